What follows belongs to an exercise in optimizing a design on an open flow for small area; a production flow would make more cautious choices.
Where RTL was checked, it was by simulation tests only, not by an equivalence proof against the original.
Runs are listed by start time; runs that overlapped did not see each other's results, and the first one shown may already differ from the original design.
Not every run is shown, and edits may drop behaviour that the tests do not exercise.
The RTL of runs 1 to 3 was laid out without a check of its function.
In runs 8 to 12 the design's own scripts or RTL, not TritonCTS, make the clock network.
The flow treats the clock pin as an ideal source. Dropping or thinning the clock tree relies on that and would not hold on a real chip.
Power figures rest on the tool's default switching activity, not on a simulated workload.

### flow/config.mk
export PLATFORM = sky130hd
export DESIGN_NAME = sram
export DESIGN_NICKNAME = sram
export VERILOG_FILES = /design/flow/design.v
export SDC_FILE = /design/flow/constraint.sdc
export NUM_CORES = 8
export LEC_CHECK = 0
export CAP_MARGIN = 40
export CORE_MARGIN = 2
export CORE_UTILIZATION = 50
export SLEW_MARGIN = 20
### flow/constraint.sdc
create_clock -name core_clock -period 15.0 [get_ports {clk}]
set_input_delay 3.0000 -clock core_clock [delete_from_list [all_inputs] [get_ports {clk}]]
set_output_delay 3.0000 -clock core_clock [all_outputs]
set_load 0.01 [all_outputs]
### flow/design.v
module sram #(
    parameter ADDR_WIDTH = 8,
    parameter DATA_WIDTH = 8,
    parameter MEM_SIZE   = 1 << ADDR_WIDTH
)(
    input  wire                  clk,
    input  wire                  reset_n,
    input  wire                  chip_enable_n,
    input  wire                  write_enable_n,
    input  wire                  read_enable_n,
    input  wire [ADDR_WIDTH-1:0] address,
    input  wire [DATA_WIDTH-1:0] data_in,
    output reg  [DATA_WIDTH-1:0] data_out
);
    reg [DATA_WIDTH-1:0] mem [0:MEM_SIZE-1];
    integer i;
    reg [1:0] current_state;
    reg [1:0] next_state;
    localparam IDLE  = 2'b00;
    localparam WRITE = 2'b01;
    localparam READ  = 2'b10;
    always @(*) begin
        case (current_state)
            IDLE: begin
                if (!chip_enable_n && !write_enable_n && read_enable_n)
                    next_state = WRITE;
                else if (!chip_enable_n && !read_enable_n && write_enable_n)
                    next_state = READ;
                else
                    next_state = IDLE;
            end
            WRITE: begin
                if (chip_enable_n || write_enable_n)
                    next_state = IDLE;
                else
                    next_state = WRITE;
            end
            READ: begin
                if (chip_enable_n || read_enable_n)
                    next_state = IDLE;
                else
                    next_state = READ;
            end
            default: next_state = IDLE;
        endcase
    end
    always @(posedge clk or negedge reset_n) begin
        if (!reset_n)
            current_state <= IDLE;
        else
            current_state <= next_state;
    end
    always @(posedge clk or negedge reset_n) begin
        if (!reset_n) begin
            for (i = 0; i < MEM_SIZE; i = i + 1)
                mem[i] <= {DATA_WIDTH{1'b0}};
        end else if (current_state == WRITE && !chip_enable_n && !write_enable_n) begin
            mem[address] <= data_in;
        end
    end
    always @(*) begin
        if (current_state == READ && !chip_enable_n && !read_enable_n)
            data_out = mem[address];
        else
            data_out = {DATA_WIDTH{1'b0}};
    end
endmodule
### flow/run.sh
#!/bin/bash
# synth_recipe.tcl (not shown) runs the flow's synth.tcl, then flattens the netlist and writes it again
# the make line also repeats each setting of config.mk as NAME=value (left out here)
make -C /OpenROAD-flow-scripts/flow DESIGN_CONFIG=/design/flow/config.mk WORK_HOME=/design/flow/orfs CLKGATE_MAP_FILE= SYNTH_SCRIPT=/design/flow/synth_recipe.tcl finish
==> flow_metrics.py, run 1 <==
metrics = {
    "run_status": {
        "result_of_the_run": "complete, no violations",
    },
    "global_route": {
        "global_route.overflow_total": 0,
        "grt_first_pass_wirelength_mm": 633.7,
        "groute.usage.overall_pct": 50.18,
        "pin_count_of_the_biggest_net_entering_global_routing": 181,
        "grt_pass1_vias": 69800,
        "antenna_found_initial": 48,
    },
    "floorplanning": {
        "num_rows": 157,
        "die_area_sq_mm": 0.1881,
        "starting_density_pct": 50.36,
        "ios": 29,
        "chipHeight_um": 433.7,
        "floorplan.core_area_sq_mm": 0.1833,
        "die_w_um": 433.7,
    },
    "setup_path": {
        "rr_startpoint": "current_state[1]$_DFF_PN0_",
        "critical_path_start_end_classification": "primary input to output pin",
        "worst-r2r-setup-slack_ps": 10780,
        "startpoint_type_of_the_worst_setup_path": "primary input",
        "timing.critical_path.cells": "buf_4 -> buf_4 -> or4b_2 -> buf_4 -> nor2_1 -> buf_4 -> a2111oi_0 -> nand4_1 -> nor4_1 -> nand4_1 -> nor4_1 -> a211oi_1 -> clkdlybuf4s50_1",
        "critical_path_arrival_ps": 8810,
        "crit_fanout": 38,
        "crit_top_cell": "sky130_fd_sc_hd__buf_4",
        "rr_endpoint": "mem[91][1]$_DFFE_PN0P_",
        "critical_path.startpoint": "address[7]",
        "slowest_delay_ps": 810,
        "setup.worst_path.end_class": "output pin",
        "critical_path.slowest_cell": "sky130_fd_sc_hd__nor4_1",
        "timing.critical_path.buf_inv": 5,
        "cpLargestDelayFamily": "simple AND/OR/NAND/NOR gates",
        "rr_worst_depth": 6,
        "critPathRequiredTime_ps": 12000,
    },
    "route": {
        "dr.pass1.iters": 7,
        "final_antenna_net_count": 0,
        "avgRoutedWirePerCell_um": 48.74,
        "drc_errors": 0,
        "vias": 74260,
        "routed_wirelength_mm": 475.1,
        "drt_iter0_markers": 12720,
        "detail_routed_via_count_per_cell": 7.618,
    },
    "sta": {
        "setup_viol": 0,
        "maxSlewViolCount": 0,
        "fin_crit_sh_pct": 78.74,
        "timing.fmax_mhz": 84.67,
        "max_slew_margin_pct": 13.99,
        "rsz0062_at_grt": "false",
        "finalWorstPathRequiredPeriod_ps": 11810,
        "worst-slew-pin-transition_ps": 1290,
        "worst_clock_skew_ps": 31.17,
        "hold_viol_final": 0,
        "fin_tns_setup_ps": 0,
    },
    "placement": {
        "dp_hpwl_mm": 321.7,
        "placement.cell_area_sq_mm": 0.09807,
        "dpl.cell_count": 9284,
        "number_of_port_buffers": 28,
        "finalWeightedCongestion": 1.087,
    },
    "clock_network": {
        "cts_buffers": 216,
        "worst_setup_hold_path_clk_slew_ps": 50,
        "cts_repair_resize_count": 0,
        "clock-sinks": 2050,
        "tritoncts": "yes",
        "ctsHtreeMaxLevel": 4,
        "cts_buffer_depth": 3,
        "clock-root-buffer": "sky130_fd_sc_hd__clkbuf_16",
        "worstSkewPairLatency_ps": 900,
        "post_cts_hold_buffer_count": 0,
        "cts_post_setup_buffers_inserted": 0,
    },
    "pwr": {
        "total_power_w": 0.01165,
        "p_per_area_mw_per_mm2": 110.1,
        "max-vdd-ir-drop_mv": 0.1056,
        "total_leakage_power_nw": 50.59,
    },
    "synthesis": {
        "synth_edf_count": 0,
        "synth_warnings": 2,
        "synthesis.area_per_instance_sq_um": 13.22,
        "synth-main-ff-cell": "sky130_fd_sc_hd__dfrtp_1",
        "synth.top_cells.by_area": "sky130_fd_sc_hd__dfrtp_1, sky130_fd_sc_hd__mux2_2, sky130_fd_sc_hd__a22oi_1",
        "syn_area_sq_mm": 0.09231,
        "synth_largest_type_area_fraction_pct": 55.58,
        "synth.ff_latch_count": 2050,
        "syn-num-nets": 7005,
        "synthMostInstantiatedCell": "sky130_fd_sc_hd__mux2_2",
        "post_synth_inst_count": 6984,
        "yosys.area.top_type": "sky130_fd_sc_hd__dfrtp_1",
        "seq_area_frac_synth_pct": 55.58,
        "async_reset_ff_share_pct": 100.0,
        "synthDistinctLibCells": 79,
        "synth_commonest_cells": "sky130_fd_sc_hd__mux2_2, sky130_fd_sc_hd__dfrtp_1, sky130_fd_sc_hd__a22oi_1",
    },
    "cells_and_area": {
        "regArea_sq_mm": 0.05130,
        "final_nets": 7098,
        "filler_cell_count": 15030,
        "area_occupied_by_multi_input_gates_sq_mm": 0.03916,
        "layout-drive-gt1-share_pct": 41.63,
        "stdcell_area_sq_mm": 0.1058,
        "layout-area-overhead-vs-synth_pct": 14.58,
        "finalNonFillerCells": 9748,
    },
    "flow_run": {
        "cap_violations": 0,
    },
    "min_path": {
        "hold_path_class": "flip-flop to flip-flop",
        "min_delay_worst_endpoint": "mem[240][7]$_DFFE_PN0P_",
        "min_delay_path_depth": 1,
        "timing.hold.worst.start": "mem[240][7]$_DFFE_PN0P_",
    },
}
layout by cell type, fill, tap and decap left out, drive strengths merged, types with 157 or more instances in the layout:
| master | synthesis | final |
|---|---|---|
| nor2 | 185 | 185 |
| dfrtp | 2050 | 2050 |
| o22ai | 157 | 157 |
| nand2 | 222 | 222 |
| mux2 | 2057 | 2057 |
| a22oi | 404 | 404 |
| nand3 | 246 | 246 |
| a32oi | 179 | 179 |
| buf | 216 | 452 |
| clkbuf | 383 | 341 |
report_power, final:
part           switching (W)  internal (W)  total [W]
Sequential         0.0000165       0.00555    0.00557
Clock                0.00237       0.00315    0.00551
Combinational       0.000467     0.0000955   0.000563
Total                0.00285       0.00880     0.0116
cell type report:
type	instances	share of cell area, %
tap	2464	2.915
inverter	5	0.01775
clock buffer	331	6.069
multi-input combinational	4330	37.02
clock inverter	59	0.6589
antenna	35	0.08281
timing repair buffer	474	4.733
sequential	2050	48.50
flip-flops by register name, summed over array words and instances (netlist names):
register,count
mem,2048
current_state,2
kinds of logic (layout without fill, tap and decap cells):
| logic type | after synthesis | count (layout) | synth area share [%] |
|---|---|---|---|
| DFF | 2050 | 2050 | 55.58 |
| muxes | 2073 | 2073 | 25.27 |
| AOI/OAI and AO/OA | 1148 | 1148 | 9.731 |
| and+or+nand+nor | 1106 | 1106 | 6.670 |
| other | 0 | 35 | 0 |
| buffers and inverters | 604 | 869 | 2.727 |
| xor gates and xnor gates | 3 | 3 | 0.02847 |
metrics by stage:
step           hold WS, ps  setup WS (ps)  utilization, %
6_report             498.8           3190           57.71
5_1_grt              507.5           3331           57.66
4_1_cts              498.6           3303           57.39
3_5_place_dp         485.1           3287           53.51
3_3_place_gp         478.9           2821           52.40
2_1_floorplan        444.2           6620               -
worst max path at each step:
stage / end / slack [ps] / cells past startpoint
2_1_floorplan: data_out[5] / 6620 / 12
3_3_place_gp: data_out[5] / 2820 / 11
3_5_place_dp: data_out[0] / 3290 / 13
4_1_cts: data_out[0] / 3300 / 13
5_1_grt: data_out[5] / 3330 / 13
6_report: data_out[5] / 3190 / 13
metal layers:
| layer | vias to the layer above | GRT usage (%) | wire length [um] |
|---|---|---|---|
| met5 | - | 0 | 176 |
| met4 | 28 | 36.66 | 43730 |
| met3 | 1776 | 22.96 | 71200 |
| met2 | 6409 | 67.18 | 187500 |
| met1 | 39060 | 63.29 | 172500 |
| li1 | 26980 | - | - |
==> run 2, diff against run 1 <==
==> flow/design.v (replaced) <==
module sram_bit (
    input  wire q,
    input  wire load,
    input  wire col,
    input  wire hold,
    output wire d
);
    assign d = ~((q | load) & (col | hold));
endmodule
module sram_rd16 (
    input  wire [15:0] q,
    input  wire [15:0] nsel,
    input  wire        nhi,
    output wire        t
);
    assign t = ~(&(q | nsel) | nhi);
endmodule
module sram #(
    parameter ADDR_WIDTH = 8,
    parameter DATA_WIDTH = 8,
    parameter MEM_SIZE   = 1 << ADDR_WIDTH
)(
    input  wire                  clk,
    input  wire                  reset_n,
    input  wire                  chip_enable_n,
    input  wire                  write_enable_n,
    input  wire                  read_enable_n,
    input  wire [ADDR_WIDTH-1:0] address,
    input  wire [DATA_WIDTH-1:0] data_in,
    output wire [DATA_WIDTH-1:0] data_out
);
    localparam IDLE  = 2'b00;
    localparam WRITE = 2'b01;
    localparam READ  = 2'b10;
    reg [1:0] current_state;
    reg [1:0] next_state;
    always @(*) begin
        case (current_state)
            IDLE: begin
                if (!chip_enable_n && !write_enable_n && read_enable_n)
                    next_state = WRITE;
                else if (!chip_enable_n && !read_enable_n && write_enable_n)
                    next_state = READ;
                else
                    next_state = IDLE;
            end
            WRITE:   next_state = (chip_enable_n || write_enable_n) ? IDLE : WRITE;
            READ:    next_state = (chip_enable_n || read_enable_n)  ? IDLE : READ;
            default: next_state = IDLE;
        endcase
    end
    always @(posedge clk or negedge reset_n) begin
        if (!reset_n)
            current_state <= IDLE;
        else
            current_state <= next_state;
    end
    reg live;
    always @(posedge clk or negedge reset_n) begin
        if (!reset_n)
            live <= 1'b0;
        else
            live <= 1'b1;
    end
    reg phase;
    always @(posedge clk or negedge reset_n) begin
        if (!reset_n)
            phase <= 1'b0;
        else
            phase <= !phase;
    end
    wire wr = (current_state == WRITE) && !chip_enable_n && !write_enable_n;
    wire rd = (current_state == READ)  && !chip_enable_n && !read_enable_n;
    wire [DATA_WIDTH-1:0] col = data_in ^ {DATA_WIDTH{!phase}};
    wire [15:0] wlo, whi, klo, khi;
    genvar i;
    generate
        for (i = 0; i < 16; i = i + 1) begin : pre
            assign wlo[i] = wr && (address[3:0] == i);
            assign whi[i] = (address[7:4] == i);
            assign klo[i] = live && !wlo[i];
            assign khi[i] = live && !whi[i];
        end
    endgenerate
    reg  [DATA_WIDTH-1:0] mem [0:MEM_SIZE-1];
    wire [MEM_SIZE-1:0]   rdq [0:DATA_WIDTH-1];
    genvar w, b;
    generate
        for (w = 0; w < MEM_SIZE; w = w + 1) begin : word
            wire hold = !(wlo[w % 16] && whi[w / 16]);
            wire load = !(klo[w % 16] || khi[w / 16]);
            wire [DATA_WIDTH-1:0] d;
            for (b = 0; b < DATA_WIDTH; b = b + 1) begin : bits
                sram_bit u (.q(mem[w][b]), .load(load), .col(col[b]), .hold(hold), .d(d[b]));
                assign rdq[b][w] = mem[w][b];
            end
            always @(posedge clk)
                mem[w] <= d;
        end
    endgenerate
    wire [15:0] rlo_n, rhi_n;
    generate
        for (i = 0; i < 16; i = i + 1) begin : rpre
            assign rlo_n[i] = !(address[3:0] == i);
            assign rhi_n[i] = !(address[7:4] == i);
        end
    endgenerate
    wire [DATA_WIDTH-1:0] rbit;
    genvar h;
    generate
        for (b = 0; b < DATA_WIDTH; b = b + 1) begin : rbits
            wire [15:0] t;
            for (h = 0; h < 16; h = h + 1) begin : grp
                sram_rd16 u (.q(rdq[b][16*h +: 16]), .nsel(rlo_n), .nhi(rhi_n[h]), .t(t[h]));
            end
            assign rbit[b] = ~|t;
        end
    endgenerate
    assign data_out = rd ? ~(rbit ^ {DATA_WIDTH{phase}}) : {DATA_WIDTH{1'b0}};
endmodule
--- a/flow/config.mk
+++ b/flow/config.mk
@@ -10,2 +10,3 @@
 export CORE_UTILIZATION = 50
 export SLEW_MARGIN = 20
+export SYNTH_HIERARCHICAL = 1
==> flow_metrics.py, run 2 <==
metrics = {
    "pwr": {
        "clock_power_share_pct": 42.7,
        "power_switching_share_pct": 24.53,
        "internal-power_w": 0.009303,
        "p_per_area_mw_per_mm2": 152.7,
        "max-vdd-ir-drop_mv": 0.1348,
        "total_leakage_power_nw": 29.31,
        "power.switching_w": 0.003023,
        "power_frac_comb_pct": 8.0,
        "p_seq_share_pct": 49.3,
        "total_power_w": 0.01233,
    },
    "cells_and_area": {
        "final_nets": 6998,
        "filler_cell_count": 11730,
        "registers.top_by_ff_count": "mem",
        "largest_reg_flops": 2048,
        "layout-area-overhead-vs-synth_pct": 16.66,
        "layout-drive-gt1-share_pct": 13.57,
        "finish.utilization_pct": 58.77,
        "largest_registers": "mem: 2048 flops, current_state: 2 flops",
        "mostFrequentLayoutCells": "sky130_fd_sc_hd__o22ai_1, sky130_fd_sc_hd__dfxtp_1, sky130_fd_sc_hd__nand2_1, sky130_fd_sc_hd__nor2_1, sky130_fd_sc_hd__o21ai_0",
        "layout_commonest_cell": "sky130_fd_sc_hd__o22ai_1",
    },
    "route": {
        "routed_wirelength_mm": 266.4,
        "drt_iter0_markers": 8217,
        "dr.pass1.iters": 6,
        "detail_routed_via_count_per_cell": 7.205,
        "avgRoutedWirePerCell_um": 29.78,
        "drc_errors": 0,
        "final_antenna_net_count": 0,
        "vias": 64450,
    },
    "synthesis": {
        "synthDistinctLibCells": 44,
        "synth-main-ff-cell": "sky130_fd_sc_hd__dfxtp_1",
        "post_synth_inst_count": 6541,
        "synthesis.area_per_instance_sq_um": 10.58,
        "synth_commonest_cells": "sky130_fd_sc_hd__o22ai_1, sky130_fd_sc_hd__dfxtp_1, sky130_fd_sc_hd__nand2_1",
        "syn-num-nets": 6562,
        "yosys.area.top_type": "sky130_fd_sc_hd__dfxtp_1",
        "synth_warnings": 9,
        "seq_area_frac_synth_pct": 59.41,
        "synth.top_cells.by_area": "sky130_fd_sc_hd__dfxtp_1, sky130_fd_sc_hd__o22ai_1, sky130_fd_sc_hd__o221ai_2",
        "synth_edf_count": 0,
        "synth.ff_latch_count": 2052,
        "synthMostInstantiatedCell": "sky130_fd_sc_hd__o22ai_1",
        "async_reset_ff_share_pct": 0.1949,
        "syn_area_sq_mm": 0.06918,
        "synth_largest_type_area_fraction_pct": 59.26,
    },
    "sta": {
        "fin_crit_sh_pct": 79.58,
        "max_slew_margin_pct": 4.924,
        "hold_viol_final": 0,
        "worst-slew-pin-transition_ps": 1426,
        "fin_tns_setup_ps": 0,
        "finalWorstPathRequiredPeriod_ps": 11940,
        "maxSlewViolCount": 0,
        "worst_clock_skew_ps": 16.77,
        "rsz0062_at_grt": "false",
        "final_critical_path_setup_slack_ps": 3063,
        "setup_viol": 0,
        "timing.fmax_mhz": 83.77,
    },
    "setup_path": {
        "setup.worst_path.end_class": "output pin",
        "crit_fanout": 51,
        "rr_startpoint": "phase$_DFF_PN0_",
        "critical_path_arrival_ps": 8940,
        "rr_endpoint": "mem[211][0]$_DFF_P_",
        "startpoint_type_of_the_worst_setup_path": "primary input",
        "worst-r2r-setup-slack_ps": 11390,
        "critPathRequiredTime_ps": 12000,
        "rr_worst_depth": 5,
        "critical_path_start_end_classification": "primary input to output pin",
    },
    "placement": {
        "place_ws_ps": 3254,
        "finalWeightedCongestion": 0.9302,
        "number_of_port_buffers": 28,
        "dp_hpwl_mm": 163.3,
    },
    "run_status": {
        "result_of_the_run": "complete, no violations",
    },
    "floorplanning": {
        "die_area_sq_mm": 0.1414,
        "starting_density_pct": 50.38,
        "floorplan.core_area_sq_mm": 0.1373,
        "ios": 29,
        "die_w_um": 376.0,
        "num_rows": 136,
        "chipHeight_um": 376.0,
    },
    "global_route": {
        "groute.usage.overall_pct": 36.19,
        "grt_first_pass_wirelength_mm": 394.3,
        "pin_count_of_the_biggest_net_entering_global_routing": 171,
        "antenna_found_initial": 5,
        "grt_pass1_vias": 61110,
        "global_route.overflow_total": 0,
    },
    "clock_network": {
        "cts_buffer_depth": 3,
        "clock-root-buffer": "sky130_fd_sc_hd__clkbuf_16",
        "cts_buffers": 203,
        "post_cts_hold_buffer_count": 0,
        "worst_setup_hold_path_clk_slew_ps": 50,
        "cts_repair_resize_count": 0,
        "cts_post_setup_buffers_inserted": 0,
        "clock-sinks": 2052,
        "ctsHtreeMaxLevel": 4,
        "worstSkewPairLatency_ps": 830,
        "tritoncts": "yes",
    },
    "min_path": {
        "timing.hold.worst.start": "mem[63][1]$_DFF_P_",
        "min_delay_path_depth": 1,
        "min_delay_worst_endpoint": "mem[63][1]$_DFF_P_",
        "hold_path_class": "flip-flop to flip-flop",
    },
    "flow_run": {
        "cap_violations": 0,
    },
}
==> run 2: cell count changes in the layout (fill, tap and decap cells not counted), sizes merged, moves of 124 or more <==
cell   before   now
o22ai     157  2816
mux2     2057     0
dfxtp       0  2048
dfrtp    2050     4
a22oi     404     0
o21ai      20   256
nand3     246    13
a32oi     179     0
buf       452   292
nor2      185   318
nand2     222   346
==> run 2: cell families (layout without fill, tap and decap cells) <==
kind of cell              after synthesis  after routing  share of synthesized area [%]
and+or+nand+nor                       903            903                          6.661
buffers and inverters                 113            721                         0.8338
AOI/OAI and AO/OA                    3456           3456                          32.87
xor gates and xnor gates                8              8                         0.1013
muxes                                   8              8                         0.1158
other                                   1              4                       0.005421
DFF                                  2052           2052                          59.41
==> run 2: how the worst max path moves through the flow <==
stage / start / slack, ps / endpoint
finish: address[1] / 3060 / data_out[4]
global route: address[1] / 3170 / data_out[6]
CTS: address[1] / 3230 / data_out[3]
detailed placement: address[1] / 3250 / data_out[3]
global placement: address[0] / 2520 / data_out[1]
floorplan: data_in[0] / 1980 / mem[0][0]$_DFF_P_
==> run 2: per-layer routing <==
metal  track usage, %  part of all wire, %  vias up
met1            49.77                   41    31760
li1                 -                    -    28110
met2            53.77                   43     3831
met3            8.091                   10      750
met5                0                0.011        -
met4            17.58                  5.0        4
==> run 2: power groups by stage <==
stage	registers, W	clock network (W)	logic, W
4_1_cts	0.00607	0.00529	0.000943
5_1_grt	0.00612	0.00552	0.00103
2_1_floorplan	0.00613	0	0.000637
3_5_place_dp	0.00619	0	0.000942
6_report	0.00608	0.00526	0.000987
3_3_place_gp	0.00618	0	0.000898
==> run 2: area by class of cell <==
cell class              instances  area (sq um)  area share [%]
well taps                    1794          2245           2.781
flip-flops and latches       2052         41100           50.93
clock buffers                 311          6254           7.748
multi-input cells            4376         27840           34.49
inverters                       1         3.754        0.004651
repair buffers                343          2560           3.172
diodes                          3         7.507        0.009302
clock inverters                66         696.9          0.8635
==> run 2: modules after synthesis (local to each module, per instance) <==
module | cells | cell area [sq um] | times used
sram | 2957 | 45480 | 1
sram_bit | 1 | 6.256 | 2048
sram_rd16 | 12 | 85.08 | 128
==> run 2: critical path, cell delays in order <==
cell and delay, ps:
sky130_fd_sc_hd__clkdlybuf4s50_1 850, sky130_fd_sc_hd__nor2_1 210, sky130_fd_sc_hd__buf_4 230, sky130_fd_sc_hd__nand2_4 620, sky130_fd_sc_hd__buf_4 700, sky130_fd_sc_hd__o22a_1 280
sky130_fd_sc_hd__o221ai_2 110, sky130_fd_sc_hd__nor3_2 250, sky130_fd_sc_hd__a31oi_1 290, sky130_fd_sc_hd__nor4_2 750, sky130_fd_sc_hd__nand4_1 670, sky130_fd_sc_hd__mux2i_1 330
sky130_fd_sc_hd__clkdlybuf4s50_1 570
==> run 2: stage by stage <==
step | instance area [sq um] | hold slack [ps] | cells
after CTS | 80290 | 445.8 | 8883
final | 80710 | 440.8 | 8946
after global placement | 72230 | 429.6 | 8336
after floorplan | 69180 | 422.5 | 6541
after global routing | 80700 | 452.8 | 8943
after detailed placement | 73340 | 437.7 | 8506
==> run 3, diff against run 2 <==
--- a/flow/config.mk
+++ b/flow/config.mk
@@ -8,5 +8,5 @@
 export CAP_MARGIN = 40
 export CORE_MARGIN = 2
-export CORE_UTILIZATION = 50
+export CORE_UTILIZATION = 70
 export SLEW_MARGIN = 20
 export SYNTH_HIERARCHICAL = 1
==> flow_metrics.py, run 3 <==
metrics = {
    "sta": {
        "fin_crit_sh_pct": 81.24,
        "max_slew_margin_pct": 17.28,
        "fin_tns_setup_ps": 0,
        "hold_viol_final": 0,
        "worst-slew-pin-transition_ps": 1241,
        "setup_viol": 0,
        "maxSlewViolCount": 0,
        "rsz0062_at_grt": "false",
        "timing.fmax_mhz": 82.07,
        "worst_clock_skew_ps": 17.96,
        "finalWorstPathRequiredPeriod_ps": 12190,
    },
    "pwr": {
        "power.switching_w": 0.002958,
        "internal-power_w": 0.009116,
        "p_per_area_mw_per_mm2": 151.6,
        "clock_power_share_pct": 41.3,
        "power_frac_comb_pct": 8.3,
        "p_seq_share_pct": 50.4,
        "max-vdd-ir-drop_mv": 0.1389,
        "total_leakage_power_nw": 29.09,
        "power_switching_share_pct": 24.50,
    },
    "route": {
        "detail_routed_via_count_per_cell": 8.145,
        "drt_iter0_markers": 12480,
        "routed_wirelength_mm": 267.2,
        "final_antenna_net_count": 0,
        "dr.pass1.iters": 11,
        "vias": 68570,
        "avgRoutedWirePerCell_um": 31.74,
        "drc_errors": 0,
    },
    "floorplanning": {
        "die_area_sq_mm": 0.1014,
        "chipHeight_um": 318.4,
        "ios": 29,
        "floorplan.core_area_sq_mm": 0.09813,
        "die_w_um": 318.4,
        "starting_density_pct": 70.50,
        "num_rows": 115,
    },
    "clock_network": {
        "tritoncts": "yes",
        "worst_setup_hold_path_clk_slew_ps": 60,
        "cts_post_setup_buffers_inserted": 0,
        "worstSkewPairLatency_ps": 830,
        "cts_buffer_depth": 3,
        "post_cts_hold_buffer_count": 0,
        "cts_buffers": 189,
        "clock-sinks": 2052,
        "cts_repair_resize_count": 0,
        "clock-root-buffer": "sky130_fd_sc_hd__clkbuf_16",
        "ctsHtreeMaxLevel": 4,
    },
    "placement": {
        "dp_hpwl_mm": 161.5,
        "finalWeightedCongestion": 1.037,
        "number_of_port_buffers": 28,
    },
    "cells_and_area": {
        "largest_reg_flops": 2048,
        "finish.utilization_pct": 81.18,
        "layout-area-overhead-vs-synth_pct": 15.16,
        "layout-drive-gt1-share_pct": 13.03,
        "mostFrequentLayoutCells": "sky130_fd_sc_hd__o22ai_1, sky130_fd_sc_hd__dfxtp_1, sky130_fd_sc_hd__nand2_1, sky130_fd_sc_hd__nor2_1, sky130_fd_sc_hd__o21ai_0",
        "filler_cell_count": 6084,
        "layout_commonest_cell": "sky130_fd_sc_hd__o22ai_1",
        "registers.top_by_ff_count": "mem",
        "final_nets": 6987,
        "largest_registers": "mem: 2048 flops, current_state: 2 flops",
    },
    "synthesis": {
        "synth_commonest_cells": "sky130_fd_sc_hd__o22ai_1, sky130_fd_sc_hd__dfxtp_1, sky130_fd_sc_hd__nand2_1",
        "synthDistinctLibCells": 44,
        "synth.ff_latch_count": 2052,
        "syn-num-nets": 6562,
        "synthesis.area_per_instance_sq_um": 10.58,
        "async_reset_ff_share_pct": 0.1949,
        "seq_area_frac_synth_pct": 59.41,
        "yosys.area.top_type": "sky130_fd_sc_hd__dfxtp_1",
        "synth.top_cells.by_area": "sky130_fd_sc_hd__dfxtp_1, sky130_fd_sc_hd__o22ai_1, sky130_fd_sc_hd__o221ai_2",
        "post_synth_inst_count": 6541,
        "synth-main-ff-cell": "sky130_fd_sc_hd__dfxtp_1",
        "syn_area_sq_mm": 0.06918,
        "synth_largest_type_area_fraction_pct": 59.26,
        "synth_edf_count": 0,
        "synth_warnings": 9,
        "synthMostInstantiatedCell": "sky130_fd_sc_hd__o22ai_1",
    },
    "setup_path": {
        "critical_path_start_end_classification": "primary input to output pin",
        "setup.worst_path.end_class": "output pin",
        "critPathRequiredTime_ps": 12000,
        "critical_path_arrival_ps": 9190,
        "startpoint_type_of_the_worst_setup_path": "primary input",
        "crit_fanout": 42,
    },
    "flow_run": {
        "cap_violations": 0,
    },
    "global_route": {
        "grt_first_pass_wirelength_mm": 393.7,
        "global_route.overflow_total": 0,
        "grt_pass1_vias": 63470,
        "pin_count_of_the_biggest_net_entering_global_routing": 181,
        "groute.usage.overall_pct": 50.21,
        "antenna_found_initial": 27,
    },
    "run_status": {
        "result_of_the_run": "complete, no violations",
    },
    "min_path": {
        "hold_path_class": "flip-flop to flip-flop",
    },
}
[run 3: cell counts after synthesis]
Identical to the previous run, type by type.
[run 3: per-module statistics from Yosys, one instance, submodules excluded]
module | flops+latches | cells inside | cell area [sq um]
sram | 2052 | 2957 | 45480
sram_bit | 0 | 1 | 6.256
sram_rd16 | 0 | 12 | 85.08
[run 3: cells by family after synthesis]
kind of cell              count (synthesis)  share of synthesized area (%)
AOI/OAI and AO/OA                      3456                          32.87
buffers and inverters                   113                         0.8338
and+or+nand+nor                         903                          6.661
DFF                                    2052                          59.41
muxes                                     8                         0.1158
other                                     1                       0.005421
xor gates and xnor gates                  8                         0.1013
[run 3: metrics by stage]
step | instances | cell area [sq um] | setup WS [ps] | power [W] | hold WS (ps)
CTS | 8312 | 78980 | 3380 | 0.01194 | 445.8
finish | 8418 | 79670 | 2815 | 0.01207 | 442.7
detailed placement | 7972 | 72590 | 3430 | 0.007109 | 437.7
global placement | 7831 | 71520 | 3098 | 0.007042 | 429.6
global route | 8405 | 79630 | 2947 | 0.01232 | 452.9
floorplan | 6541 | 69180 | 1977 | 0.006772 | 422.5
[run 3: final cells by class]
cell class | instances | area (sq um) | share of cell area (%)
Antenna cell | 16 | 40.04 | 0.05026
Clock buffer | 271 | 5525 | 6.936
Clock inverter | 69 | 859.6 | 1.079
Inverter | 1 | 3.754 | 0.004712
Multi-Input combinational cell | 4376 | 27800 | 34.90
Sequential cell | 2052 | 41100 | 51.59
Tap cell | 1287 | 1610 | 2.021
Timing Repair Buffer | 346 | 2720 | 3.414
[run 3: power groups by stage]
stage	clock [W]	sequential, W	combinational [W]
2_1_floorplan	0	0.00613	0.000637
3_3_place_gp	0	0.00617	0.000868
3_5_place_dp	0	0.00619	0.000920
4_1_cts	0.00494	0.00608	0.000928
5_1_grt	0.00517	0.00612	0.00103
6_report	0.00498	0.00609	0.00100
[run 3: worst paths after layout]
path	cells past startpoint	slack, ps	start	endpoint
setup / recovery	13	2810	address[0]	data_out[5]
hold / removal	1	440	mem[51][5]$_DFF_P_	mem[51][5]$_DFF_P_
setup reg to reg	6	11450	current_state[1]$_DFF_PN0_	mem[167][5]$_DFF_P_
hold reg to reg	1	440	mem[51][5]$_DFF_P_	mem[51][5]$_DFF_P_
max in group asynchronous	1	12210	reset_n	live$_DFF_PN0_
min in group asynchronous	1	2470	reset_n	current_state[0]$_DFF_PN0_
[run 3: routing by layer]
| layer | track usage [%] | vias up | part of all wire (%) |
|---|---|---|---|
| met2 | 71.31 | 6208 | 41 |
| met1 | 64.48 | 32700 | 35 |
| met4 | 33.09 | 30 | 8.0 |
| li1 | - | 28060 | - |
| met3 | 18.03 | 1575 | 15 |
| met5 | 0 | - | 0.14 |
[run 3: critical path, cell delays in order]
cell and delay, ps:
sky130_fd_sc_hd__clkdlybuf4s50_1 930, sky130_fd_sc_hd__nor2b_1 220, sky130_fd_sc_hd__buf_4 240, sky130_fd_sc_hd__nand2_4 540
sky130_fd_sc_hd__buf_4 680, sky130_fd_sc_hd__o22a_1 290, sky130_fd_sc_hd__o221ai_2 100, sky130_fd_sc_hd__nor3_2 280
sky130_fd_sc_hd__a31oi_1 230, sky130_fd_sc_hd__nor4_1 910, sky130_fd_sc_hd__nand4_1 240, sky130_fd_sc_hd__mux2i_1 750
sky130_fd_sc_hd__clkdlybuf4s50_1 700
==> run 4, diff against run 3 <==
--- a/flow/design.v
+++ b/flow/design.v
@@ -8,11 +8,62 @@
     assign d = ~((q | load) & (col | hold));
 endmodule
+module sram_nand2 (
+    input  wire a,
+    input  wire b,
+    output wire y
+);
+    assign y = ~(a & b);
+endmodule
+module sram_nor2 (
+    input  wire a,
+    input  wire b,
+    output wire y
+);
+    assign y = ~(a | b);
+endmodule
+module sram_oai22 (
+    input  wire a,
+    input  wire b,
+    input  wire c,
+    input  wire d,
+    output wire y
+);
+    assign y = ~((a | b) & (c | d));
+endmodule
+module sram_or4 (
+    input  wire a,
+    input  wire b,
+    input  wire c,
+    input  wire d,
+    output wire y
+);
+    assign y = a | b | c | d;
+endmodule
+module sram_oai21 (
+    input  wire a,
+    input  wire b,
+    input  wire c,
+    output wire y
+);
+    assign y = ~((a | b) & c);
+endmodule
 module sram_rd16 (
     input  wire [15:0] q,
     input  wire [15:0] nsel,
-    input  wire        nhi,
+    input  wire        hi,
     output wire        t
 );
-    assign t = ~(&(q | nsel) | nhi);
+    wire [7:0] y;
+    wire [1:0] z;
+    genvar k;
+    generate
+        for (k = 0; k < 8; k = k + 1) begin : pair
+            sram_oai22 u (.a(q[2*k]), .b(nsel[2*k]), .c(q[2*k+1]), .d(nsel[2*k+1]), .y(y[k]));
+        end
+        for (k = 0; k < 2; k = k + 1) begin : quad
+            sram_or4 u (.a(y[4*k]), .b(y[4*k+1]), .c(y[4*k+2]), .d(y[4*k+3]), .y(z[k]));
+        end
+    endgenerate
+    sram_oai21 u_t (.a(z[0]), .b(z[1]), .c(hi), .y(t));
 endmodule
 module sram #(
@@ -88,6 +139,7 @@
     generate
         for (w = 0; w < MEM_SIZE; w = w + 1) begin : word
-            wire hold = !(wlo[w % 16] && whi[w / 16]);
-            wire load = !(klo[w % 16] || khi[w / 16]);
+            wire hold, load;
+            sram_nand2 u_hold (.a(wlo[w % 16]), .b(whi[w / 16]), .y(hold));
+            sram_nor2  u_load (.a(klo[w % 16]), .b(khi[w / 16]), .y(load));
             wire [DATA_WIDTH-1:0] d;
             for (b = 0; b < DATA_WIDTH; b = b + 1) begin : bits
@@ -99,9 +151,9 @@
         end
     endgenerate
-    wire [15:0] rlo_n, rhi_n;
+    wire [15:0] rlo_n, rhi;
     generate
         for (i = 0; i < 16; i = i + 1) begin : rpre
             assign rlo_n[i] = !(address[3:0] == i);
-            assign rhi_n[i] = !(address[7:4] == i);
+            assign rhi[i]   = (address[7:4] == i);
         end
     endgenerate
@@ -112,7 +164,7 @@
             wire [15:0] t;
             for (h = 0; h < 16; h = h + 1) begin : grp
-                sram_rd16 u (.q(rdq[b][16*h +: 16]), .nsel(rlo_n), .nhi(rhi_n[h]), .t(t[h]));
+                sram_rd16 u (.q(rdq[b][16*h +: 16]), .nsel(rlo_n), .hi(rhi[h]), .t(t[h]));
             end
-            assign rbit[b] = ~|t;
+            assign rbit[b] = &t;
         end
     endgenerate
--- a/flow/config.mk
+++ b/flow/config.mk
@@ -9,4 +9,6 @@
 export CORE_MARGIN = 2
 export CORE_UTILIZATION = 70
+export CTS_CLUSTER_DIAMETER = 80
+export CTS_CLUSTER_SIZE = 30
 export SLEW_MARGIN = 20
 export SYNTH_HIERARCHICAL = 1
==> flow_metrics.py, run 4 <==
metrics = {
    "clock_network": {
        "cts_repair_resize_count": 0,
        "worstSkewPairLatency_ps": 720,
        "tritoncts": "yes",
        "cts_buffer_depth": 3,
        "post_cts_hold_buffer_count": 0,
        "cts_buffers": 78,
        "cts_post_setup_buffers_inserted": 0,
        "ctsHtreeMaxLevel": 3,
        "clock-root-buffer": "sky130_fd_sc_hd__clkbuf_16",
        "worst_setup_hold_path_clk_slew_ps": 100,
        "clock-sinks": 2052,
    },
    "setup_path": {
        "rr_endpoint": "mem[88][3]$_DFF_P_",
        "rr_worst_depth": 6,
        "critPathRequiredTime_ps": 12000,
        "crit_fanout": 50,
        "startpoint_type_of_the_worst_setup_path": "primary input",
        "critical_path_arrival_ps": 8650,
        "critical_path_start_end_classification": "primary input to output pin",
        "setup.worst_path.end_class": "output pin",
        "worst-r2r-setup-slack_ps": 11250,
        "rr_startpoint": "phase$_DFF_PN0_",
    },
    "pwr": {
        "max-vdd-ir-drop_mv": 0.1302,
        "total_power_w": 0.01040,
        "p_per_area_mw_per_mm2": 144.6,
        "total_leakage_power_nw": 26.66,
    },
    "placement": {
        "dp_hpwl_mm": 151.6,
        "number_of_port_buffers": 28,
        "finalWeightedCongestion": 0.9682,
        "dpl.cell_count": 7601,
    },
    "cells_and_area": {
        "final_nets": 6456,
        "finalNonFillerCells": 7704,
        "largest_reg_flops": 2048,
        "registers.top_by_ff_count": "mem",
        "layout-area-overhead-vs-synth_pct": 9.167,
        "largest_registers": "mem: 2048 flops, current_state: 2 flops",
        "mostFrequentLayoutCells": "sky130_fd_sc_hd__o22ai_1, sky130_fd_sc_hd__dfxtp_1, sky130_fd_sc_hd__nand2_1, sky130_fd_sc_hd__nor2_1, sky130_fd_sc_hd__or4_1",
        "layout_commonest_cell": "sky130_fd_sc_hd__o22ai_1",
        "layout-drive-gt1-share_pct": 4.534,
    },
    "global_route": {
        "pin_count_of_the_biggest_net_entering_global_routing": 184,
        "grt_pass1_vias": 56920,
        "grt_first_pass_wirelength_mm": 358.3,
        "groute.usage.overall_pct": 47.53,
        "global_route.overflow_total": 0,
        "antenna_found_initial": 15,
    },
    "synthesis": {
        "synth-main-ff-cell": "sky130_fd_sc_hd__dfxtp_1",
        "async_reset_ff_share_pct": 0.1949,
        "synth_warnings": 9,
        "syn_area_sq_mm": 0.06587,
        "synth.ff_latch_count": 2052,
        "yosys.area.top_type": "sky130_fd_sc_hd__dfxtp_1",
        "synthesis.area_per_instance_sq_um": 10.63,
        "synthDistinctLibCells": 30,
        "synth.top_cells.by_area": "sky130_fd_sc_hd__dfxtp_1, sky130_fd_sc_hd__o22ai_1, sky130_fd_sc_hd__or4_1",
        "synth_largest_type_area_fraction_pct": 62.24,
        "syn-num-nets": 6217,
        "post_synth_inst_count": 6196,
        "synth_edf_count": 0,
        "synthMostInstantiatedCell": "sky130_fd_sc_hd__o22ai_1",
        "seq_area_frac_synth_pct": 62.39,
        "synth_commonest_cells": "sky130_fd_sc_hd__o22ai_1, sky130_fd_sc_hd__dfxtp_1, sky130_fd_sc_hd__nor2_1",
    },
    "sta": {
        "worst-slew-pin-transition_ps": 1224,
        "max_slew_margin_pct": 18.37,
        "worst_clock_skew_ps": 18.54,
        "hold_viol_final": 0,
        "maxSlewViolCount": 0,
        "hold-worst-slack_ps": 449.2,
        "fin_crit_sh_pct": 77.66,
        "finalWorstPathRequiredPeriod_ps": 11650,
        "rsz0062_at_grt": "false",
        "setup_viol": 0,
        "timing.fmax_mhz": 85.85,
        "fin_tns_setup_ps": 0,
    },
    "route": {
        "avgRoutedWirePerCell_um": 31.49,
        "vias": 63230,
        "dr.pass1.iters": 10,
        "final_antenna_net_count": 0,
        "routed_wirelength_mm": 242.6,
        "detail_routed_via_count_per_cell": 8.207,
        "drt_iter0_markers": 11460,
        "drc_errors": 0,
    },
    "min_path": {
        "hold_path_class": "flip-flop to flip-flop",
        "min_delay_path_depth": 1,
        "timing.hold.worst.start": "mem[57][5]$_DFF_P_",
        "min_delay_worst_endpoint": "mem[57][5]$_DFF_P_",
    },
    "floorplanning": {
        "die_area_sq_mm": 0.09657,
        "starting_density_pct": 70.58,
        "chipHeight_um": 310.8,
        "ios": 29,
        "floorplan.core_area_sq_mm": 0.09333,
        "die_w_um": 310.8,
        "num_rows": 112,
    },
    "run_status": {
        "result_of_the_run": "complete, no violations",
    },
    "flow_run": {
        "cap_violations": 0,
    },
}
## run 4: cell count changes after synthesis, moves of 33 or more
cell / previous run / this run
sky130_fd_sc_hd__o221ai_2: 128 / 0
sky130_fd_sc_hd__o21ai_0: 241 / 0
sky130_fd_sc_hd__nand2_1: 343 / 273
sky130_fd_sc_hd__nor3_2: 128 / 0
sky130_fd_sc_hd__or4_1: 1 / 256
sky130_fd_sc_hd__nor2_1: 318 / 285
sky130_fd_sc_hd__o22ai_1: 2816 / 3072
sky130_fd_sc_hd__a31oi_1: 128 / 0
sky130_fd_sc_hd__o21ai_1: 15 / 128
sky130_fd_sc_hd__o22a_1: 128 / 0
sky130_fd_sc_hd__clkbuf_1: 67 / 1
## run 4: worst max-delay path, cell delays in order
cell and delay (ps):
sky130_fd_sc_hd__clkdlybuf4s50_1 740, sky130_fd_sc_hd__and2b_1 400, sky130_fd_sc_hd__nand2_4 450, sky130_fd_sc_hd__buf_4 620
sky130_fd_sc_hd__o22ai_1 230, sky130_fd_sc_hd__or4_1 640, sky130_fd_sc_hd__o21ai_1 300, sky130_fd_sc_hd__nand4_1 630
sky130_fd_sc_hd__nor4_1 540, sky130_fd_sc_hd__mux2i_1 400, sky130_fd_sc_hd__clkdlybuf4s50_1 610
## run 4: layout make-up
class                      count  area (sq um)
clock inverter                 2         21.27
antenna                       10         25.02
inverter                       1         3.754
multi-input combinational   4133         25090
clock buffer                  83          2054
sequential                  2052         41100
timing repair buffer         169          2053
tap                         1254          1569
fill                        6455         21420
## run 4: kinds of logic (layout without fill, tap and decap cells)
| family | Yosys count | count (layout) | share of synthesized area, % |
|---|---|---|---|
| AOI/OAI and AO/OA | 3216 | 3216 | 30.33 |
| DFF | 2052 | 2052 | 62.39 |
| and+or+nand+nor | 900 | 900 | 6.927 |
| buffers and inverters | 11 | 255 | 0.1178 |
| xor gates and xnor gates | 8 | 8 | 0.1064 |
| muxes | 8 | 8 | 0.1216 |
| other | 1 | 11 | 0.005693 |
## run 4: routing by layer
layer | wire (um) | up-vias | global-route usage, % | part of all wire (%)
met5 | 126 | - | 0 | 0.052
met4 | 16380 | 20 | 26.58 | 6.8
met3 | 38190 | 1049 | 17.11 | 16
met2 | 100100 | 5434 | 67.04 | 41
met1 | 87760 | 30310 | 63.37 | 36
li1 | - | 26420 | - | -
## run 4: per-stage QoR
step | util, % | setup WS (ps) | area [sq um]
floorplan | - | 1977 | 65870
global placement | 73.75 | 3435 | 68830
detailed placement | 74.60 | 3549 | 69630
CTS | 76.83 | 3502 | 71700
global route | 77.03 | 3374 | 71890
finish | 77.05 | 3352 | 71910
## run 4: worst max-delay path by stage
stage	cells after the start	endpoint	slack [ps]	start
after floorplan	2	mem[0][0]$_DFF_P_	1980	data_in[0]
after global placement	11	data_out[4]	3440	address[2]
after detailed placement	11	data_out[3]	3550	address[0]
after CTS	11	data_out[7]	3500	address[0]
after global routing	11	data_out[7]	3370	address[2]
final	11	data_out[6]	3350	address[1]
## run 4: power breakdown
| part | internal [W] | switching [W] | total (W) |
|---|---|---|---|
| Sequential | 0.00618 | 0.000405 | 0.00658 |
| Clock | 0.000991 | 0.00163 | 0.00262 |
| Combinational | 0.000505 | 0.000692 | 0.00120 |
| Total | 0.00767 | 0.00272 | 0.0104 |
## run 4: Yosys stat by module (local to each module, per instance), a selection
module / cell area [sq um] / cells inside / times used / flops+latches
sram_oai22: 6.256 / 1 / 1024 / 0
sram_or4: 7.507 / 1 / 256 / 0
sram: 42170 / 2228 / 1 / 2052
sram_oai21: 5.005 / 1 / 128 / 0
sram_nor2: 3.754 / 1 / 256 / 0
sram_nand2: 3.754 / 1 / 256 / 0
sram_bit: 6.256 / 1 / 2048 / 0
==> run 5, diff against run 4 <==
--- a/flow/config.mk
+++ b/flow/config.mk
@@ -6,9 +6,9 @@
 export NUM_CORES = 8
 export LEC_CHECK = 0
-export CAP_MARGIN = 40
+export CAP_MARGIN = 10
 export CORE_MARGIN = 2
 export CORE_UTILIZATION = 70
 export CTS_CLUSTER_DIAMETER = 80
 export CTS_CLUSTER_SIZE = 30
-export SLEW_MARGIN = 20
+export SLEW_MARGIN = 10
 export SYNTH_HIERARCHICAL = 1
==> flow_metrics.py, run 5 <==
metrics = {
    "run_status": {
        "result_of_the_run": "complete, no violations",
    },
    "synthesis": {
        "async_reset_ff_share_pct": 0.1949,
        "synthesis.area_per_instance_sq_um": 10.63,
        "synth-main-ff-cell": "sky130_fd_sc_hd__dfxtp_1",
        "synth_edf_count": 0,
        "largest_family_of_logic_cells_by_synthesized_area": "compound AO/OA/AOI/OAI gates",
        "syn-num-nets": 6217,
        "synth_compound_gate_area_share_pct": 30.33,
        "synthMostInstantiatedCell": "sky130_fd_sc_hd__o22ai_1",
        "yosys.area.top_type": "sky130_fd_sc_hd__dfxtp_1",
        "syn_area_sq_mm": 0.06587,
        "post_synth_simple_gate_area_pct": 6.927,
        "synth.top_cells.by_area": "sky130_fd_sc_hd__dfxtp_1, sky130_fd_sc_hd__o22ai_1, sky130_fd_sc_hd__or4_1",
        "synth_warnings": 9,
        "synthDistinctLibCells": 30,
        "synth_largest_type_area_fraction_pct": 62.24,
        "synth_adder_area_share_pct": 0,
        "post_synth_xor_area_fraction_pct": 0.1064,
        "synth_commonest_cells": "sky130_fd_sc_hd__o22ai_1, sky130_fd_sc_hd__dfxtp_1, sky130_fd_sc_hd__nor2_1",
        "muxShareOfSynthArea_pct": 0.1216,
        "seq_area_frac_synth_pct": 62.39,
        "post_synth_inst_count": 6196,
        "synth.ff_latch_count": 2052,
    },
    "setup_path": {
        "crit_fanout": 68,
        "critical_path_arrival_ps": 8880,
        "critPathRequiredTime_ps": 12000,
        "startpoint_type_of_the_worst_setup_path": "primary input",
        "critical_path.slowest_cell": "sky130_fd_sc_hd__buf_4",
        "critical_path_start_end_classification": "primary input to output pin",
        "setup.worst_path.end_class": "output pin",
        "timing.critical_path.cells": "clkdlybuf4s50_1 -> nor2b_1 -> nand3_4 -> buf_4 -> o22ai_1 -> or4_1 -> o21ai_1 -> nand4_1 -> nor4_1 -> mux2i_1 -> clkdlybuf4s50_1",
        "slowest_delay_ps": 870,
        "crit_top_cell": "sky130_fd_sc_hd__clkdlybuf4s50_1",
        "rr_worst_depth": 5,
    },
    "clock_network": {
        "worstSkewPairLatency_ps": 730,
        "post_cts_hold_buffer_count": 0,
        "clock-root-buffer": "sky130_fd_sc_hd__clkbuf_16",
        "cts_repair_resize_count": 0,
        "tritoncts": "yes",
        "worst_setup_hold_path_clk_slew_ps": 100,
        "cts_post_setup_buffers_inserted": 0,
        "cts_buffer_depth": 3,
        "ctsHtreeMaxLevel": 3,
        "cts_buffers": 78,
        "clock-sinks": 2052,
    },
    "cells_and_area": {
        "layout_commonest_cell": "sky130_fd_sc_hd__o22ai_1",
        "layout-area-overhead-vs-synth_pct": 7.805,
        "mostFrequentLayoutCells": "sky130_fd_sc_hd__o22ai_1, sky130_fd_sc_hd__dfxtp_1, sky130_fd_sc_hd__nand2_1, sky130_fd_sc_hd__nor2_1, sky130_fd_sc_hd__or4_1",
        "finish.utilization_pct": 76.09,
        "largest_registers": "mem: 2048 flops, current_state: 2 flops",
        "filler_cell_count": 6670,
        "layout-drive-gt1-share_pct": 3.907,
        "final_nets": 6412,
        "largest_reg_flops": 2048,
        "registers.top_by_ff_count": "mem",
    },
    "route": {
        "final_antenna_net_count": 0,
        "drt-met1-wl_mm": 88.67,
        "wl_met3_mm": 35.60,
        "detail_routed_via_count_per_cell": 8.186,
        "vias": 62810,
        "dr.pass1.iters": 14,
        "top_layer": "met5",
        "routed-wl-met2_mm": 98.45,
        "drc_errors": 0,
        "drt_iter0_markers": 10950,
        "avgRoutedWirePerCell_um": 31.26,
        "routed_wirelength_mm": 239.9,
    },
    "floorplanning": {
        "die_w_um": 310.8,
        "starting_density_pct": 70.58,
        "ios": 29,
        "chipHeight_um": 310.8,
        "num_rows": 112,
        "die_area_sq_mm": 0.09657,
        "floorplan.core_area_sq_mm": 0.09333,
    },
    "pwr": {
        "max-vdd-ir-drop_mv": 0.1358,
        "total_power_w": 0.01040,
        "p_per_area_mw_per_mm2": 146.5,
        "total_leakage_power_nw": 26.23,
    },
    "flow_run": {
        "cap_violations": 0,
    },
    "sta": {
        "finalWorstPathRequiredPeriod_ps": 11880,
        "rsz0062_at_grt": "false",
        "hold_viol_final": 0,
        "timing.fmax_mhz": 84.14,
        "worst_clock_skew_ps": 30.97,
        "max_slew_margin_pct": 7.578,
        "fin_tns_setup_ps": 0,
        "setup_viol": 0,
        "maxSlewViolCount": 0,
        "worst-slew-pin-transition_ps": 1383,
        "fin_crit_sh_pct": 79.23,
    },
    "global_route": {
        "global_route.overflow_total": 0,
        "pin_count_of_the_biggest_net_entering_global_routing": 184,
        "grt_first_pass_wirelength_mm": 354.1,
        "groute.usage.overall_pct": 46.96,
        "antenna_found_initial": 15,
        "grt_pass1_vias": 56160,
    },
    "placement": {
        "dp_hpwl_mm": 143.5,
        "number_of_port_buffers": 28,
        "finalWeightedCongestion": 0.9682,
    },
    "min_path": {
        "min_delay_path_depth": 1,
        "hold_path_class": "flip-flop to flip-flop",
    },
}
==> run 5: cell counts after synthesis <==
No cell type changed its count.
==> run 5: through the flow <==
step	area (sq um)	hold slack [ps]	setup WS (ps)	cells
floorplan	65870	422.5	1977	6196
global placement	68830	429.5	3435	7565
detailed placement	68830	437.7	3377	7565
CTS	70960	452.5	3368	7653
global route	70970	461.0	3058	7655
finish	71010	449.5	3115	7673
==> run 5: logic make-up (layout without fill, tap and decap cells) <==
kind of cell	Yosys count	in the layout
AND/OR/NAND/NOR	900	900
other	1	21
buffers and inverters	11	214
flip-flops	2052	2052
XOR/XNOR	8	8
AO/OA/AOI/OAI	3216	3216
multiplexers	8	8
==> run 5: layout make-up <==
cell class,count,area [sq um],share of cell area [%]
Multi-Input combinational cell,4133,25090,35.32
Timing Repair Buffer,125,1071,1.508
Tap cell,1254,1569,2.209
Sequential cell,2052,41100,57.87
Clock inverter,5,80.08,0.1128
Inverter,1,3.754,0.005286
Antenna cell,20,50.05,0.07048
Clock buffer,83,2056,2.895
==> run 5: worst max-delay path: cells and delay by family <==
family	cells	cell delay [ps]
AND/OR/NAND/NOR	5	2610
multiplexers	1	500
buffers and inverters	3	2290
AO/OA/AOI/OAI	2	410
==> run 5: power by group <==
part / internal, W / switching, W / leakage, nW
Combinational: 0.000486 / 0.000684 / 7.87
Clock: 0.00101 / 0.00164 / 1.05
Sequential: 0.00618 / 0.000402 / 17.3
Total: 0.00768 / 0.00272 / 26.2
==> run 5: Yosys stat by module, one instance, submodules excluded, a selection <==
module	times used	area [sq um]	flip-flops and latches
sram_oai22	1024	6.256	0
sram_nand2	256	3.754	0
sram_oai21	128	5.005	0
sram_bit	2048	6.256	0
sram	1	42170	2052
sram_or4	256	7.507	0
sram_nor2	256	3.754	0
==> run 5: metal layers <==
metal  GRT usage [%]  up-vias
li1                -    26360
met1           63.44    29990
met2           65.21     5346
met3           15.89     1095
met4           27.76       22
met5           1.433        -
==> run 5: final timing paths <==
kind | to | slack [ps] | start
setup / recovery | data_out[1] | 3120 | address[2]
hold / removal | mem[188][6]$_DFF_P_ | 450 | mem[188][6]$_DFF_P_
setup reg to reg | mem[8][7]$_DFF_P_ | 11090 | phase$_DFF_PN0_
hold reg to reg | mem[188][6]$_DFF_P_ | 450 | mem[188][6]$_DFF_P_
max in group asynchronous | phase$_DFF_PN0_ | 12330 | reset_n
min in group asynchronous | current_state[1]$_DFF_PN0_ | 2480 | reset_n
==> run 6, diff against run 5 <==
--- a/flow/design.v
+++ b/flow/design.v
@@ -123,26 +123,39 @@
     wire wr = (current_state == WRITE) && !chip_enable_n && !write_enable_n;
     wire rd = (current_state == READ)  && !chip_enable_n && !read_enable_n;
-    wire [DATA_WIDTH-1:0] col = data_in ^ {DATA_WIDTH{!phase}};
-    wire [15:0] wlo, whi, klo, khi;
+    wire [DATA_WIDTH-1:0] col_n = ~(data_in ^ {DATA_WIDTH{!phase}});
+    wire [15:0] lo, hi;
     genvar i;
     generate
         for (i = 0; i < 16; i = i + 1) begin : pre
-            assign wlo[i] = wr && (address[3:0] == i);
-            assign whi[i] = (address[7:4] == i);
-            assign klo[i] = live && !wlo[i];
-            assign khi[i] = live && !whi[i];
+            assign lo[i] = (address[3:0] == i);
+            assign hi[i] = (address[7:4] == i);
+        end
+    endgenerate
+    wire [15:0] hold, klo, khi;
+    generate
+        for (i = 0; i < 16; i = i + 1) begin : rowpre
+            assign hold[i] = !(wr && lo[i]);
+            assign klo[i]  = live && !(wr && lo[i]);
+            assign khi[i]  = live && !hi[i];
+        end
+    endgenerate
+    wire [DATA_WIDTH-1:0] colx [0:15];
+    genvar w, b;
+    generate
+        for (i = 0; i < 16; i = i + 1) begin : cols
+            for (b = 0; b < DATA_WIDTH; b = b + 1) begin : bits
+                sram_nand2 u (.a(hi[i]), .b(col_n[b]), .y(colx[i][b]));
+            end
         end
     endgenerate
     reg  [DATA_WIDTH-1:0] mem [0:MEM_SIZE-1];
     wire [MEM_SIZE-1:0]   rdq [0:DATA_WIDTH-1];
-    genvar w, b;
     generate
         for (w = 0; w < MEM_SIZE; w = w + 1) begin : word
-            wire hold, load;
-            sram_nand2 u_hold (.a(wlo[w % 16]), .b(whi[w / 16]), .y(hold));
-            sram_nor2  u_load (.a(klo[w % 16]), .b(khi[w / 16]), .y(load));
+            wire load;
+            sram_nor2 u_load (.a(klo[w % 16]), .b(khi[w / 16]), .y(load));
             wire [DATA_WIDTH-1:0] d;
             for (b = 0; b < DATA_WIDTH; b = b + 1) begin : bits
-                sram_bit u (.q(mem[w][b]), .load(load), .col(col[b]), .hold(hold), .d(d[b]));
+                sram_bit u (.q(mem[w][b]), .load(load), .col(colx[w / 16][b]), .hold(hold[w % 16]), .d(d[b]));
                 assign rdq[b][w] = mem[w][b];
             end
@@ -151,11 +164,5 @@
         end
     endgenerate
-    wire [15:0] rlo_n, rhi;
-    generate
-        for (i = 0; i < 16; i = i + 1) begin : rpre
-            assign rlo_n[i] = !(address[3:0] == i);
-            assign rhi[i]   = (address[7:4] == i);
-        end
-    endgenerate
+    wire [15:0] rlo_n = ~lo;
     wire [DATA_WIDTH-1:0] rbit;
     genvar h;
@@ -164,5 +171,5 @@
             wire [15:0] t;
             for (h = 0; h < 16; h = h + 1) begin : grp
-                sram_rd16 u (.q(rdq[b][16*h +: 16]), .nsel(rlo_n), .hi(rhi[h]), .t(t[h]));
+                sram_rd16 u (.q(rdq[b][16*h +: 16]), .nsel(rlo_n), .hi(hi[h]), .t(t[h]));
             end
             assign rbit[b] = &t;
==> flow_metrics.py, run 6 <==
metrics = {
    "cells_and_area": {
        "largest_registers": "mem: 2048 flops, current_state: 2 flops",
        "mostFrequentLayoutCells": "sky130_fd_sc_hd__o22ai_1, sky130_fd_sc_hd__dfxtp_1, sky130_fd_sc_hd__nor2_1, sky130_fd_sc_hd__or4_1, sky130_fd_sc_hd__nand2_1",
        "largest_reg_flops": 2048,
        "layout-drive-gt1-share_pct": 4.285,
        "layout_commonest_cell": "sky130_fd_sc_hd__o22ai_1",
        "layout-area-overhead-vs-synth_pct": 8.357,
        "filler_cell_count": 6584,
        "final_nets": 6291,
        "stdcell_area_sq_mm": 0.07085,
        "finalNonFillerCells": 7547,
        "registers.top_by_ff_count": "mem",
    },
    "global_route": {
        "global_route.overflow_total": 0,
        "grt_pass1_vias": 57970,
        "groute.usage.overall_pct": 49.29,
        "grt_first_pass_wirelength_mm": 359.2,
        "antenna_found_initial": 15,
        "pin_count_of_the_biggest_net_entering_global_routing": 89,
    },
    "synthesis": {
        "synth_edf_count": 0,
        "post_synth_inst_count": 6066,
        "syn_area_sq_mm": 0.06539,
        "synth_largest_type_area_fraction_pct": 62.70,
        "synth.ff_latch_count": 2052,
        "syn-num-nets": 6087,
        "synth_commonest_cells": "sky130_fd_sc_hd__o22ai_1, sky130_fd_sc_hd__dfxtp_1, sky130_fd_sc_hd__nor2_1",
        "synth.top_cells.by_area": "sky130_fd_sc_hd__dfxtp_1, sky130_fd_sc_hd__o22ai_1, sky130_fd_sc_hd__or4_1",
        "synthesis.area_per_instance_sq_um": 10.78,
        "async_reset_ff_share_pct": 0.1949,
        "synthMostInstantiatedCell": "sky130_fd_sc_hd__o22ai_1",
        "synth-main-ff-cell": "sky130_fd_sc_hd__dfxtp_1",
        "synthDistinctLibCells": 26,
        "synth_warnings": 9,
        "yosys.area.top_type": "sky130_fd_sc_hd__dfxtp_1",
        "seq_area_frac_synth_pct": 62.86,
    },
    "placement": {
        "place_ws_ps": 3263,
        "dpl.cell_count": 7444,
        "placement.cell_area_sq_mm": 0.06872,
        "finalWeightedCongestion": 0.9283,
        "number_of_port_buffers": 28,
        "dp_hpwl_mm": 141.3,
    },
    "floorplanning": {
        "die_w_um": 309.6,
        "chipHeight_um": 309.6,
        "ios": 29,
        "floorplan.core_area_sq_mm": 0.09291,
        "num_rows": 112,
        "starting_density_pct": 70.38,
        "die_area_sq_mm": 0.09587,
    },
    "sta": {
        "finalWorstPathRequiredPeriod_ps": 12220,
        "maxSlewViolCount": 0,
        "setup_viol": 0,
        "hold_viol_final": 0,
        "worst-slew-pin-transition_ps": 1288,
        "final_critical_path_setup_slack_ps": 2779,
        "max_slew_margin_pct": 13.97,
        "fin_crit_sh_pct": 81.47,
        "timing.fmax_mhz": 81.83,
        "rsz0062_at_grt": "false",
        "fin_tns_setup_ps": 0,
        "worst_clock_skew_ps": 24.81,
    },
    "setup_path": {
        "critPathRequiredTime_ps": 12000,
        "cpLargestDelayFamily": "simple AND/OR/NAND/NOR gates",
        "critical_path_arrival_ps": 9220,
        "rr_worst_depth": 6,
        "crit_path_depth": 11,
        "worst-r2r-setup-slack_ps": 11130,
        "critical_path.endpoint": "data_out[0]",
        "critical_path_start_end_classification": "primary input to output pin",
        "crit_fanout": 53,
        "timing.critical_path.buf_inv": 3,
        "rr_startpoint": "current_state[1]$_DFF_PN0_",
        "rr_endpoint": "mem[182][4]$_DFF_P_",
        "crit_top_cell": "sky130_fd_sc_hd__clkdlybuf4s50_1",
        "critical_path.slowest_cell": "sky130_fd_sc_hd__nor4_1",
        "setup.worst_path.end_class": "output pin",
        "critical_path.startpoint": "address[1]",
        "slowest_delay_ps": 1140,
        "timing.critical_path.cells": "clkdlybuf4s50_1 -> nor2b_1 -> nand2_4 -> buf_4 -> o22ai_1 -> or4_1 -> o21ai_1 -> nand4_1 -> nor4_1 -> mux2i_1 -> clkdlybuf4s50_1",
        "startpoint_type_of_the_worst_setup_path": "primary input",
    },
    "clock_network": {
        "post_cts_hold_buffer_count": 0,
        "clock-root-buffer": "sky130_fd_sc_hd__clkbuf_16",
        "cts_buffers": 78,
        "worstSkewPairLatency_ps": 720,
        "ctsHtreeMaxLevel": 3,
        "worst_setup_hold_path_clk_slew_ps": 110,
        "cts_post_setup_buffers_inserted": 0,
        "tritoncts": "yes",
        "cts_repair_resize_count": 0,
        "cts_buffer_depth": 3,
        "clock-sinks": 2052,
    },
    "pwr": {
        "p_per_area_mw_per_mm2": 145.4,
        "max-vdd-ir-drop_mv": 0.1358,
        "power.switching_w": 0.002659,
        "power_frac_comb_pct": 10.8,
        "total_leakage_power_nw": 25.80,
        "internal-power_w": 0.007639,
        "p_seq_share_pct": 63.8,
        "total_power_w": 0.01030,
        "power_switching_share_pct": 25.82,
        "clock_power_share_pct": 25.4,
    },
    "route": {
        "drc_errors": 0,
        "routed_wirelength_mm": 246.7,
        "vias": 63210,
        "dr.pass1.iters": 10,
        "avgRoutedWirePerCell_um": 32.69,
        "detail_routed_via_count_per_cell": 8.376,
        "drt_iter0_markers": 12010,
        "final_antenna_net_count": 0,
    },
    "run_status": {
        "result_of_the_run": "complete, no violations",
    },
    "min_path": {
        "timing.hold.worst.start": "mem[247][6]$_DFF_P_",
        "hold_path_class": "flip-flop to flip-flop",
    },
    "flow_run": {
        "cap_violations": 0,
    },
}
[run 6: cell types whose count changed in the layout (fill, tap and decap cells not counted), sizes merged, moves of 9 or more]
cell / change
nand2: -112
buf: +9
nor2: -15
o21a: -16
a21boi: +16
[run 6: worst reg2reg max path: stages, from the launching register on]
cell	delay [ps]
sky130_fd_sc_hd__dfrtp_1	420
sky130_fd_sc_hd__or4b_4	570
sky130_fd_sc_hd__nor3b_4	830
sky130_fd_sc_hd__a21boi_4	310
sky130_fd_sc_hd__buf_4	430
sky130_fd_sc_hd__nor2_1	920
sky130_fd_sc_hd__o22ai_1	220
[run 6: layer usage]
layer	GRT usage (%)	up-vias	part of all wire, %
li1	-	25920	-
met1	65.48	30200	36
met2	66.86	5796	40
met3	18.86	1267	16
met4	31.80	26	7.2
met5	0.2022	-	0.076
[run 6: kinds of logic (layout without fill, tap and decap cells)]
| logic type | after synthesis | in the layout | share of synthesized area [%] |
|---|---|---|---|
| flip-flops | 2052 | 2052 | 62.86 |
| buffers and inverters | 11 | 222 | 0.08610 |
| AND/OR/NAND/NOR | 770 | 770 | 6.267 |
| XOR/XNOR | 8 | 8 | 0.1072 |
| AO/OA/AOI/OAI | 3216 | 3216 | 30.56 |
| other | 1 | 17 | 0.005735 |
| multiplexers | 8 | 8 | 0.1225 |
[run 6: area by class of cell]
type	count	area, sq um	share of cell area, %
Multi-Input combinational cell	4003	24880	35.11
Clock buffer	81	2027	2.861
Clock inverter	6	56.30	0.07947
Sequential cell	2052	41100	58.01
Timing Repair Buffer	134	1176	1.660
Tap cell	1254	1569	2.215
Inverter	1	3.754	0.005298
Antenna cell	16	40.04	0.05651
[run 6: modules after synthesis, one instance, submodules excluded, a selection]
module	flip-flops and latches	cells
sram	2052	2226
sram_bit	0	1
sram_nand2	0	1
sram_nor2	0	1
sram_oai21	0	1
sram_oai22	0	1
sram_or4	0	1
[run 6: worst min-delay path by stage]
stage / endpoint / cells past startpoint
4_1_cts: mem[77][5]$_DFF_P_ / 1
5_1_grt: mem[76][0]$_DFF_P_ / 1
3_3_place_gp: mem[27][1]$_DFF_P_ / 1
3_5_place_dp: mem[125][4]$_DFF_P_ / 1
2_1_floorplan: mem[101][0]$_DFF_P_ / 1
6_report: mem[247][6]$_DFF_P_ / 1
[run 6: metrics by stage]
step | hold WS [ps] | utilization, %
after detailed placement | 437.7 | 73.97
after floorplan | 422.5 | -
after CTS | 450.8 | 76.21
final | 449.7 | 76.26
after global placement | 429.7 | 73.97
after global routing | 458.1 | 76.22
[run 6: power by group through the flow]
stage,combinational (W),clock (W),sequential (W)
floorplan,0.000718,0,0.00658
global placement,0.000993,0,0.00665
detailed placement,0.00104,0,0.00667
CTS,0.00104,0.00259,0.00656
global route,0.00114,0.00276,0.00664
finish,0.00111,0.00262,0.00657
==> run 7, diff against run 6 <==
--- a/flow/design.v
+++ b/flow/design.v
@@ -22,5 +22,5 @@
     assign y = ~(a | b);
 endmodule
-module sram_oai22 (
+module sram_or4 (
     input  wire a,
     input  wire b,
@@ -29,7 +29,7 @@
     output wire y
 );
-    assign y = ~((a | b) & (c | d));
-endmodule
-module sram_or4 (
+    assign y = a | b | c | d;
+endmodule
+module sram_nand4 (
     input  wire a,
     input  wire b,
@@ -38,7 +38,18 @@
     output wire y
 );
-    assign y = a | b | c | d;
-endmodule
-module sram_oai21 (
+    assign y = ~(a & b & c & d);
+endmodule
+module sram_aoi222 (
+    input  wire a0,
+    input  wire s0,
+    input  wire a1,
+    input  wire s1,
+    input  wire a2,
+    input  wire s2,
+    output wire y
+);
+    assign y = ~((a0 & s0) | (a1 & s1) | (a2 & s2));
+endmodule
+module sram_nand3 (
     input  wire a,
     input  wire b,
@@ -46,24 +57,41 @@
     output wire y
 );
-    assign y = ~((a | b) & c);
+    assign y = ~(a & b & c);
+endmodule
+module sram_rd48 (
+    input  wire [47:0] q,
+    input  wire [47:0] sel,
+    output wire        one
+);
+    wire [15:0] y;
+    wire [3:0]  o;
+    genvar k;
+    generate
+        for (k = 0; k < 16; k = k + 1) begin : unit
+            sram_aoi222 u (.a0(q[k]), .s0(sel[k]), .a1(q[16+k]), .s1(sel[16+k]),
+                           .a2(q[32+k]), .s2(sel[32+k]), .y(y[k]));
+        end
+        for (k = 0; k < 4; k = k + 1) begin : quad
+            sram_nand4 u (.a(y[4*k]), .b(y[4*k+1]), .c(y[4*k+2]), .d(y[4*k+3]), .y(o[k]));
+        end
+    endgenerate
+    sram_or4 u_one (.a(o[0]), .b(o[1]), .c(o[2]), .d(o[3]), .y(one));
 endmodule
 module sram_rd16 (
     input  wire [15:0] q,
-    input  wire [15:0] nsel,
-    input  wire        hi,
-    output wire        t
-);
-    wire [7:0] y;
-    wire [1:0] z;
+    input  wire [15:0] sel,
+    output wire [1:0]  o
+);
+    wire [5:0] y;
     genvar k;
     generate
-        for (k = 0; k < 8; k = k + 1) begin : pair
-            sram_oai22 u (.a(q[2*k]), .b(nsel[2*k]), .c(q[2*k+1]), .d(nsel[2*k+1]), .y(y[k]));
-        end
-        for (k = 0; k < 2; k = k + 1) begin : quad
-            sram_or4 u (.a(y[4*k]), .b(y[4*k+1]), .c(y[4*k+2]), .d(y[4*k+3]), .y(z[k]));
-        end
-    endgenerate
-    sram_oai21 u_t (.a(z[0]), .b(z[1]), .c(hi), .y(t));
+        for (k = 0; k < 5; k = k + 1) begin : unit
+            sram_aoi222 u (.a0(q[3*k]), .s0(sel[3*k]), .a1(q[3*k+1]), .s1(sel[3*k+1]),
+                           .a2(q[3*k+2]), .s2(sel[3*k+2]), .y(y[k]));
+        end
+    endgenerate
+    sram_nand2 u_y5 (.a(q[15]), .b(sel[15]), .y(y[5]));
+    sram_nand4 u_o0 (.a(y[0]), .b(y[1]), .c(y[2]), .d(y[3]), .y(o[0]));
+    sram_nand2 u_o1 (.a(y[4]), .b(y[5]), .y(o[1]));
 endmodule
 module sram #(
@@ -132,10 +160,10 @@
         end
     endgenerate
-    wire [15:0] hold, klo, khi;
+    wire [15:0] hold, khi, hix;
     generate
         for (i = 0; i < 16; i = i + 1) begin : rowpre
-            assign hold[i] = !(wr && lo[i]);
-            assign klo[i]  = live && !(wr && lo[i]);
+            assign hold[i] = live && !(wr && lo[i]);
             assign khi[i]  = live && !hi[i];
+            assign hix[i]  = live && hi[i];
         end
     endgenerate
@@ -145,5 +173,5 @@
         for (i = 0; i < 16; i = i + 1) begin : cols
             for (b = 0; b < DATA_WIDTH; b = b + 1) begin : bits
-                sram_nand2 u (.a(hi[i]), .b(col_n[b]), .y(colx[i][b]));
+                sram_nand2 u (.a(hix[i]), .b(col_n[b]), .y(colx[i][b]));
             end
         end
@@ -154,5 +182,5 @@
         for (w = 0; w < MEM_SIZE; w = w + 1) begin : word
             wire load;
-            sram_nor2 u_load (.a(klo[w % 16]), .b(khi[w / 16]), .y(load));
+            sram_nor2 u_load (.a(hold[w % 16]), .b(khi[w / 16]), .y(load));
             wire [DATA_WIDTH-1:0] d;
             for (b = 0; b < DATA_WIDTH; b = b + 1) begin : bits
@@ -165,13 +193,36 @@
     endgenerate
     wire [15:0] rlo_n = ~lo;
+    wire [2:0]  hm_n;
+    wire [5:0]  hg;
+    wire [47:0] rsel;
+    assign hm_n[0] = !(hi[0] || hi[3] || hi[6] || hi[9]  || hi[12] || hi[15]);
+    assign hm_n[1] = !(hi[1] || hi[4] || hi[7] || hi[10] || hi[13]);
+    assign hm_n[2] = !(hi[2] || hi[5] || hi[8] || hi[11] || hi[14]);
+    generate
+        for (i = 0; i < 5; i = i + 1) begin : rgrp
+            assign hg[i] = hi[3*i] || hi[3*i+1] || hi[3*i+2];
+        end
+        for (i = 0; i < 48; i = i + 1) begin : rpre
+            sram_nor2 u (.a(hm_n[i / 16]), .b(rlo_n[i % 16]), .y(rsel[i]));
+        end
+    endgenerate
+    assign hg[5] = hi[15];
     wire [DATA_WIDTH-1:0] rbit;
-    genvar h;
+    genvar g;
     generate
         for (b = 0; b < DATA_WIDTH; b = b + 1) begin : rbits
-            wire [15:0] t;
-            for (h = 0; h < 16; h = h + 1) begin : grp
-                sram_rd16 u (.q(rdq[b][16*h +: 16]), .nsel(rlo_n), .hi(hi[h]), .t(t[h]));
-            end
-            assign rbit[b] = &t;
+            wire [4:0] one;
+            wire [1:0] o5;
+            wire [2:0] y;
+            for (g = 0; g < 5; g = g + 1) begin : grp
+                sram_rd48 u (.q(rdq[b][48*g +: 48]), .sel(rsel), .one(one[g]));
+            end
+            sram_rd16 u_last (.q(rdq[b][240 +: 16]), .sel(rsel[15:0]), .o(o5));
+            sram_aoi222 u_ya (.a0(one[0]), .s0(hg[0]), .a1(one[1]), .s1(hg[1]),
+                              .a2(one[2]), .s2(hg[2]), .y(y[0]));
+            sram_aoi222 u_yb (.a0(one[3]), .s0(hg[3]), .a1(one[4]), .s1(hg[4]),
+                              .a2(o5[0]), .s2(hg[5]), .y(y[1]));
+            sram_nand2  u_yc (.a(o5[1]), .b(hg[5]), .y(y[2]));
+            sram_nand3  u_r  (.a(y[0]), .b(y[1]), .c(y[2]), .y(rbit[b]));
         end
     endgenerate
==> flow_metrics.py, run 7 <==
metrics = {
    "run_status": {
        "result_of_the_run": "complete, no violations",
    },
    "cells_and_area": {
        "largest_reg_flops": 2048,
        "largest_registers": "mem: 2048 flops, current_state: 2 flops",
        "layout_commonest_cell": "sky130_fd_sc_hd__o22ai_1",
        "layout-area-overhead-vs-synth_pct": 7.828,
        "layout-drive-gt1-share_pct": 4.336,
        "registers.top_by_ff_count": "mem",
        "stdcell_area_sq_mm": 0.07003,
        "mostFrequentLayoutCells": "sky130_fd_sc_hd__o22ai_1, sky130_fd_sc_hd__dfxtp_1, sky130_fd_sc_hd__a222oi_1, sky130_fd_sc_hd__nor2_1, sky130_fd_sc_hd__nand2_1",
        "final_nets": 5822,
    },
    "synthesis": {
        "syn_area_sq_mm": 0.06494,
        "yosys.area.top_type": "sky130_fd_sc_hd__dfxtp_1",
        "synthMostInstantiatedCell": "sky130_fd_sc_hd__o22ai_1",
        "synth.top_cells.by_area": "sky130_fd_sc_hd__dfxtp_1, sky130_fd_sc_hd__o22ai_1, sky130_fd_sc_hd__a222oi_1",
        "synth_largest_type_area_fraction_pct": 63.13,
        "seq_area_frac_synth_pct": 63.28,
        "synth.ff_latch_count": 2052,
        "synth_edf_count": 0,
        "async_reset_ff_share_pct": 0.1949,
        "synthDistinctLibCells": 37,
        "synth_commonest_cells": "sky130_fd_sc_hd__o22ai_1, sky130_fd_sc_hd__dfxtp_1, sky130_fd_sc_hd__a222oi_1",
        "post_synth_inst_count": 5627,
        "synth_warnings": 9,
        "synth-main-ff-cell": "sky130_fd_sc_hd__dfxtp_1",
        "synthesis.area_per_instance_sq_um": 11.54,
        "syn-num-nets": 5648,
    },
    "placement": {
        "placement.cell_area_sq_mm": 0.06791,
        "dp_hpwl_mm": 150.7,
        "finalWeightedCongestion": 0.9918,
        "number_of_port_buffers": 28,
        "place_ws_ps": 2492,
    },
    "global_route": {
        "global_route.overflow_total": 0,
        "grt_pass1_vias": 56740,
        "groute.usage.overall_pct": 51.10,
        "antenna_found_initial": 16,
        "pin_count_of_the_biggest_net_entering_global_routing": 145,
        "grt_first_pass_wirelength_mm": 364.7,
    },
    "floorplanning": {
        "die_area_sq_mm": 0.09523,
        "num_rows": 111,
        "die_w_um": 308.6,
        "ios": 29,
        "chipHeight_um": 308.6,
        "floorplan.core_area_sq_mm": 0.09180,
        "starting_density_pct": 70.74,
    },
    "setup_path": {
        "timing.critical_path.buf_inv": 3,
        "timing.critical_path.cells": "clkdlybuf4s50_1 -> nand2b_1 -> o22ai_1 -> a41oi_4 -> nor2_4 -> buf_4 -> a222oi_1 -> nand4_1 -> or4_1 -> a222oi_1 -> nand3_1 -> xor2_1 -> nor2_1 -> clkdlybuf4s50_1",
        "cpLargestDelayFamily": "compound AO/OA/AOI/OAI gates",
        "critPathRequiredTime_ps": 12000,
        "slowest_delay_ps": 970,
        "critical_path_start_end_classification": "primary input to output pin",
        "crit_fanout": 48,
        "critical_path_arrival_ps": 10280,
        "startpoint_type_of_the_worst_setup_path": "primary input",
        "setup.worst_path.end_class": "output pin",
        "critical_path.slowest_cell": "sky130_fd_sc_hd__a222oi_1",
    },
    "sta": {
        "setup_viol": 0,
        "timing.fmax_mhz": 75.30,
        "fin_tns_setup_ps": 0,
        "final_critical_path_setup_slack_ps": 1719,
        "max_slew_margin_pct": 7.169,
        "rsz0062_at_grt": "false",
        "maxSlewViolCount": 0,
        "hold_viol_final": 0,
        "finalWorstPathRequiredPeriod_ps": 13280,
        "worst_clock_skew_ps": 16.38,
        "worst-slew-pin-transition_ps": 1389,
        "fin_crit_sh_pct": 88.54,
    },
    "route": {
        "detail_routed_via_count_per_cell": 8.781,
        "routed_wirelength_mm": 254.5,
        "dr.pass1.iters": 22,
        "drc_errors": 0,
        "avgRoutedWirePerCell_um": 36.05,
        "vias": 62000,
        "drt_iter0_markers": 15950,
        "final_antenna_net_count": 0,
    },
    "pwr": {
        "max-vdd-ir-drop_mv": 0.1389,
        "p_per_area_mw_per_mm2": 149.4,
        "total_leakage_power_nw": 24.45,
        "total_power_w": 0.01046,
    },
    "clock_network": {
        "ctsHtreeMaxLevel": 3,
        "clock-sinks": 2052,
        "clock-root-buffer": "sky130_fd_sc_hd__clkbuf_16",
        "cts_buffers": 78,
        "cts_repair_resize_count": 0,
        "tritoncts": "yes",
        "cts_buffer_depth": 3,
        "post_cts_hold_buffer_count": 0,
        "cts_post_setup_buffers_inserted": 0,
        "worst_setup_hold_path_clk_slew_ps": 110,
        "worstSkewPairLatency_ps": 730,
    },
    "flow_run": {
        "cap_violations": 0,
    },
    "min_path": {
        "hold_path_class": "flip-flop to flip-flop",
    },
}
==> run 7: worst paths after layout <==
path                                                  from                    endpoint  slack (ps)  depth (start not counted)
max in group asynchronous                          reset_n              live$_DFF_PN0_       12370                          1
worst max-delay path                            address[6]                 data_out[2]        1720                         14
worst min-delay path                   mem[216][2]$_DFF_P_         mem[216][2]$_DFF_P_         450                          1
worst max register to register  current_state[0]$_DFF_PN0_         mem[219][2]$_DFF_P_       11210                          7
min in group asynchronous                          reset_n  current_state[1]$_DFF_PN0_        2460                          1
worst min register to register         mem[216][2]$_DFF_P_         mem[216][2]$_DFF_P_         450                          1
==> run 7: final cells by class <==
| type | count | area, sq um |
|---|---|---|
| tap | 1243 | 1555 |
| fill | 6244 | 21770 |
| clock buffer | 85 | 2052 |
| sequential | 2052 | 41100 |
| clock inverter | 6 | 53.80 |
| antenna | 5 | 12.51 |
| timing repair buffer | 111 | 915.9 |
| inverter | 2 | 7.507 |
| multi-input combinational | 3556 | 24330 |
==> run 7: routing by layer <==
metal | part of all wire, % | up-vias | track usage (%)
li1 | - | 25000 | -
met1 | 34 | 29470 | 66.66
met2 | 40 | 6066 | 70.28
met3 | 18 | 1441 | 20.40
met4 | 8.0 | 20 | 32.69
met5 | 0.10 | - | 0.8595
==> run 7: power by group <==
group	internal (W)	switching, W	leakage [nW]
sequential	0.00623	0.000433	17.3
clock	0.000993	0.00164	1.03
combinational	0.000450	0.000719	6.11
total	0.00767	0.00279	24.5
==> run 7: metrics by stage <==
step           util [%]  hold slack [ps]  instances
6_report          76.28            450.3       7060
2_1_floorplan         -            421.3       5627
4_1_cts           76.26            451.3       7055
3_3_place_gp      73.97            428.4       6964
5_1_grt           76.27            460.7       7057
3_5_place_dp      73.97            436.3       6964
==> run 7: kinds of logic (layout without fill, tap and decap cells) <==
group,count (synthesis),after routing,synth area share (%)
other,1,6,0.005774
and+or+nand+nor,754,754,5.393
xor gates and xnor gates,16,16,0.2158
AOI/OAI and AO/OA,2783,2783,30.91
buffers and inverters,19,204,0.1618
muxes,2,2,0.03275
DFF,2052,2052,63.28
==> run 7: modules after synthesis (local to each module, per instance), excerpt <==
module	cell area [sq um]	times used	cells inside	flip-flops and latches
sram_nand2	3.754	152	1	0
sram_nand3	5.005	8	1	0
sram_bit	6.256	2048	1	0
sram_nor2	3.754	304	1	0
sram_nand4	6.256	168	1	0
sram_or4	7.507	40	1	0
sram	42060	1	2211	2052
sram_aoi222	10.01	696	1	0
==> run 8, diff against run 7 <==
==> flow/flow/run.sh (new file) <==
#!/bin/bash
# Standard layout, except for the clock tree: TritonCTS runs as usual, then
# the POST_CTS hook replaces its tree with a tree of inverters (see
# clock_tree.tcl).
set -euo pipefail
FLOW_DIR=$(cd "$(dirname "${BASH_SOURCE[0]}")" && pwd)
export CTS_ARGS="-sink_clustering_enable -sink_clustering_size 100 -sink_clustering_max_diameter 500 -dont_use_dummy_load"
export POST_CTS_TCL=$FLOW_DIR/post_cts.tcl
bash standard.sh finish > standard.log 2>&1
==> flow/flow/clock_tree.tcl (new file) <==
# Clock tree of inverters.
#
# clk_ripup deletes every buffer and inverter between the clock port and the
# flip-flops and connects the flip-flop clock pins to the port's net again.
#
# clk_build splits the flip-flop clock pins into clusters of at most leaf_n by
# recursive bisection on their placement (cutting the longer side of the
# bounding box each time), drives each cluster from one cell at its centroid,
# and does the same on the inputs of those cells with at most mid_n per
# cluster until one cell is left. The number of inverters on every path from
# the port to a flip-flop is made even, so the flip-flops see the clock with
# its own polarity.

proc clk_ripup {} {
  set block [ord::get_db_block]
  set clknet [$block findNet clk]
  set todo [list $clknet]
  set dead_insts {}
  set dead_nets {}
  set sinks {}
  while {[llength $todo]} {
    set net [lindex $todo 0]
    set todo [lrange $todo 1 end]
    foreach it [$net getITerms] {
      if {[$it isOutputSignal]} continue
      set inst [$it getInst]
      set m [[$inst getMaster] getName]
      if {[regexp {__(clk)?(buf|inv)_[0-9]+$} $m]} {
        lappend dead_insts $inst
        foreach o [$inst getITerms] {
          if {[$o isOutputSignal] && [$o getNet] ne "NULL"} {
            lappend todo [$o getNet]
            lappend dead_nets [$o getNet]
          }
        }
      } else {
        lappend sinks $it
      }
    }
  }
  foreach it $sinks { $it disconnect }
  foreach inst $dead_insts { odb::dbInst_destroy $inst }
  foreach net $dead_nets { odb::dbNet_destroy $net }
  foreach it $sinks { $it connect $clknet }
  puts "clock rip-up: removed [llength $dead_insts] cells, [llength $sinks] sinks back on clk"
}

# items: list of {iterm x y}; returns a list of clusters of at most maxn
proc clk_bisect {items maxn} {
  if {[llength $items] <= $maxn} { return [list $items] }
  set xs {}; set ys {}
  foreach it $items { lappend xs [lindex $it 1]; lappend ys [lindex $it 2] }
  set xs [lsort -integer $xs]; set ys [lsort -integer $ys]
  set dx [expr {[lindex $xs end] - [lindex $xs 0]}]
  set dy [expr {[lindex $ys end] - [lindex $ys 0]}]
  set idx [expr {$dx >= $dy ? 1 : 2}]
  set sorted [lsort -integer -index $idx $items]
  set n [llength $sorted]
  set k [expr {int(ceil(double($n) / $maxn))}]
  set nl [expr {int(round(double($n) * ($k / 2) / $k))}]
  return [concat [clk_bisect [lrange $sorted 0 [expr {$nl - 1}]] $maxn] \
                 [clk_bisect [lrange $sorted $nl end] $maxn]]
}

# one level of the tree: a cell of type master per cluster; returns the
# cells' inputs as items for the next level
proc clk_level {items maxn master prefix} {
  set block [ord::get_db_block]
  set mast [[ord::get_db] findMaster $master]
  set out {}
  set i 0
  foreach cl [clk_bisect $items $maxn] {
    set sx 0; set sy 0
    foreach it $cl { set sx [expr {$sx + [lindex $it 1]}]; set sy [expr {$sy + [lindex $it 2]}] }
    set cx [expr {int($sx / [llength $cl])}]
    set cy [expr {int($sy / [llength $cl])}]
    set inst [odb::dbInst_create $block $mast "${prefix}_$i"]
    $inst setLocation $cx $cy
    $inst setPlacementStatus PLACED
    set net [odb::dbNet_create $block "${prefix}_net_$i"]
    $net setSigType CLOCK
    foreach it $cl {
      [lindex $it 0] disconnect
      [lindex $it 0] connect $net
    }
    set y [$inst findITerm Y]
    if {$y eq "NULL"} { set y [$inst findITerm X] }
    $y connect $net
    lappend out [list [$inst findITerm A] $cx $cy]
    incr i
  }
  puts "$prefix: $i cells of $master"
  return $out
}

proc clk_build {leaf_n mid_n leaf_cell mid_cell root_inv} {
  set block [ord::get_db_block]
  set clknet [$block findNet clk]
  set items {}
  foreach it [$clknet getITerms] {
    set bb [[$it getInst] getBBox]
    lappend items [list $it [expr {([$bb xMin] + [$bb xMax]) / 2}] [expr {([$bb yMin] + [$bb yMax]) / 2}]]
  }
  puts "clock sinks: [llength $items]"
  set ninv 0
  set items [clk_level $items $leaf_n $leaf_cell clkleaf]
  if {[string match "*inv*" $leaf_cell]} { incr ninv }
  set lv 1
  while {[llength $items] > 1} {
    set items [clk_level $items $mid_n $mid_cell clkl$lv]
    if {[string match "*inv*" $mid_cell]} { incr ninv }
    incr lv
  }
  if {$ninv % 2} {
    set items [clk_level $items 1 $root_inv clkl$lv]
  }
  [lindex [lindex $items 0] 0] connect $clknet
}
==> flow/flow/post_cts.tcl (new file) <==
# Replace the clock tree TritonCTS built with an inverter tree.
set flow_dir [file dirname [info script]]
source $flow_dir/clock_tree.tcl
clk_ripup
clk_build 30 8 sky130_fd_sc_hd__inv_16 sky130_fd_sc_hd__inv_16 sky130_fd_sc_hd__inv_4
detailed_placement
estimate_parasitics -placement
check_placement -verbose
==> flow/standard.sh (new file) <==
#!/bin/bash
# synth_recipe.tcl (not shown) runs the flow's synth.tcl, then flattens the netlist and writes it again
# the make line also repeats each setting of config.mk as NAME=value (left out here)
make -C /OpenROAD-flow-scripts/flow DESIGN_CONFIG=/design/flow/config.mk WORK_HOME=/design/flow/orfs CLKGATE_MAP_FILE= SYNTH_SCRIPT=/design/flow/synth_recipe.tcl "${@:-finish}"
--- a/flow/config.mk
+++ b/flow/config.mk
@@ -6,9 +6,7 @@
 export NUM_CORES = 8
 export LEC_CHECK = 0
-export CAP_MARGIN = 10
+export CAP_MARGIN = 20
 export CORE_MARGIN = 2
 export CORE_UTILIZATION = 70
-export CTS_CLUSTER_DIAMETER = 80
-export CTS_CLUSTER_SIZE = 30
 export SLEW_MARGIN = 10
 export SYNTH_HIERARCHICAL = 1
removed: flow/run.sh
==> flow_metrics.py, run 8 <==
metrics = {
    "run_status": {
        "result_of_the_run": "complete, no violations",
    },
    "floorplanning": {
        "die_w_um": 308.6,
        "num_rows": 111,
        "floorplan.core_area_sq_mm": 0.09180,
        "die_area_sq_mm": 0.09523,
        "chipHeight_um": 308.6,
        "ios": 29,
        "starting_density_pct": 70.74,
    },
    "setup_path": {
        "rr_startpoint": "current_state[0]$_DFF_PN0_",
        "critical_path.startpoint": "address[6]",
        "rr_endpoint": "mem[183][2]$_DFF_P_",
        "critical_path_arrival_ps": 10080,
        "worst-r2r-setup-slack_ps": 11210,
        "critical_path_start_end_classification": "primary input to output pin",
        "rr_worst_depth": 7,
        "critPathRequiredTime_ps": 12000,
        "crit_fanout": 40,
        "startpoint_type_of_the_worst_setup_path": "primary input",
        "setup.worst_path.end_class": "output pin",
        "critical_path.endpoint": "data_out[2]",
    },
    "pwr": {
        "total_leakage_power_nw": 24.32,
        "p_per_area_mw_per_mm2": 147.1,
        "power_switching_share_pct": 31.54,
        "clock_power_share_pct": 23.7,
        "power_frac_comb_pct": 11.4,
        "internal-power_w": 0.007027,
        "max-vdd-ir-drop_mv": 0.1360,
        "p_seq_share_pct": 64.9,
        "power.switching_w": 0.003237,
    },
    "route": {
        "routed_wirelength_mm": 253.4,
        "final_antenna_net_count": 0,
        "dr.pass1.iters": 15,
        "drt_iter0_markers": 15980,
        "avgRoutedWirePerCell_um": 35.88,
        "detail_routed_via_count_per_cell": 8.782,
        "drc_errors": 0,
        "vias": 62040,
    },
    "placement": {
        "dp_hpwl_mm": 151.0,
        "finalWeightedCongestion": 0.9918,
        "dpl.cell_count": 6967,
        "place_ws_ps": 2503,
        "placement.cell_area_sq_mm": 0.06795,
        "number_of_port_buffers": 28,
    },
    "sta": {
        "finalWorstPathRequiredPeriod_ps": 13080,
        "rsz0062_at_grt": "false",
        "worst_clock_skew_ps": 91.49,
        "final_critical_path_setup_slack_ps": 1925,
        "worst-slew-pin-transition_ps": 1270,
        "setup_viol": 0,
        "hold_viol_final": 0,
        "maxSlewViolCount": 0,
        "timing.fmax_mhz": 76.48,
        "fin_crit_sh_pct": 87.17,
        "max_slew_margin_pct": 15.31,
        "fin_tns_setup_ps": 0,
    },
    "min_path": {
        "hold_path_class": "flip-flop to flip-flop",
    },
    "synthesis": {
        "synth_edf_count": 0,
        "synthDistinctLibCells": 37,
        "synthesis.area_per_instance_sq_um": 11.54,
        "synth-main-ff-cell": "sky130_fd_sc_hd__dfxtp_1",
        "syn-num-nets": 5648,
        "seq_area_frac_synth_pct": 63.28,
        "synth_largest_type_area_fraction_pct": 63.13,
        "post_synth_inst_count": 5627,
        "syn_area_sq_mm": 0.06494,
        "synth_commonest_cells": "sky130_fd_sc_hd__o22ai_1, sky130_fd_sc_hd__dfxtp_1, sky130_fd_sc_hd__a222oi_1",
        "synthMostInstantiatedCell": "sky130_fd_sc_hd__o22ai_1",
        "synth.top_cells.by_area": "sky130_fd_sc_hd__dfxtp_1, sky130_fd_sc_hd__o22ai_1, sky130_fd_sc_hd__a222oi_1",
        "yosys.area.top_type": "sky130_fd_sc_hd__dfxtp_1",
        "async_reset_ff_share_pct": 0.1949,
        "synth.ff_latch_count": 2052,
        "synth_warnings": 9,
    },
    "cells_and_area": {
        "finalNonFillerCells": 7064,
        "filler_cell_count": 6270,
        "largest_reg_flops": 2048,
        "mostFrequentLayoutCells": "sky130_fd_sc_hd__o22ai_1, sky130_fd_sc_hd__dfxtp_1, sky130_fd_sc_hd__a222oi_1, sky130_fd_sc_hd__nor2_1, sky130_fd_sc_hd__nand2_1",
        "registers.top_by_ff_count": "mem",
        "final_nets": 5838,
        "largest_registers": "mem: 2048 flops, current_state: 2 flops",
        "regArea_sq_mm": 0.04110,
        "stdcell_area_sq_mm": 0.06976,
        "layout_commonest_cell": "sky130_fd_sc_hd__o22ai_1",
        "layout-drive-gt1-share_pct": 4.420,
        "layout-area-overhead-vs-synth_pct": 7.414,
        "area_occupied_by_multi_input_gates_sq_mm": 0.02433,
    },
    "global_route": {
        "grt_first_pass_wirelength_mm": 363.9,
        "grt_pass1_vias": 56750,
        "groute.usage.overall_pct": 50.68,
        "pin_count_of_the_biggest_net_entering_global_routing": 145,
        "global_route.overflow_total": 0,
        "antenna_found_initial": 12,
    },
    "clock_network": {
        "clock-sinks": 2052,
        "worst_setup_hold_path_clk_slew_ps": 100,
        "worstSkewPairLatency_ps": 580,
    },
    "flow_run": {
        "cap_violations": 0,
    },
}
-- run 8: cell counts after synthesis --
Identical to the previous run, type by type.
-- run 8: critical path, stage by stage --
cell	delay [ps]
sky130_fd_sc_hd__clkdlybuf4s50_1	760
sky130_fd_sc_hd__nand2b_1	450
sky130_fd_sc_hd__o22ai_1	200
sky130_fd_sc_hd__a41oi_4	880
sky130_fd_sc_hd__buf_4	360
sky130_fd_sc_hd__nor2_4	100
sky130_fd_sc_hd__buf_4	350
sky130_fd_sc_hd__a222oi_1	510
sky130_fd_sc_hd__nand4_1	390
sky130_fd_sc_hd__or4_1	750
sky130_fd_sc_hd__a222oi_1	750
sky130_fd_sc_hd__nand3_1	270
sky130_fd_sc_hd__xor2_1	210
sky130_fd_sc_hd__nor2_1	390
sky130_fd_sc_hd__clkdlybuf4s50_1	630
-- run 8: worst min path at each step --
stage                               end  slack (ps)  depth (start not counted)                start
floorplan             mem[0][0]$_DFF_P_         420                          1    mem[0][0]$_DFF_P_
global placement    mem[252][3]$_DFF_P_         430                          1  mem[252][3]$_DFF_P_
detailed placement    mem[3][4]$_DFF_P_         440                          1    mem[3][4]$_DFF_P_
global route         mem[77][4]$_DFF_P_         460                          1   mem[77][4]$_DFF_P_
finish              mem[199][6]$_DFF_P_         450                          1  mem[199][6]$_DFF_P_
-- run 8: area by class of cell --
type / count / area share [%]
repair buffers: 124 / 1.621
inverters: 83 / 2.335
flip-flops and latches: 2052 / 58.92
multi-input cells: 3556 / 34.88
well taps: 1243 / 2.229
diodes: 6 / 0.02152
-- run 8: per-layer routing --
metal / up-vias / GRT usage [%] / part of all wire [%]
met5: - / 0 / 0.065
met4: 14 / 32.64 / 7.6
met3: 1374 / 19.27 / 18
met2: 6231 / 69.51 / 40
met1: 29380 / 66.92 / 34
li1: 25040 / - / -
-- run 8: per-stage QoR --
| step | utilization (%) | hold slack, ps | power, W |
|---|---|---|---|
| 5_1_grt | 75.97 | 459.3 | 0.01052 |
| 3_5_place_dp | 74.02 | 436.3 | 0.007837 |
| 6_report | 75.99 | 448.9 | 0.01026 |
| 2_1_floorplan | - | 421.3 | 0.007383 |
| 3_3_place_gp | 73.97 | 428.4 | 0.007765 |
-- run 8: kinds of logic (layout without fill, tap and decap cells) --
kind of cell | after synthesis | after routing | share of synthesized area (%)
buf+inv | 19 | 207 | 0.1618
compound gates | 2783 | 2783 | 30.91
simple gates | 754 | 754 | 5.393
xor+xnor | 16 | 16 | 0.2158
mux | 2 | 2 | 0.03275
flops | 2052 | 2052 | 63.28
other cells | 1 | 7 | 0.005774
-- run 8: power by group through the flow --
stage                     Clock, W  Combinational (W)  Sequential [W]
final                      0.00243            0.00117         0.00666
after global routing       0.00259            0.00120         0.00673
after detailed placement         0            0.00109         0.00675
after global placement           0            0.00104         0.00673
after floorplan                  0           0.000744         0.00664
-- run 8: Yosys stat by module (local to each module, per instance), excerpt --
module / copies in the design / cells inside
sram: 1 / 2211
sram_or4: 40 / 1
sram_nor2: 304 / 1
sram_nand3: 8 / 1
sram_nand4: 168 / 1
sram_nand2: 152 / 1
sram_aoi222: 696 / 1
sram_bit: 2048 / 1
==> run 9, diff against run 8 <==
==> flow/flow/post_cts.tcl (replaced) <==
# Replace the clock tree TritonCTS built with an inverter tree.
set flow_dir [file dirname [info script]]
source $flow_dir/clock_tree.tcl
clk_ripup
clk_build 34 5 sky130_fd_sc_hd__inv_16 sky130_fd_sc_hd__inv_8 sky130_fd_sc_hd__inv_4
detailed_placement
estimate_parasitics -placement
check_placement -verbose
--- a/flow/config.mk
+++ b/flow/config.mk
@@ -6,5 +6,5 @@
 export NUM_CORES = 8
 export LEC_CHECK = 0
-export CAP_MARGIN = 20
+export CAP_MARGIN = 15
 export CORE_MARGIN = 2
 export CORE_UTILIZATION = 70
==> flow_metrics.py, run 9 <==
metrics = {
    "floorplanning": {
        "starting_density_pct": 70.74,
        "floorplan.core_area_sq_mm": 0.09180,
        "ios": 29,
        "die_area_sq_mm": 0.09523,
        "die_w_um": 308.6,
        "num_rows": 111,
        "chipHeight_um": 308.6,
    },
    "sta": {
        "hold_viol_final": 0,
        "worst-slew-pin-transition_ps": 1374,
        "max_slew_margin_pct": 8.353,
        "finalWorstPathRequiredPeriod_ps": 13010,
        "fin_tns_setup_ps": 0,
        "maxSlewViolCount": 0,
        "rsz0062_at_grt": "false",
        "fin_crit_sh_pct": 86.76,
        "hold-worst-slack_ps": 449.6,
        "timing.fmax_mhz": 76.84,
        "worst_clock_skew_ps": 103.5,
        "final_critical_path_setup_slack_ps": 1987,
        "setup_viol": 0,
    },
    "route": {
        "final_antenna_net_count": 0,
        "drt_iter0_markers": 16170,
        "drt-met1-wl_mm": 87.15,
        "avgRoutedWirePerCell_um": 35.83,
        "vias": 61990,
        "top_layer": "met5",
        "detail_routed_via_count_per_cell": 8.795,
        "routed_wirelength_mm": 252.5,
        "drc_errors": 0,
        "routed-wl-met2_mm": 100.3,
        "wl_met3_mm": 45.12,
        "dr.pass1.iters": 17,
    },
    "setup_path": {
        "critical_path.slowest_cell": "sky130_fd_sc_hd__a41oi_4",
        "critical_path_arrival_ps": 10010,
        "rr_startpoint": "current_state[0]$_DFF_PN0_",
        "critical_path_start_end_classification": "primary input to output pin",
        "slowest_delay_ps": 850,
        "rr_worst_depth": 7,
        "critPathRequiredTime_ps": 12000,
        "worst-r2r-setup-slack_ps": 11160,
        "crit_fanout": 40,
        "startpoint_type_of_the_worst_setup_path": "primary input",
        "setup.worst_path.end_class": "output pin",
        "rr_endpoint": "mem[87][3]$_DFF_P_",
        "timing.critical_path.cells": "clkdlybuf4s50_1 -> nand2b_1 -> o22ai_1 -> a41oi_4 -> buf_4 -> nor2_4 -> buf_4 -> a222oi_1 -> nand4_1 -> or4_1 -> a222oi_1 -> nand3_1 -> xor2_1 -> nor2_1 -> clkdlybuf4s50_1",
    },
    "pwr": {
        "p_seq_share_pct": 65.7,
        "max-vdd-ir-drop_mv": 0.1243,
        "power.switching_w": 0.003147,
        "clock_power_share_pct": 22.8,
        "power_frac_comb_pct": 11.5,
        "total_leakage_power_nw": 24.12,
        "internal-power_w": 0.006979,
        "power_switching_share_pct": 31.08,
        "p_per_area_mw_per_mm2": 146.0,
    },
    "cells_and_area": {
        "mostFrequentLayoutCells": "sky130_fd_sc_hd__o22ai_1, sky130_fd_sc_hd__dfxtp_1, sky130_fd_sc_hd__a222oi_1, sky130_fd_sc_hd__nor2_1, sky130_fd_sc_hd__nand2_1",
        "largest_registers": "mem: 2048 flops, current_state: 2 flops",
        "layout-area-overhead-vs-synth_pct": 6.768,
        "layout-drive-gt1-share_pct": 4.172,
        "layout_commonest_cell": "sky130_fd_sc_hd__o22ai_1",
        "final_nets": 5823,
        "largest_reg_flops": 2048,
        "finish.utilization_pct": 75.53,
        "registers.top_by_ff_count": "mem",
        "stdcell_area_sq_mm": 0.06934,
    },
    "placement": {
        "finalWeightedCongestion": 0.9918,
        "dp_hpwl_mm": 150.5,
        "number_of_port_buffers": 28,
        "place_ws_ps": 2489,
        "placement.cell_area_sq_mm": 0.06791,
    },
    "flow_run": {
        "cap_violations": 0,
    },
    "synthesis": {
        "yosys.area.top_type": "sky130_fd_sc_hd__dfxtp_1",
        "post_synth_inst_count": 5627,
        "synth_edf_count": 0,
        "syn_area_sq_mm": 0.06494,
        "syn-num-nets": 5648,
        "synth_largest_type_area_fraction_pct": 63.13,
        "seq_area_frac_synth_pct": 63.28,
        "synthDistinctLibCells": 37,
        "synth.ff_latch_count": 2052,
        "synth-main-ff-cell": "sky130_fd_sc_hd__dfxtp_1",
        "synth_commonest_cells": "sky130_fd_sc_hd__o22ai_1, sky130_fd_sc_hd__dfxtp_1, sky130_fd_sc_hd__a222oi_1",
        "async_reset_ff_share_pct": 0.1949,
        "synth_warnings": 9,
        "synthesis.area_per_instance_sq_um": 11.54,
        "synth.top_cells.by_area": "sky130_fd_sc_hd__dfxtp_1, sky130_fd_sc_hd__o22ai_1, sky130_fd_sc_hd__a222oi_1",
        "synthMostInstantiatedCell": "sky130_fd_sc_hd__o22ai_1",
    },
    "global_route": {
        "groute.usage.overall_pct": 50.38,
        "grt_pass1_vias": 56470,
        "grt_first_pass_wirelength_mm": 362.0,
        "antenna_found_initial": 8,
        "pin_count_of_the_biggest_net_entering_global_routing": 145,
        "global_route.overflow_total": 0,
    },
    "clock_network": {
        "worstSkewPairLatency_ps": 620,
        "worst_setup_hold_path_clk_slew_ps": 100,
        "clock-sinks": 2052,
    },
    "min_path": {
        "min_delay_path_depth": 1,
        "min_delay_worst_endpoint": "mem[227][5]$_DFF_P_",
        "timing.hold.worst.start": "mem[227][5]$_DFF_P_",
        "hold_path_class": "flip-flop to flip-flop",
    },
    "run_status": {
        "result_of_the_run": "complete, no violations",
    },
}
run 9: cell counts after synthesis:
Identical to the previous run, type by type.
run 9: routing by layer:
| layer | GRT usage, % | vias up |
|---|---|---|
| met5 | 0 | - |
| met4 | 32.46 | 8 |
| met3 | 17.84 | 1373 |
| li1 | - | 25000 |
| met1 | 66.96 | 29340 |
| met2 | 69.57 | 6265 |
run 9: power groups by stage:
| stage | Clock (W) | Combinational, W | Sequential (W) |
|---|---|---|---|
| 2_1_floorplan | 0 | 0.000744 | 0.00664 |
| 6_report | 0.00231 | 0.00116 | 0.00666 |
| 3_5_place_dp | 0 | 0.00109 | 0.00675 |
| 3_3_place_gp | 0 | 0.00104 | 0.00673 |
| 5_1_grt | 0.00246 | 0.00119 | 0.00673 |
run 9: worst max-delay path by stage:
stage	start	endpoint	cells past startpoint
after floorplan	chip_enable_n	mem[111][0]$_DFF_P_	5
after detailed placement	address[6]	data_out[2]	15
final	address[6]	data_out[2]	15
after global routing	address[6]	data_out[2]	14
after global placement	address[6]	data_out[2]	15
run 9: area by class of cell:
cell class	instances	area, sq um
diodes	5	12.51
fillers	6364	22460
inverters	80	1420
multi-input cells	3556	24330
flip-flops and latches	2052	41100
well taps	1243	1555
repair buffers	112	923.4
run 9: logic make-up (layout without fill, tap and decap cells):
group                     Yosys count  count (layout)  synth area share, %
AOI/OAI and AO/OA                2783            2783                30.91
xor gates and xnor gates           16              16               0.2158
buffers and inverters              19             192               0.1618
DFF                              2052            2052                63.28
muxes                               2               2              0.03275
other                               1               6             0.005774
and+or+nand+nor                   754             754                5.393
run 9: through the flow:
step,power [W],instances
2_1_floorplan,0.007383,5627
3_3_place_gp,0.007765,6964
3_5_place_dp,0.007835,6965
5_1_grt,0.01038,7043
6_report,0.01013,7048
run 9: critical path: cells and delay by family:
kind	cells	cell delay (ps)
AO/OA/AOI/OAI	4	2320
XOR/XNOR	1	210
buffers and inverters	4	2110
AND/OR/NAND/NOR	6	2310
run 9: modules after synthesis, one instance, submodules excluded, a selection:
module	cells	copies in the design	area [sq um]	flip-flops and latches
sram	2211	1	42060	2052
sram_aoi222	1	696	10.01	0
sram_bit	1	2048	6.256	0
sram_nand2	1	152	3.754	0
sram_nand3	1	8	5.005	0
sram_nand4	1	168	6.256	0
sram_nor2	1	304	3.754	0
sram_or4	1	40	7.507	0
==> run 10, diff against run 9 <==
--- a/flow/config.mk
+++ b/flow/config.mk
@@ -6,7 +6,7 @@
 export NUM_CORES = 8
 export LEC_CHECK = 0
-export CAP_MARGIN = 15
+export CAP_MARGIN = 10
 export CORE_MARGIN = 2
-export CORE_UTILIZATION = 70
+export CORE_UTILIZATION = 75
 export SLEW_MARGIN = 10
 export SYNTH_HIERARCHICAL = 1
==> flow_metrics.py, run 10 <==
metrics = {
    "run_status": {
        "result_of_the_run": "complete, no violations",
    },
    "sta": {
        "timing.fmax_mhz": 75.73,
        "setup_viol": 0,
        "hold_viol_final": 0,
        "hold-worst-slack_ps": 451.2,
        "fin_crit_sh_pct": 88.03,
        "rsz0062_at_grt": "false",
        "finalWorstPathRequiredPeriod_ps": 13200,
        "worst-slew-pin-transition_ps": 1355,
        "fin_tns_setup_ps": 0,
        "worst_clock_skew_ps": 79.91,
        "maxSlewViolCount": 0,
        "max_slew_margin_pct": 9.418,
    },
    "synthesis": {
        "syn-num-nets": 5648,
        "seq_area_frac_synth_pct": 63.28,
        "post_synth_xor_area_fraction_pct": 0.2158,
        "synth-main-ff-cell": "sky130_fd_sc_hd__dfxtp_1",
        "synth_warnings": 9,
        "post_synth_simple_gate_area_pct": 5.393,
        "synth_commonest_cells": "sky130_fd_sc_hd__o22ai_1, sky130_fd_sc_hd__dfxtp_1, sky130_fd_sc_hd__a222oi_1",
        "synthesis.area_per_instance_sq_um": 11.54,
        "synth_adder_area_share_pct": 0,
        "syn_area_sq_mm": 0.06494,
        "muxShareOfSynthArea_pct": 0.03275,
        "synthDistinctLibCells": 37,
        "synth.top_cells.by_area": "sky130_fd_sc_hd__dfxtp_1, sky130_fd_sc_hd__o22ai_1, sky130_fd_sc_hd__a222oi_1",
        "largest_family_of_logic_cells_by_synthesized_area": "compound AO/OA/AOI/OAI gates",
        "synth_largest_type_area_fraction_pct": 63.13,
        "synthMostInstantiatedCell": "sky130_fd_sc_hd__o22ai_1",
        "post_synth_inst_count": 5627,
        "synth_edf_count": 0,
        "synth_compound_gate_area_share_pct": 30.91,
        "async_reset_ff_share_pct": 0.1949,
        "yosys.area.top_type": "sky130_fd_sc_hd__dfxtp_1",
        "synth.ff_latch_count": 2052,
    },
    "floorplanning": {
        "num_rows": 107,
        "starting_density_pct": 75.91,
        "chipHeight_um": 298.3,
        "floorplan.core_area_sq_mm": 0.08555,
        "die_area_sq_mm": 0.08896,
        "die_w_um": 298.3,
        "ios": 29,
    },
    "setup_path": {
        "slowest_delay_ps": 990,
        "startpoint_type_of_the_worst_setup_path": "primary input",
        "crit_fanout": 24,
        "critPathRequiredTime_ps": 12000,
        "critical_path_arrival_ps": 10200,
        "timing.critical_path.cells": "clkdlybuf4s50_1 -> nand2b_1 -> mux2i_1 -> o22ai_4 -> nor2_4 -> buf_4 -> a222oi_1 -> nand4_1 -> or4_1 -> a222oi_1 -> nand3_1 -> xor2_1 -> nor2_1 -> clkdlybuf4s50_1",
        "setup.worst_path.end_class": "output pin",
        "critical_path_start_end_classification": "primary input to output pin",
        "critical_path.slowest_cell": "sky130_fd_sc_hd__o22ai_4",
    },
    "global_route": {
        "grt_pass1_vias": 57420,
        "groute.usage.overall_pct": 52.83,
        "antenna_found_initial": 14,
        "global_route.overflow_total": 0,
        "grt_first_pass_wirelength_mm": 359.5,
        "pin_count_of_the_biggest_net_entering_global_routing": 91,
    },
    "cells_and_area": {
        "filler_cell_count": 5264,
        "largest_reg_flops": 2048,
        "finish.utilization_pct": 80.95,
        "final_nets": 5829,
        "registers.top_by_ff_count": "mem",
        "mostFrequentLayoutCells": "sky130_fd_sc_hd__o22ai_1, sky130_fd_sc_hd__dfxtp_1, sky130_fd_sc_hd__a222oi_1, sky130_fd_sc_hd__nor2_1, sky130_fd_sc_hd__nand2_1",
        "layout-drive-gt1-share_pct": 4.271,
        "layout-area-overhead-vs-synth_pct": 6.635,
        "layout_commonest_cell": "sky130_fd_sc_hd__o22ai_1",
        "largest_registers": "mem: 2048 flops, current_state: 2 flops",
    },
    "route": {
        "detail_routed_via_count_per_cell": 8.977,
        "dr.pass1.iters": 30,
        "avgRoutedWirePerCell_um": 35.84,
        "final_antenna_net_count": 0,
        "drc_errors": 0,
        "routed_wirelength_mm": 249.3,
        "drt_iter0_markers": 15920,
        "vias": 62450,
    },
    "pwr": {
        "total_leakage_power_nw": 24.15,
        "total_power_w": 0.01014,
        "max-vdd-ir-drop_mv": 0.1162,
        "p_per_area_mw_per_mm2": 146.4,
    },
    "placement": {
        "dp_hpwl_mm": 152.5,
        "number_of_port_buffers": 28,
        "finalWeightedCongestion": 0.9845,
    },
    "clock_network": {
        "clock-sinks": 2052,
        "worst_setup_hold_path_clk_slew_ps": 100,
        "worstSkewPairLatency_ps": 600,
    },
    "flow_run": {
        "cap_violations": 0,
    },
    "min_path": {
        "hold_path_class": "flip-flop to flip-flop",
    },
}
==> run 10: where the power goes <==
part | switching (W) | total [W] | internal, W
sequential | 0.000439 | 0.00666 | 0.00623
clock | 0.00199 | 0.00230 | 0.000303
combinational | 0.000724 | 0.00117 | 0.000450
total | 0.00316 | 0.0101 | 0.00698
==> run 10: routing by layer <==
| layer | global-route usage (%) | wire length (um) | vias to the layer above |
|---|---|---|---|
| li1 | - | - | 25080 |
| met1 | 68.60 | 83060 | 29360 |
| met2 | 72.97 | 99580 | 6432 |
| met3 | 21.22 | 46180 | 1562 |
| met4 | 34.10 | 20400 | 14 |
| met5 | 0 | 102 | - |
==> run 10: layout make-up <==
type	instances	area (sq um)	share of cell area (%)
timing repair buffer	118	955.9	1.380
inverter	80	1420	2.051
multi-input combinational	3556	24330	35.13
sequential	2052	41100	59.35
tap	1144	1431	2.067
antenna	7	17.52	0.02529
==> run 10: per-module statistics from Yosys (local to each module, per instance), a selection <==
| module | flip-flops and latches | times used |
|---|---|---|
| sram | 2052 | 1 |
| sram_nor2 | 0 | 304 |
| sram_aoi222 | 0 | 696 |
| sram_nand4 | 0 | 168 |
| sram_bit | 0 | 2048 |
| sram_or4 | 0 | 40 |
==> run 10: cells by family (layout without fill, tap and decap cells) <==
group	Yosys count	after routing
buffers and inverters	19	198
AO/OA/AOI/OAI	2783	2783
AND/OR/NAND/NOR	754	754
flip-flops	2052	2052
multiplexers	2	2
XOR/XNOR	16	16
other	1	8
==> run 10: metrics by stage <==
| stage | instances | cell area [sq um] | worst slack (ps) |
|---|---|---|---|
| finish | 6957 | 69250 | 1796 |
| global route | 6950 | 69240 | 1898 |
| detailed placement | 6872 | 67820 | 2431 |
| global placement | 6872 | 67820 | 2475 |
| floorplan | 5627 | 64940 | 2255 |
==> run 10: path summary, 6_finish.rpt <==
path                                startpoint                  end  slack (ps)  depth (start not counted)
max                                 address[7]          data_out[4]        1800                         14
min in group asynchronous              reset_n      phase$_DFF_PN0_        2610                          1
min reg2reg                mem[189][3]$_DFF_P_  mem[189][3]$_DFF_P_         450                          1
max reg2reg                    phase$_DFF_PN0_  mem[214][7]$_DFF_P_       11330                          4
max in group asynchronous              reset_n       live$_DFF_PN0_       12180                          1
min                        mem[189][3]$_DFF_P_  mem[189][3]$_DFF_P_         450                          1
==> run 10: critical path, delay by kind of cell <==
kind | cells | cell delay, ps
xor gates and xnor gates | 1 | 210
AOI/OAI and AO/OA | 3 | 2480
buffers and inverters | 3 | 1760
and+or+nand+nor | 6 | 2460
muxes | 1 | 260
==> run 11, diff against run 10 <==
==> flow/flow/run.sh (replaced) <==
#!/bin/bash
# Standard layout, except that:
# - the ports are buffered with buf_1 cells;
# - TritonCTS runs as usual, then the POST_CTS hook replaces its tree with a
#   tree of inverters (see clock_tree.tcl).
set -euo pipefail
FLOW_DIR=$(cd "$(dirname "${BASH_SOURCE[0]}")" && pwd)
export CTS_ARGS="-sink_clustering_enable -sink_clustering_size 100 -sink_clustering_max_diameter 500 -dont_use_dummy_load"
export POST_CTS_TCL=$FLOW_DIR/post_cts.tcl
export BUFFER_PORTS_ARGS="-buffer_cell sky130_fd_sc_hd__buf_1"
bash standard.sh finish > standard.log 2>&1
--- a/flow/config.mk
+++ b/flow/config.mk
@@ -6,7 +6,7 @@
 export NUM_CORES = 8
 export LEC_CHECK = 0
-export CAP_MARGIN = 10
+export CAP_MARGIN = 15
 export CORE_MARGIN = 2
-export CORE_UTILIZATION = 75
+export CORE_UTILIZATION = 70
 export SLEW_MARGIN = 10
 export SYNTH_HIERARCHICAL = 1
==> flow_metrics.py, run 11 <==
metrics = {
    "sta": {
        "fin_crit_sh_pct": 81.69,
        "maxSlewViolCount": 0,
        "setup_viol": 0,
        "rsz0062_at_grt": "false",
        "hold_viol_final": 0,
        "max_slew_margin_pct": 8.061,
        "fin_tns_setup_ps": 0,
        "finalWorstPathRequiredPeriod_ps": 12250,
        "final_critical_path_setup_slack_ps": 2746,
        "timing.fmax_mhz": 81.61,
        "worst_clock_skew_ps": 50.09,
        "worst-slew-pin-transition_ps": 1376,
    },
    "cells_and_area": {
        "largest_registers": "mem: 2048 flops, current_state: 2 flops",
        "layout_commonest_cell": "sky130_fd_sc_hd__o22ai_1",
        "mostFrequentLayoutCells": "sky130_fd_sc_hd__o22ai_1, sky130_fd_sc_hd__dfxtp_1, sky130_fd_sc_hd__a222oi_1, sky130_fd_sc_hd__nor2_1, sky130_fd_sc_hd__nand2_1",
        "largest_reg_flops": 2048,
        "final_nets": 5825,
        "layout-drive-gt1-share_pct": 4.223,
        "registers.top_by_ff_count": "mem",
        "layout-area-overhead-vs-synth_pct": 6.670,
    },
    "route": {
        "detail_routed_via_count_per_cell": 8.777,
        "avgRoutedWirePerCell_um": 36.15,
        "vias": 61920,
        "drt_iter0_markers": 15620,
        "routed_wirelength_mm": 255.0,
        "drc_errors": 0,
        "final_antenna_net_count": 0,
        "dr.pass1.iters": 15,
    },
    "synthesis": {
        "syn-num-nets": 5648,
        "synth.ff_latch_count": 2052,
        "yosys.area.top_type": "sky130_fd_sc_hd__dfxtp_1",
        "synth.top_cells.by_area": "sky130_fd_sc_hd__dfxtp_1, sky130_fd_sc_hd__o22ai_1, sky130_fd_sc_hd__a222oi_1",
        "syn_area_sq_mm": 0.06494,
        "post_synth_inst_count": 5627,
        "async_reset_ff_share_pct": 0.1949,
        "synth_warnings": 9,
        "synth_largest_type_area_fraction_pct": 63.13,
        "synth_edf_count": 0,
        "synthesis.area_per_instance_sq_um": 11.54,
        "seq_area_frac_synth_pct": 63.28,
        "synth-main-ff-cell": "sky130_fd_sc_hd__dfxtp_1",
        "synth_commonest_cells": "sky130_fd_sc_hd__o22ai_1, sky130_fd_sc_hd__dfxtp_1, sky130_fd_sc_hd__a222oi_1",
        "synthMostInstantiatedCell": "sky130_fd_sc_hd__o22ai_1",
        "synthDistinctLibCells": 37,
    },
    "clock_network": {
        "clock-sinks": 2052,
        "worst_setup_hold_path_clk_slew_ps": 100,
        "worstSkewPairLatency_ps": 580,
    },
    "global_route": {
        "pin_count_of_the_biggest_net_entering_global_routing": 145,
        "global_route.overflow_total": 0,
        "groute.usage.overall_pct": 50.80,
        "antenna_found_initial": 10,
        "grt_first_pass_wirelength_mm": 363.8,
        "grt_pass1_vias": 55900,
    },
    "pwr": {
        "power_switching_share_pct": 31.17,
        "p_per_area_mw_per_mm2": 146.3,
        "clock_power_share_pct": 22.8,
        "max-vdd-ir-drop_mv": 0.1110,
        "total_leakage_power_nw": 24.10,
        "p_seq_share_pct": 65.7,
        "power_frac_comb_pct": 11.5,
        "internal-power_w": 0.006977,
        "power.switching_w": 0.003159,
    },
    "setup_path": {
        "startpoint_type_of_the_worst_setup_path": "primary input",
        "critical_path_start_end_classification": "primary input to output pin",
        "critical_path_arrival_ps": 9250,
        "critPathRequiredTime_ps": 12000,
        "crit_fanout": 32,
        "setup.worst_path.end_class": "output pin",
    },
    "floorplanning": {
        "chipHeight_um": 308.6,
        "ios": 29,
        "num_rows": 111,
        "starting_density_pct": 70.74,
        "die_area_sq_mm": 0.09523,
        "die_w_um": 308.6,
        "floorplan.core_area_sq_mm": 0.09180,
    },
    "placement": {
        "finalWeightedCongestion": 1.014,
        "place_ws_ps": 3538,
        "dp_hpwl_mm": 154.1,
        "number_of_port_buffers": 28,
    },
    "run_status": {
        "result_of_the_run": "complete, no violations",
    },
    "min_path": {
        "hold_path_class": "flip-flop to flip-flop",
    },
    "flow_run": {
        "cap_violations": 0,
    },
}
run 11: cell counts after synthesis:
Identical to the previous run, type by type.
run 11: per-layer routing:
metal | share of wire [%] | up-vias | global-route usage (%)
met3 | 18 | 1395 | 19.18
met5 | 0.0031 | - | 0
li1 | - | 25050 | -
met4 | 8.0 | 2 | 32.90
met2 | 40 | 5960 | 70.41
met1 | 34 | 29520 | 66.43
run 11: cell families (layout without fill, tap and decap cells):
kind of cell	count (synthesis)	after routing	share of synthesized area, %
buffers and inverters	19	194	0.1618
and+or+nand+nor	754	754	5.393
xor gates and xnor gates	16	16	0.2158
muxes	2	2	0.03275
AOI/OAI and AO/OA	2783	2783	30.91
other	1	11	0.005774
DFF	2052	2052	63.28
run 11: final cells by class:
cell class	count	area (sq um)
flip-flops and latches	2052	41100
multi-input cells	3556	24330
fillers	6395	22530
well taps	1243	1555
inverters	80	1420
repair buffers	114	845.8
diodes	10	25.02
run 11: modules after synthesis (local to each module, per instance), a selection:
module,flip-flops and latches,area (sq um)
sram,2052,42060
sram_aoi222,0,10.01
sram_or4,0,7.507
sram_bit,0,6.256
sram_nand4,0,6.256
sram_nand3,0,5.005
sram_nand2,0,3.754
sram_nor2,0,3.754
run 11: path summary, 6_finish.rpt:
| path | slack (ps) | cells after the start | from | endpoint |
|---|---|---|---|---|
| max in group asynchronous | 12550 | 1 | reset_n | current_state[1]$_DFF_PN0_ |
| max | 2750 | 15 | address[6] | data_out[4] |
| min | 450 | 1 | mem[244][5]$_DFF_P_ | mem[244][5]$_DFF_P_ |
| min reg2reg | 450 | 1 | mem[244][5]$_DFF_P_ | mem[244][5]$_DFF_P_ |
| min in group asynchronous | 2250 | 1 | reset_n | live$_DFF_PN0_ |
| max reg2reg | 11080 | 4 | phase$_DFF_PN0_ | mem[179][1]$_DFF_P_ |
run 11: power groups by stage:
| stage | sequential (W) | clock (W) | combinational (W) |
|---|---|---|---|
| final | 0.00666 | 0.00231 | 0.00116 |
| after global placement | 0.00673 | 0 | 0.00103 |
| after detailed placement | 0.00675 | 0 | 0.00108 |
| after global routing | 0.00674 | 0.00246 | 0.00119 |
| after floorplan | 0.00664 | 0 | 0.000744 |
run 11: per-stage QoR:
stage	hold WS (ps)	utilization [%]	total power [W]	cells	cell area [sq um]
after global routing	460.2	75.44	0.01039	7046	69250
after floorplan	421.3	-	0.007383	5627	64940
after global placement	428.7	73.76	0.007766	6962	67720
after detailed placement	436.3	73.82	0.007838	6964	67770
final	450.5	75.46	0.01014	7055	69280
run 11: worst max-delay path, cell delays in order:
cell and delay (ps):
sky130_fd_sc_hd__buf_1 410, sky130_fd_sc_hd__nand2b_1 420, sky130_fd_sc_hd__mux2i_1 270, sky130_fd_sc_hd__o22ai_4 700, sky130_fd_sc_hd__buf_16 250, sky130_fd_sc_hd__nor2_4 100, sky130_fd_sc_hd__buf_4 390, sky130_fd_sc_hd__a222oi_1 760
sky130_fd_sc_hd__nand4_1 310, sky130_fd_sc_hd__or4_1 600, sky130_fd_sc_hd__a222oi_1 920, sky130_fd_sc_hd__nand3_1 500, sky130_fd_sc_hd__xor2_1 280, sky130_fd_sc_hd__nor2_1 130, sky130_fd_sc_hd__buf_1 180
==> run 12, diff against run 11 <==
==> flow/flow/post_cts.tcl (replaced) <==
# Replace the clock tree TritonCTS built with an inverter tree.
set flow_dir [file dirname [info script]]
source $flow_dir/clock_tree.tcl
clk_ripup
clk_build 36 5 sky130_fd_sc_hd__inv_16 sky130_fd_sc_hd__inv_12 sky130_fd_sc_hd__inv_4
detailed_placement
estimate_parasitics -placement
check_placement -verbose
--- a/flow/config.mk
+++ b/flow/config.mk
@@ -6,7 +6,7 @@
 export NUM_CORES = 8
 export LEC_CHECK = 0
-export CAP_MARGIN = 15
+export CAP_MARGIN = 10
 export CORE_MARGIN = 2
-export CORE_UTILIZATION = 70
+export CORE_UTILIZATION = 65
 export SLEW_MARGIN = 10
 export SYNTH_HIERARCHICAL = 1
==> flow_metrics.py, run 12 <==
metrics = {
    "cells_and_area": {
        "regArea_sq_mm": 0.04110,
        "final_nets": 5822,
        "largest_reg_flops": 2048,
        "registers.top_by_ff_count": "mem",
        "layout_commonest_cell": "sky130_fd_sc_hd__o22ai_1",
        "area_occupied_by_multi_input_gates_sq_mm": 0.02433,
        "largest_registers": "mem: 2048 flops, current_state: 2 flops",
        "filler_cell_count": 7499,
        "finalNonFillerCells": 7088,
        "layout-drive-gt1-share_pct": 4.156,
        "mostFrequentLayoutCells": "sky130_fd_sc_hd__o22ai_1, sky130_fd_sc_hd__dfxtp_1, sky130_fd_sc_hd__a222oi_1, sky130_fd_sc_hd__nor2_1, sky130_fd_sc_hd__nand2_1",
        "layout-area-overhead-vs-synth_pct": 6.581,
    },
    "pwr": {
        "power_frac_comb_pct": 11.4,
        "power.switching_w": 0.003151,
        "clock_power_share_pct": 22.8,
        "internal-power_w": 0.006980,
        "p_per_area_mw_per_mm2": 146.4,
        "power_switching_share_pct": 31.10,
        "total_leakage_power_nw": 24.04,
        "p_seq_share_pct": 65.7,
        "max-vdd-ir-drop_mv": 0.1029,
    },
    "route": {
        "drc_errors": 0,
        "routed-wl-met2_mm": 104.1,
        "wl_met3_mm": 41.80,
        "drt-met1-wl_mm": 89.79,
        "vias": 60910,
        "detail_routed_via_count_per_cell": 8.593,
        "final_antenna_net_count": 0,
        "avgRoutedWirePerCell_um": 35.79,
        "drt_iter0_markers": 13840,
        "top_layer": "met5",
        "routed_wirelength_mm": 253.7,
        "dr.pass1.iters": 14,
    },
    "setup_path": {
        "critical_path_arrival_ps": 9060,
        "crit_fanout": 32,
        "critical_path_start_end_classification": "primary input to output pin",
        "critPathRequiredTime_ps": 12000,
        "setup.worst_path.end_class": "output pin",
        "startpoint_type_of_the_worst_setup_path": "primary input",
    },
    "global_route": {
        "grt_first_pass_wirelength_mm": 364.5,
        "global_route.overflow_total": 0,
        "pin_count_of_the_biggest_net_entering_global_routing": 86,
        "grt_pass1_vias": 56250,
        "groute.usage.overall_pct": 46.96,
        "antenna_found_initial": 14,
    },
    "synthesis": {
        "async_reset_ff_share_pct": 0.1949,
        "synthDistinctLibCells": 37,
        "synth.ff_latch_count": 2052,
        "synthesis.area_per_instance_sq_um": 11.54,
        "yosys.area.top_type": "sky130_fd_sc_hd__dfxtp_1",
        "synth_warnings": 9,
        "synth_largest_type_area_fraction_pct": 63.13,
        "post_synth_inst_count": 5627,
        "synth-main-ff-cell": "sky130_fd_sc_hd__dfxtp_1",
        "syn_area_sq_mm": 0.06494,
        "syn-num-nets": 5648,
        "synth_edf_count": 0,
        "synth_commonest_cells": "sky130_fd_sc_hd__o22ai_1, sky130_fd_sc_hd__dfxtp_1, sky130_fd_sc_hd__a222oi_1",
        "synthMostInstantiatedCell": "sky130_fd_sc_hd__o22ai_1",
        "synth.top_cells.by_area": "sky130_fd_sc_hd__dfxtp_1, sky130_fd_sc_hd__o22ai_1, sky130_fd_sc_hd__a222oi_1",
        "seq_area_frac_synth_pct": 63.28,
    },
    "floorplanning": {
        "num_rows": 115,
        "die_area_sq_mm": 0.1025,
        "starting_density_pct": 65.79,
        "floorplan.core_area_sq_mm": 0.09871,
        "chipHeight_um": 320.1,
        "ios": 29,
        "die_w_um": 320.1,
    },
    "placement": {
        "finalWeightedCongestion": 0.9755,
        "dpl.cell_count": 7013,
        "number_of_port_buffers": 28,
        "dp_hpwl_mm": 154.1,
    },
    "sta": {
        "worst-slew-pin-transition_ps": 1325,
        "max_slew_margin_pct": 11.68,
        "fin_tns_setup_ps": 0,
        "timing.fmax_mhz": 82.94,
        "rsz0062_at_grt": "false",
        "fin_crit_sh_pct": 80.38,
        "worst_clock_skew_ps": 35.32,
        "maxSlewViolCount": 0,
        "setup_viol": 0,
        "hold_viol_final": 0,
        "finalWorstPathRequiredPeriod_ps": 12060,
    },
    "min_path": {
        "hold_path_class": "flip-flop to flip-flop",
    },
    "flow_run": {
        "cap_violations": 0,
    },
    "run_status": {
        "result_of_the_run": "complete, no violations",
    },
    "clock_network": {
        "worstSkewPairLatency_ps": 510,
        "clock-sinks": 2052,
        "worst_setup_hold_path_clk_slew_ps": 110,
    },
}
[run 12: cell counts after synthesis]
Identical to the previous run, type by type.
[run 12: worst paths after layout]
path	cells after the start	start	slack [ps]	endpoint
min	1	mem[83][6]$_DFF_P_	450	mem[83][6]$_DFF_P_
max in group asynchronous	1	reset_n	12470	current_state[0]$_DFF_PN0_
max reg2reg	7	current_state[1]$_DFF_PN0_	11210	mem[87][7]$_DFF_P_
min in group asynchronous	1	reset_n	2310	current_state[1]$_DFF_PN0_
min reg2reg	1	mem[83][6]$_DFF_P_	450	mem[83][6]$_DFF_P_
max	15	address[7]	2940	data_out[4]
[run 12: power groups by stage]
stage / Sequential (W) / Clock [W] / Combinational, W
detailed placement: 0.00676 / 0 / 0.00109
floorplan: 0.00664 / 0 / 0.000744
global placement: 0.00674 / 0 / 0.00104
global route: 0.00673 / 0.00248 / 0.00120
finish: 0.00666 / 0.00231 / 0.00116
[run 12: worst max-delay path: stages]
cell	delay, ps
sky130_fd_sc_hd__buf_1	410
sky130_fd_sc_hd__nand2b_1	430
sky130_fd_sc_hd__mux2i_1	260
sky130_fd_sc_hd__o22ai_4	200
sky130_fd_sc_hd__buf_4	490
sky130_fd_sc_hd__nor2_4	130
sky130_fd_sc_hd__buf_4	350
sky130_fd_sc_hd__a222oi_1	530
sky130_fd_sc_hd__nand4_1	310
sky130_fd_sc_hd__or4_1	790
sky130_fd_sc_hd__a222oi_1	1070
sky130_fd_sc_hd__nand3_1	490
sky130_fd_sc_hd__xor2_1	270
sky130_fd_sc_hd__nor2_1	100
sky130_fd_sc_hd__buf_1	170
[run 12: routing by layer]
layer / GRT usage (%) / up-vias
met2: 67.09 / 5497
met1: 62.04 / 29160
met5: 0 / -
met3: 15.44 / 1194
met4: 28.01 / 12
li1: - / 25050
[run 12: kinds of logic after synthesis]
| kind of cell | synth area share (%) |
|---|---|
| xor gates and xnor gates | 0.2158 |
| DFF | 63.28 |
| muxes | 0.03275 |
| buffers and inverters | 0.1618 |
| other | 0.005774 |
| and+or+nand+nor | 5.393 |
| AOI/OAI and AO/OA | 30.91 |
[run 12: area by class of cell]
| cell class | instances | area share (%) |
|---|---|---|
| Inverter | 75 | 2.035 |
| Timing Repair Buffer | 116 | 1.106 |
| Multi-Input combinational cell | 3556 | 35.15 |
| Tap cell | 1287 | 2.326 |
| Sequential cell | 2052 | 59.38 |
| Antenna cell | 2 | 0.007231 |
[run 12: modules after synthesis (local to each module, per instance), a selection]
module       cell area, sq um  cells inside  flip-flops and latches
sram_bit                6.256             1                       0
sram_nand4              6.256             1                       0
sram_nand3              5.005             1                       0
sram                    42060          2211                    2052
sram_or4                7.507             1                       0
sram_nand2              3.754             1                       0
sram_nor2               3.754             1                       0
sram_aoi222             10.01             1                       0
[run 12: per-stage QoR]
stage / utilization (%) / worst slack [ps] / total power, W / cell area (sq um) / hold slack [ps]
5_1_grt: 70.12 / 3008 / 0.01041 / 69210 / 458.2
3_5_place_dp: 68.70 / 3436 / 0.007844 / 67810 / 436.3
6_report: 70.12 / 2944 / 0.01013 / 69220 / 449.1
3_3_place_gp: 68.70 / 3464 / 0.007785 / 67810 / 429.0
2_1_floorplan: - / 2255 / 0.007383 / 64940 / 421.3

-- re-timing with driven ports --
The flow's constraints put no driver on any port. The routed layouts listed below were extracted and timed again, unchanged, in two steps. Step 1 (the two cells are an assumption about what drives the block):
set clk [get_ports {clk}]
set_driving_cell -lib_cell sky130_fd_sc_hd__clkbuf_16 $clk
set_driving_cell -lib_cell sky130_fd_sc_hd__buf_2 [delete_from_list [all_inputs] $clk]
Step 2 adds t to the input delays and takes it off the output delays; t is the mean of the earliest and latest rising clock arrival at the registers after step 1. Input paths then give back, and output paths get back, about the clock's delay inside the block. a / b / c = ideal / step 1 / step 2; a / b = the first two.
run | shift t [ns] | setup WS [ns] | worst setup path after step 2 | worst register clock-pin slew, ns
run 1 | 0.989 | 3.190 / 3.156 / 3.156 | input to output | 0.08 / 0.08
run 2 | 0.895 | 3.063 / 2.948 / 2.948 | input to output | 0.07 / 0.07
run 3 | 0.904 | 2.815 / 2.787 / 2.787 | input to output | 0.07 / 0.07
run 4 | 0.784 | 3.352 / 3.312 / 3.312 | input to output | 0.12 / 0.12
run 5 | 0.793 | 3.115 / 3.076 / 3.076 | input to output | 0.12 / 0.12
run 6 | 0.780 | 2.779 / 2.725 / 2.725 | input to output | 0.12 / 0.12
run 7 | 0.792 | 1.719 / 1.602 / 1.602 | input to output | 0.12 / 0.12
run 8 | 0.631 | 1.925 / 1.804 / 1.804 | input to output | 0.11 / 0.11
run 9 | 0.656 | 1.987 / 1.879 / 1.879 | input to output | 0.12 / 0.12
run 10 | 0.665 | 1.796 / 1.705 / 1.705 | input to output | 0.11 / 0.11
run 11 | 0.661 | 2.746 / 2.634 / 2.634 | input to output | 0.11 / 0.11
run 12 | 0.586 | 2.944 / 2.823 / 2.823 | input to output | 0.11 / 0.11
After both steps every run listed still meets setup and hold.
